Context: an optimization exercise on an open-source flow, tuned for small area and a short achievable clock period. The choices shown serve that exercise and are no tape-out recipe. Function was checked by simulation only, so behaviour that the tests miss may differ from the original. Order is by start time. A run may have started before the one above it ended, and the first run may already hold edits. The series may have gaps, and a smaller design here may also do less where the tests do not look. Power figures rest on the tool's default switching activity, not on a simulated workload.

==> design/flow/design.v <==
`timescale 1ns/1ps
module pipeline_riscv (
  input          clk,
  input          nrst,
  input  [31:0]  inst,
  input  [31:0]  data_in,
  output [31:0]  inst_addr,
  output [31:0]  data_addr,
  output [31:0]  data_out,
  output         data_wr,
  output [31:0]  pc_IF,
  output [31:0]  pc_ID,
  output [31:0]  pc_EXE,
  output [31:0]  pc_MEM,
  output [31:0]  pc_WB
  );
  reg  [31:0] pc_r;                       
  reg  [31:0] pc_id, ir;                  
  reg  [31:0] pc_ex, opa_r, md_r;         
  reg  [15:0] imm_r;
  reg         ex_add, ex_sub, ex_slt, ex_beq, ex_bne, ex_uimm;
  reg         ex_ld, ex_sw, ex_jal, ex_rdw;
  reg  [4:0]  ex_wa;
  reg  [2:0]  fwd_a, fwd_b, fwd_s;        
  reg  [31:0] pc_mem, alu_m, md_m;        
  reg         me_ld, me_sw, me_jal, me_rdw;
  reg  [4:0]  me_wa;
  reg  [31:0] pc_wb, rd_w, fwd3;          
  reg         wb_ld, wb_rdw;
  reg  [4:0]  wb_wa;
  reg  [31:0] rf [1:31];
  wire [5:0] op  = ir[5:0];
  wire [4:0] rd  = ir[10:6];
  wire [4:0] rs1 = ir[19:15];
  wire [4:0] rs2 = ir[24:20];
  wire [6:0] fn  = ir[31:25];
  wire op0    = (op == 6'h00);
  wire f8     = (fn == 7'h08);
  wire d_jr   = op0 & f8;
  wire d_r    = op0 & ~f8;
  wire d_i    = (op == 6'h08) | (op == 6'h0A);
  wire d_ld   = (op == 6'h23);
  wire d_sw   = (op == 6'h2B);
  wire d_br   = (op == 6'h04) | (op == 6'h05);
  wire d_j    = (op == 6'h02);
  wire d_jal  = (op == 6'h03);
  wire d_jt   = d_jr | d_j | d_jal;
  wire d_wr   = op0 | d_i | d_ld | d_jal;
  wire d_rdw  = d_r | d_i | d_ld | d_jal;
  wire [4:0] rs2a = (d_jr | d_sw) ? rd : rs2;
  wire [31:0] rfa = (rs1  == 5'd0) ? 32'd0 : rf[rs1];
  wire [31:0] rfb = (rs2a == 5'd0) ? 32'd0 : rf[rs2a];
  wire [2:0] rs1hit = { rs1 == ex_wa & ex_rdw, rs1 == me_wa & me_rdw, rs1 == wb_wa & wb_rdw };
  wire [2:0] rs2hit = { rs2 == ex_wa & ex_rdw, rs2 == me_wa & me_rdw, rs2 == wb_wa & wb_rdw };
  wire [2:0] rdhit  = { rd  == ex_wa & ex_rdw, rd  == me_wa & me_rdw, rd  == wb_wa & wb_rdw };
  wire [2:0] rs1dep = (rs1 != 5'd0 && !d_jt)        ? rs1hit : 3'b000;
  wire [2:0] rs2dep = (rs2 != 5'd0 && (d_r | d_br)) ? rs2hit : 3'b000;
  wire [2:0] rddep  = (rd  != 5'd0 && ((d_jt & f8) | d_sw)) ? rdhit : 3'b000;
  wire stall = |((rs1dep | rs2dep | rddep) & {ex_ld, me_ld, wb_ld});
  wire [31:0] opa = fwd_a[2] ? alu_m : fwd_a[1] ? rd_w : fwd_a[0] ? fwd3 : opa_r;
  wire [31:0] opb = fwd_b[2] ? alu_m : fwd_b[1] ? rd_w : fwd_b[0] ? fwd3 :
                    ex_uimm ? {{16{imm_r[15]}}, imm_r} : md_r;
  wire [31:0] mdx = fwd_s[2] ? alu_m : fwd_s[1] ? rd_w : fwd_s[0] ? fwd3 : md_r;
  wire        sub  = ex_sub | ex_slt;
  wire [31:0] sum  = opa + (sub ? ~opb : opb) + {31'd0, sub};
  wire        lt   = (opa[31] ^ opb[31]) ? opa[31] : sum[31];
  wire [31:0] alu_e = (ex_add | ex_sub) ? sum : {31'd0, ex_slt & lt};
  wire        eq   = (opa == opb);
  wire        taken = (ex_beq & eq) | (ex_bne & ~eq);
  wire [31:0] bra_pc = pc_ex + 32'd4 + {{16{imm_r[15]}}, imm_r};
  wire flush1 = ~stall & (taken | d_jt);
  wire flush0 = ~stall & taken;
  wire [31:0] jr_pc = rddep[2] ? rd_w : rddep[1] ? alu_m : rddep[0] ? alu_e : rfb;
  wire [31:0] next_pc = taken ? bra_pc :
                        (d_j | d_jal) ? {{6{ir[31]}}, ir[31:6]} :
                        d_jr ? jr_pc : pc_r + 32'd4;
  wire [31:0] rdata_m = me_ld ? data_in : me_jal ? pc_mem + 32'd4 : alu_m;
  always @(posedge clk) begin
    if (!nrst)
      pc_r <= 32'd0;
    else if (!stall)
      pc_r <= next_pc;
    if (!nrst || flush1) begin
      pc_id <= 32'd0;
      ir    <= 32'd0;
    end else if (!stall) begin
      pc_id <= pc_r;
      ir    <= inst;
    end
    opa_r <= rfa;
    imm_r <= d_br ? {ir[31:25], ir[14:6]} : {ir[31:20], ir[14:11]};
    if (!nrst || flush0 || stall) begin
      pc_ex   <= 32'd0;
      md_r    <= 32'd0;
      ex_add  <= 1'b0;
      ex_sub  <= 1'b0;
      ex_slt  <= 1'b0;
      ex_beq  <= 1'b0;
      ex_bne  <= 1'b0;
      ex_uimm <= 1'b0;
      ex_ld   <= 1'b0;
      ex_sw   <= 1'b0;
      ex_jal  <= 1'b0;
      ex_rdw  <= 1'b0;
      ex_wa   <= 5'd0;
    end else begin
      pc_ex   <= pc_id;
      md_r    <= rfb;
      ex_add  <= (op == 6'h08) | d_ld | d_sw | (op0 & ((fn == 7'h20) | f8));
      ex_sub  <= d_br | (op0 & (fn == 7'h22));
      ex_slt  <= (op == 6'h0A) | (op0 & ((fn == 7'h0A) | (fn == 7'h2A)));
      ex_beq  <= (op == 6'h04);
      ex_bne  <= (op == 6'h05);
      ex_uimm <= d_i | d_ld | d_sw;
      ex_ld   <= d_ld;
      ex_sw   <= d_sw;
      ex_jal  <= d_jal;
      ex_rdw  <= d_rdw;
      ex_wa   <= d_wr ? (d_jal ? 5'd1 : rd) : 5'd0;
    end
    if (!nrst) begin
      fwd_a <= 3'b000;
      fwd_b <= 3'b000;
      fwd_s <= 3'b000;
    end else begin
      fwd_a <= rs1dep;
      fwd_b <= rs2dep;
      fwd_s <= rddep;
    end
    if (!nrst) begin
      pc_mem <= 32'd0;
      alu_m  <= 32'd0;
      md_m   <= 32'd0;
      me_ld  <= 1'b0;
      me_sw  <= 1'b0;
      me_jal <= 1'b0;
      me_rdw <= 1'b0;
      me_wa  <= 5'd0;
    end else begin
      pc_mem <= pc_ex;
      alu_m  <= alu_e;
      md_m   <= mdx;
      me_ld  <= ex_ld;
      me_sw  <= ex_sw;
      me_jal <= ex_jal;
      me_rdw <= ex_rdw;
      me_wa  <= ex_wa;
    end
    rd_w <= rdata_m;
    fwd3 <= rd_w;
    if (!nrst) begin
      pc_wb  <= 32'd0;
      wb_ld  <= 1'b0;
      wb_rdw <= 1'b0;
      wb_wa  <= 5'd0;
    end else begin
      pc_wb  <= pc_mem;
      wb_ld  <= me_ld;
      wb_rdw <= me_rdw;
      wb_wa  <= me_wa;
    end
  end
  genvar g;
  generate
    for (g = 1; g < 32; g = g + 1) begin : regs
      always @(posedge clk)
        if (!nrst || wb_wa == g)
          rf[g] <= nrst ? rd_w : 32'd0;
    end
  endgenerate
  assign inst_addr = pc_r;
  assign pc_IF     = pc_r;
  assign pc_ID     = pc_id;
  assign pc_EXE    = pc_ex;
  assign pc_MEM    = pc_mem;
  assign pc_WB     = pc_wb;
  assign data_addr = alu_m;
  assign data_out  = md_m;
  assign data_wr   = me_sw;
endmodule
==> design/flow/run.sh <==
#!/bin/bash
# synth_recipe.tcl (not shown) runs the flow's synth.tcl, then flattens the netlist and writes it again
# the make line also repeats each setting of config.mk as NAME=value (left out here)
make -C /OpenROAD-flow-scripts/flow DESIGN_CONFIG=/design/flow/config.mk WORK_HOME=/design/flow/orfs CLKGATE_MAP_FILE= SYNTH_SCRIPT=/design/flow/synth_recipe.tcl finish
==> design/flow/config.mk <==
export PLATFORM = sky130hd
export DESIGN_NAME = pipeline_riscv
export DESIGN_NICKNAME = pipeline_riscv
export VERILOG_FILES = /design/flow/design.v
export SDC_FILE = /design/flow/constraint.sdc
export NUM_CORES = 4
export LEC_CHECK = 0
export CAP_MARGIN = 20
export CORE_MARGIN = 2
export CORE_UTILIZATION = 40
export PLACE_DENSITY = 0.6
export SLEW_MARGIN = 20
==> design/flow/constraint.sdc <==
create_clock -name core_clock -period 7.5 [get_ports {clk}]
set_input_delay 1.5000 -clock core_clock [delete_from_list [all_inputs] [get_ports {clk}]]
set_output_delay 1.5000 -clock core_clock [all_outputs]
set_load 0.01 [all_outputs]
==> metrics.cfg, run 1 <==
[power_and_ir_drop]
p_leak_nw=29.0
peakVddDrop_mv=0.248
power_density_mw_per_mm2=252

[global_routing]
antenna_found_initial=33
grt_pass1_vias=59400
met3_usage_pct=19.7
met2_usage_pct=58.4
grt.busiest_layer=met2
use_met1_pct=48.9
grt-ovfl-total=0
grt_pass1_wl_um=500000
grt_max_degree=85
track_usage_pct=41.6

[die]
core_area_mm2=0.169
die_h_um=416
row_count=151
die_x_um=416
start_util_pct=40.2
dieArea_mm2=0.173
boundaryPins=323

[hold_path]
holdPathStages=0
hp-class=flop to flop
holdPathEnd=imm_r[11]$_DFF_P_
worstHoldStart=ir[27]$_SDFFE_PP0N_

[detailed_routing]
viasPerCell=7.36
ant_nets=0
vias=64800
drt_pass1_iterations=14
routedWlPerCell_um=42.6
totalWireLength_um=375000
drt_iter0_markers=15300
drc_errors=0

[clocking]
htree_levels=4
cts_hold_buf=0
clockRootBuffer=clkbuf_16
clk_latency_ps=860
cts_tree=done
path_clk_slew_ps=60
clockBufferDepth=3
cts_resized=0
cts_setup_buffers=0
numCtsBuffers=156
cts.sinks=1432

[timing]
tns_ps=0
maxSlewViolCount=0
hold_violations=0
min_period_over_period_pct=86.1
relSlewSlack_pct=14.2
setup_viol=0
skew_ps=62.4
setup_ws_ps=1050
rsz0062_at_grt=false
timing.fmax_ghz=0.155
timing.hold.ws_ps=406
period_needed_ps=6450
worst_pin_slew_ps=1280

[synth]
ys_seq_area_share_pct=56.7
synth_cell_types=98
synth-seq-cells=1432
synth-main-ff-cell=edfxtp_1
syn_avg_cell_area_um2=11.1
async_flop_share_pct=0
yosysTopAreaCellShare_pct=43.8
syn_area_mm2=0.0680
synth-edff-count=992
synth_top_cells_by_area=edfxtp_1, dfxtp_1, a22oi_1
yosys_warnings=34
synth_top_area_cell=edfxtp_1
syn-instance-count=6146

[outcome]
status=timing/DRC/antenna clean

[setup_path]
r2r_start=ir[28]$_SDFFE_PP0N_
crit_arrival_ps=7230
cpPeakStageDelay_ps=1090
cp_num_buf_inv=2
critPathKind=flop to flop
worstSetupEndpointType=flop
start_kind=flop
r2r_slack_ps=1050
cp_data_required_time_ps=8280
cp_max_fo=9
cp_top_family=simple AND/OR/NAND/NOR gates
path_cells=nor4b_1 > nand4_1 > nand3_1 > nand3_1 > nor3_2 > buf_4 > a22o_1 > a2111oi_0 > buf_4 > a21oi_1 > a221oi_1 > o21ai_0 > a21o_1
reg2regPathDepth=13
r2r-end=pc_r[24]$_SDFFE_PN0N_
slowest_stage=nor3_2

[placement]
place_area_mm2=0.0754
dpl_worst_slack_ps=1450
portBuffers=322
dp.cells=8497
hpwl_um=240000
gp_congestion=1.06

[finish]
fin_area_mm2=0.0809
fin_nets=6602
fin_cells=8807
final_cell_mix=edfxtp_1, nand2_1, dfxtp_1
final_common_cell=edfxtp_1
drive_gt1_share_pct=12.0
n_fill_cell=15100
syn_to_final_growth_pct=18.9

[flow_run]
drv_cap=0

logic make-up after synthesis:
group	share of synthesized area [%]
AO/OA/AOI/OAI	18.6
XOR/XNOR	2.55
adder cells (fa/ha/maj)	1.77
buffers and inverters	3.30
flip-flops	56.7
multiplexers	2.43
AND/OR/NAND/NOR	14.6
layout make-up:
type                            count  area [um^2]  area share (%)
Timing Repair Buffer              631         5730            7.09
Antenna cell                       19         47.5          0.0588
Clock buffer                      206         4280            5.29
Clock inverter                     81         1040            1.29
Tap cell                         2218         2780            3.43
Inverter                           49          184           0.227
Multi-Input combinational cell   4171        28200            34.9
Sequential cell                  1432        38600            47.7
where the power goes:
group / leakage, nW / switching, mW / internal [mW] / total (mW)
Sequential: 13.8 / 0.391 / 8.86 / 9.25
Clock: 2.57 / 3.46 / 4.64 / 8.11
Combinational: 12.6 / 2.22 / 0.850 / 3.07
Total: 29.0 / 6.07 / 14.3 / 20.4
worst reg2reg max path, stage by stage (launching register included):
cell,delay (ps)
dfxtp_1,460
nor4b_1,870
nand4_1,580
nand3_1,700
nand3_1,480
nor3_2,1090
buf_4,360
a22o_1,170
a2111oi_0,60
buf_4,190
a21oi_1,940
a221oi_1,180
o21ai_0,190
a21o_1,150
how the worst max path moves through the flow:
stage / start / endpoint / slack (ps) / depth (start not counted)
4_1_cts: ir[25]$_SDFFE_PP0N_ / pc_r[24]$_SDFFE_PN0N_ / 1430 / 12
6_report: ir[28]$_SDFFE_PP0N_ / pc_r[24]$_SDFFE_PN0N_ / 1050 / 13
5_1_grt: ir[1]$_SDFFE_PP0N_ / pc_r[24]$_SDFFE_PN0N_ / 1150 / 13
3_3_place_gp: ir[25]$_SDFFE_PP0N_ / pc_r[24]$_SDFFE_PN0N_ / 1540 / 12
3_5_place_dp: ir[28]$_SDFFE_PP0N_ / pc_r[9]$_SDFFE_PN0N_ / 1450 / 12
2_1_floorplan: fwd_b[2]$_SDFF_PN0_ / pc_r[29]$_SDFFE_PN0N_ / 2540 / 20
synthesized netlist by cell type, drive strengths merged, types with 15 or more instances:
library cell and n:
a31oi 39, nand4 174, a21o 42, mux2i 94
o21a 21, buf 117, clkbuf 377, a21oi 331
or3 32, o22ai 24, and4 16, nor2 286
nor4 45, a22o 180, xor2 96, and2 131
xnor2 102, mux2 61, nor3b 19, and3 129
nand2 462, ha 93, a22oi 314, nand3 429
nand2b 40, a211oi 52, o221ai 39, a221oi 159
edfxtp 992, a2111oi 41, a32oi 17, a222oi 50
dfxtp 440, nor3 100, a211o 15, inv 48
a221o 18, o21ai 248, o211ai 34, nor2b 45
flip-flops by register name (all words and copies together) (netlist names), 3 cells and up:
name,cells
rf,992
alu_m,32
fwd3,32
ir,32
md_m,32
md_r,32
opa_r,32
pc_ex,32
pc_id,32
pc_mem,32
pc_r,32
pc_wb,32
rd_w,32
imm_r,16
ex_wa,5
me_wa,5
wb_wa,5
fwd_a,3
fwd_b,3
fwd_s,3
routing by layer:
metal / routed length (um) / vias to the layer above
li1: - / 24600
met3: 62200 / 2306
met2: 149000 / 6962
met5: 184 / -
met4: 38600 / 21
met1: 125000 / 30900
through the flow:
stage | power [mW] | util (%)
CTS | 20.1 | 47.8
global placement | 12.2 | 44.6
global route | 20.7 | 47.8
floorplan | 10.6 | -
finish | 20.4 | 47.8
detailed placement | 12.2 | 44.6
==> run 2, diff against run 1 <==
--- a/design/flow/design.v
+++ b/design/flow/design.v
@@ -16,12 +16,15 @@
   );
   reg  [31:0] pc_r;                       
   reg  [31:0] pc_id, ir;                  
+  reg  [4:0]  rs2_r;                      
   reg  [31:0] pc_ex, opa_r, md_r;         
   reg  [15:0] imm_r;
   reg         ex_add, ex_sub, ex_slt, ex_beq, ex_bne, ex_uimm;
   reg         ex_ld, ex_sw, ex_jal, ex_rdw;
   reg  [4:0]  ex_wa;
-  reg  [2:0]  fwd_a, fwd_b, fwd_s;        
+  reg  [3:0]  sel_a;                      
+  reg  [3:0]  sel_b;                      
+  reg  [3:0]  sel_s;                      
   reg  [31:0] pc_mem, alu_m, md_m;        
   reg         me_ld, me_sw, me_jal, me_rdw;
   reg  [4:0]  me_wa;
@@ -47,9 +50,25 @@
   wire d_jt   = d_jr | d_j | d_jal;
   wire d_wr   = op0 | d_i | d_ld | d_jal;
   wire d_rdw  = d_r | d_i | d_ld | d_jal;
-  wire [4:0] rs2a = (d_jr | d_sw) ? rd : rs2;
-  wire [31:0] rfa = (rs1  == 5'd0) ? 32'd0 : rf[rs1];
-  wire [31:0] rfb = (rs2a == 5'd0) ? 32'd0 : rf[rs2a];
+  wire [4:0] rs2a = rs2_r;
+  wire [5:0] iop = inst[5:0];
+  wire [4:0] rs2_if = ((iop == 6'h00 && inst[31:25] == 7'h08) || iop == 6'h2B) ? inst[10:6] : inst[24:20];
+  wire [31:0] pc_if = pc_r;
+  wire [32*32-1:0] rf_flat;
+  wire [31:0] sel_ra, sel_rb, rfa, rfb;
+  assign rf_flat[31:0] = 32'd0;
+  genvar gr;
+  generate
+    for (gr = 1; gr < 32; gr = gr + 1) begin : rflat
+      assign rf_flat[gr*32 +: 32] = rf[gr];
+    end
+    for (gr = 0; gr < 32; gr = gr + 1) begin : rdec
+      assign sel_ra[gr] = (rs1 == gr);
+      assign sel_rb[gr] = (rs2a == gr);
+    end
+  endgenerate
+  rf_rdport port_a (.sel(sel_ra), .rf_flat(rf_flat), .q(rfa));
+  rf_rdport port_b (.sel(sel_rb), .rf_flat(rf_flat), .q(rfb));
   wire [2:0] rs1hit = { rs1 == ex_wa & ex_rdw, rs1 == me_wa & me_rdw, rs1 == wb_wa & wb_rdw };
   wire [2:0] rs2hit = { rs2 == ex_wa & ex_rdw, rs2 == me_wa & me_rdw, rs2 == wb_wa & wb_rdw };
   wire [2:0] rdhit  = { rd  == ex_wa & ex_rdw, rd  == me_wa & me_rdw, rd  == wb_wa & wb_rdw };
@@ -57,10 +76,13 @@
   wire [2:0] rs2dep = (rs2 != 5'd0 && (d_r | d_br)) ? rs2hit : 3'b000;
   wire [2:0] rddep  = (rd  != 5'd0 && ((d_jt & f8) | d_sw)) ? rdhit : 3'b000;
   wire stall = |((rs1dep | rs2dep | rddep) & {ex_ld, me_ld, wb_ld});
-  wire [31:0] opa = fwd_a[2] ? alu_m : fwd_a[1] ? rd_w : fwd_a[0] ? fwd3 : opa_r;
-  wire [31:0] opb = fwd_b[2] ? alu_m : fwd_b[1] ? rd_w : fwd_b[0] ? fwd3 :
-                    ex_uimm ? {{16{imm_r[15]}}, imm_r} : md_r;
-  wire [31:0] mdx = fwd_s[2] ? alu_m : fwd_s[1] ? rd_w : fwd_s[0] ? fwd3 : md_r;
+  wire [31:0] opb_r = ex_uimm ? {{16{imm_r[15]}}, imm_r} : md_r;
+  wire [31:0] opa = ({32{sel_a[3]}} & alu_m) | ({32{sel_a[2]}} & rd_w) |
+                    ({32{sel_a[1]}} & fwd3)  | ({32{sel_a[0]}} & opa_r);
+  wire [31:0] opb = ({32{sel_b[3]}} & alu_m) | ({32{sel_b[2]}} & rd_w) |
+                    ({32{sel_b[1]}} & fwd3)  | ({32{sel_b[0]}} & opb_r);
+  wire [31:0] mdx = ({32{sel_s[3]}} & alu_m) | ({32{sel_s[2]}} & rd_w) |
+                    ({32{sel_s[1]}} & fwd3)  | ({32{sel_s[0]}} & md_r);
   wire        sub  = ex_sub | ex_slt;
   wire [31:0] sum  = opa + (sub ? ~opb : opb) + {31'd0, sub};
   wire        lt   = (opa[31] ^ opb[31]) ? opa[31] : sum[31];
@@ -70,10 +92,10 @@
   wire [31:0] bra_pc = pc_ex + 32'd4 + {{16{imm_r[15]}}, imm_r};
   wire flush1 = ~stall & (taken | d_jt);
   wire flush0 = ~stall & taken;
-  wire [31:0] jr_pc = rddep[2] ? rd_w : rddep[1] ? alu_m : rddep[0] ? alu_e : rfb;
-  wire [31:0] next_pc = taken ? bra_pc :
-                        (d_j | d_jal) ? {{6{ir[31]}}, ir[31:6]} :
-                        d_jr ? jr_pc : pc_r + 32'd4;
+  wire jr_alu = d_jr & ~rddep[2] & ~rddep[1] & rddep[0];
+  wire [31:0] pc_early = (d_j | d_jal) ? {{6{ir[31]}}, ir[31:6]} :
+                         d_jr ? (rddep[2] ? rd_w : rddep[1] ? alu_m : rfb) : pc_if + 32'd4;
+  wire [31:0] next_pc = taken ? bra_pc : jr_alu ? alu_e : pc_early;
   wire [31:0] rdata_m = me_ld ? data_in : me_jal ? pc_mem + 32'd4 : alu_m;
   always @(posedge clk) begin
     if (!nrst)
@@ -83,9 +105,11 @@
     if (!nrst || flush1) begin
       pc_id <= 32'd0;
       ir    <= 32'd0;
+      rs2_r <= 5'd0;
     end else if (!stall) begin
-      pc_id <= pc_r;
+      pc_id <= pc_if;
       ir    <= inst;
+      rs2_r <= rs2_if;
     end
     opa_r <= rfa;
     imm_r <= d_br ? {ir[31:25], ir[14:6]} : {ir[31:20], ir[14:11]};
@@ -119,13 +143,13 @@
       ex_wa   <= d_wr ? (d_jal ? 5'd1 : rd) : 5'd0;
     end
     if (!nrst) begin
-      fwd_a <= 3'b000;
-      fwd_b <= 3'b000;
-      fwd_s <= 3'b000;
-    end else begin
-      fwd_a <= rs1dep;
-      fwd_b <= rs2dep;
-      fwd_s <= rddep;
+      sel_a <= 4'b0001;
+      sel_b <= 4'b0001;
+      sel_s <= 4'b0001;
+    end else begin
+      sel_a <= {rs1dep[2], ~rs1dep[2] & rs1dep[1], ~rs1dep[2] & ~rs1dep[1] & rs1dep[0], ~|rs1dep};
+      sel_b <= {rs2dep[2], ~rs2dep[2] & rs2dep[1], ~rs2dep[2] & ~rs2dep[1] & rs2dep[0], ~|rs2dep};
+      sel_s <= {rddep[2],  ~rddep[2]  & rddep[1],  ~rddep[2]  & ~rddep[1]  & rddep[0],  ~|rddep};
     end
     if (!nrst) begin
       pc_mem <= 32'd0;
@@ -168,8 +192,8 @@
           rf[g] <= nrst ? rd_w : 32'd0;
     end
   endgenerate
-  assign inst_addr = pc_r;
-  assign pc_IF     = pc_r;
+  assign inst_addr = pc_if;
+  assign pc_IF     = pc_if;
   assign pc_ID     = pc_id;
   assign pc_EXE    = pc_ex;
   assign pc_MEM    = pc_mem;
@@ -178,3 +202,31 @@
   assign data_out  = md_m;
   assign data_wr   = me_sw;
 endmodule
+module rf_rdport (
+  input  [31:0]      sel,
+  input  [32*32-1:0] rf_flat,
+  output [31:0]      q
+  );
+  wire [31:0] n [0:10];
+  genvar j, b;
+  generate
+    for (j = 0; j < 11; j = j + 1) begin : grp
+      for (b = 0; b < 32; b = b + 1) begin : bt
+        if (j < 10) begin : g3
+          rf_aoi222 u (.a1(sel[3*j+1]), .a2(rf_flat[(3*j+1)*32+b]),
+                       .b1(sel[3*j+2]), .b2(rf_flat[(3*j+2)*32+b]),
+                       .c1(sel[3*j+3]), .c2(rf_flat[(3*j+3)*32+b]), .y(n[j][b]));
+        end else begin : g1
+          assign n[j][b] = ~(sel[31] & rf_flat[31*32+b]);
+        end
+      end
+    end
+  endgenerate
+  assign q = ~(n[0] & n[1] & n[2] & n[3] & n[4] & n[5] & n[6] & n[7] & n[8] & n[9] & n[10]);
+endmodule
+module rf_aoi222 (
+  input  a1, a2, b1, b2, c1, c2,
+  output y
+  );
+  assign y = ~((a1 & a2) | (b1 & b2) | (c1 & c2));
+endmodule
--- a/design/flow/config.mk
+++ b/design/flow/config.mk
@@ -7,6 +7,11 @@
 export LEC_CHECK = 0
 export CAP_MARGIN = 20
 export CORE_MARGIN = 2
-export CORE_UTILIZATION = 40
-export PLACE_DENSITY = 0.6
+export CORE_UTILIZATION = 65
+export CTS_BUF_LIST = sky130_fd_sc_hd__clkbuf_16
+export CTS_CLUSTER_DIAMETER = 80
+export CTS_CLUSTER_SIZE = 20
+export PLACE_DENSITY = 0.75
+export SETUP_SLACK_MARGIN = 4
 export SLEW_MARGIN = 20
+export SYNTH_HIERARCHICAL = 1
==> run 2 against run 1 <==
Still clean. Register-to-register slack gained 2600 ps. Non-clock buffer count shrank 2. Core utilization grew 29 points. Sequential cell count grew 8. Sequential share of layout area grew 5.5 points. Global-route usage grew 6.4 points. Hold slack lost 4.4 ps. Critical endpoint is now rs2_r[0]$_SDFFE_PP0N_. Largest power group unchanged. Highest routed layer unchanged.
==> metrics.cfg, run 2 <==
[outcome]
status=timing/DRC/antenna clean  ; unchanged

[timing]
worst_pin_slew_ps=1220  ; was 1280 ps
tns_ps=0  ; unchanged
timing.fmax_ghz=0.256  ; was 0.155 GHz
setup_ws_ps=3600  ; was 1050 ps
hold_violations=0  ; unchanged
rsz0062_at_grt=true  ; was false
setup_viol=0  ; unchanged
maxSlewViolCount=0  ; unchanged
skew_ps=38.6  ; was 62.4 ps
period_needed_ps=3900  ; was 6450 ps
min_period_over_period_pct=52.0  ; was 86.1%
relSlewSlack_pct=18.8  ; was 14.2%
timing.hold.ws_ps=402  ; was 406 ps

[detailed_routing]
vias=52900  ; was 64800
drt_iter0_markers=14300  ; was 15300
totalWireLength_um=249000  ; was 375000 um
drt_pass1_iterations=13  ; was 14
drc_errors=0  ; unchanged
ant_nets=0  ; unchanged
routedWlPerCell_um=38.4  ; was 42.6 um
viasPerCell=8.15  ; was 7.36

[finish]
seqCellArea_mm2=0.0388  ; was 0.0386 mm^2
multi_input_area_mm2=0.0238  ; was 0.0282 mm^2
final_cell_mix=edfxtp_1, a222oi_1, dfxtp_1  ; was edfxtp_1, nand2_1, dfxtp_1
post-route-util_pct=77.1  ; was 47.8%
fin_nets=5352  ; was 6602
drive_gt1_share_pct=16.0  ; was 12.0%
n_fill_cell=5829  ; was 15100
syn_to_final_growth_pct=18.0  ; was 18.9%
largest_register_ffs=992  ; unchanged
regMostFlops=rf  ; unchanged
final_common_cell=edfxtp_1  ; unchanged

[setup_path]
critical_path_depth=15  ; was 13
worstSetupEndpointType=flop  ; unchanged
cp_max_fo=6  ; was 9
crit_arrival_ps=4520  ; was 7230 ps
r2r-end=rs2_r[0]$_SDFFE_PP0N_  ; was pc_r[24]$_SDFFE_PN0N_
r2r_start=sel_b[3]$_SDFF_PN0_  ; was ir[28]$_SDFFE_PP0N_
path_cells=bufbuf_16 > a222oi_1 > o21ai_1 > buf_4 > buf_4 > xor2_2 > nor4_4 > nand4_1 > nor2_4 > mux2i_4 > buf_12 > a21oi_4 > nand2b_4 > buf_12 > a211oi_2  ; was nor4b_1 > nand4_1 > nand3_1 > nand3_1 > nor3_2 > buf_4 > a22o_1 > a2111oi_0 > buf_4 > a21oi_1 > a221oi_1 > o21ai_0 > a21o_1
slowest_stage=dfxtp_4  ; was nor3_2
cp_top_family=simple AND/OR/NAND/NOR gates  ; unchanged
critPathCapture=rs2_r[0]$_SDFFE_PP0N_  ; was pc_r[24]$_SDFFE_PN0N_
cp_data_required_time_ps=8120  ; was 8280 ps
r2r_slack_ps=3600  ; was 1050 ps
start_kind=flop  ; unchanged
crit_start=sel_b[3]$_SDFF_PN0_  ; was ir[28]$_SDFFE_PP0N_
cp_num_buf_inv=5  ; was 2
critPathKind=flop to flop  ; unchanged
cpPeakStageDelay_ps=400  ; was 1090 ps
reg2regPathDepth=15  ; was 13

[die]
start_util_pct=65.4  ; was 40.2%
die_x_um=312  ; was 416 um
row_count=113  ; was 151
dieArea_mm2=0.0976  ; was 0.173 mm^2
boundaryPins=323  ; unchanged
core_area_mm2=0.0946  ; was 0.169 mm^2
die_h_um=312  ; was 416 um

[power_and_ir_drop]
intPower_mw=11.7  ; was 14.3 mW
seqPwrFrac_pct=57.0  ; was 45.3%
power_density_mw_per_mm2=221  ; was 252 mW/mm^2
swShare_pct=27.4  ; was 29.7%
clock_power_share_pct=29.1  ; was 39.7%
p_leak_nw=26.1  ; was 29.0 nW
switching_power_mw=4.42  ; was 6.07 mW
total_power_mw=16.2  ; was 20.4 mW
peakVddDrop_mv=0.252  ; was 0.248 mV
comb_power_share_pct=13.9  ; was 15.0%

[global_routing]
antenna_found_initial=10  ; was 33
track_usage_pct=48.0  ; was 41.6%
grt_pass1_vias=48900  ; was 59400
grt-ovfl-total=0  ; unchanged
grt_max_degree=84  ; was 85
grt_pass1_wl_um=339000  ; was 500000 um

[clocking]
path_clk_slew_ps=90  ; was 60 ps
clockRootBuffer=clkbuf_16  ; unchanged
htree_levels=3  ; was 4
clockBufferDepth=3  ; unchanged
cts_hold_buf=0  ; unchanged
cts_tree=done  ; unchanged
clk_latency_ps=730  ; was 860 ps
cts.sinks=1440  ; was 1432
numCtsBuffers=83  ; was 156

[hold_path]
worstHoldStart=ir[31]$_SDFFE_PP0N_  ; was ir[27]$_SDFFE_PP0N_
holdPathStages=0  ; unchanged
hp-class=flop to flop  ; unchanged

[placement]
hpwl_um=153000  ; was 240000 um
dpl_worst_slack_ps=2730  ; was 1450 ps
gp_congestion=1.04  ; was 1.06
portBuffers=322  ; unchanged

[synth]
syn_area_mm2=0.0618  ; was 0.0680 mm^2
syn_avg_cell_area_um2=13.2  ; was 11.1 um^2
yosys_warnings=9  ; was 34
syn-instance-count=4693  ; was 6146

[flow_run]
drv_cap=0  ; unchanged

-- run 2: how the worst min path moves through the flow --
stage | to | slack [ps]
final | imm_r[15]$_DFF_P_ | 400
after global placement | imm_r[15]$_DFF_P_ | 380
after detailed placement | imm_r[15]$_DFF_P_ | 380
after CTS | imm_r[15]$_DFF_P_ | 390
after global routing | imm_r[15]$_DFF_P_ | 420
after floorplan | imm_r[15]$_DFF_P_ | 370
-- run 2: timing repair --
item	4_1_cts	5_1_grt
gates cloned	9	19
resized for setup	197	216
setup endpoints to repair	213	328
setup buffers	101	64
pin swaps	99	91
-- run 2: per-layer routing --
| metal | wire, um | track usage [%] | vias up |
|---|---|---|---|
| met4 | 24300 | 33.2 | 8 |
| met3 | 41800 | 16.6 | 1456 |
| li1 | - | - | 20700 |
| met5 | 47 | 0 | - |
| met2 | 107000 | 72.2 | 5664 |
| met1 | 76600 | 58.4 | 25100 |
-- run 2: power by group through the flow --
stage	Combinational (mW)	Sequential [mW]	Clock [mW]
2_1_floorplan	0.951	9.21	0
3_3_place_gp	1.69	9.32	0
3_5_place_dp	1.69	9.35	0
4_1_cts	1.91	9.16	4.68
5_1_grt	2.27	9.21	4.94
6_report	2.24	9.20	4.71
-- run 2: cell type report --
type / instances / area share, %
Antenna cell: 9 / 0.0309
Clock buffer: 83 / 2.85
Clock inverter: 31 / 0.405
Inverter: 28 / 0.144
Multi-Input combinational cell: 3009 / 32.6
Sequential cell: 1440 / 53.2
Tap cell: 1265 / 2.17
Timing Repair Buffer: 629 / 8.55
-- run 2: stage by stage --
| stage | instances | area (um^2) |
|---|---|---|
| 3_3_place_gp | 6175 | 67000 |
| 2_1_floorplan | 4693 | 61900 |
| 3_5_place_dp | 6175 | 67000 |
| 4_1_cts | 6399 | 71000 |
| 6_report | 6494 | 73000 |
| 5_1_grt | 6485 | 72900 |
==> run 3, diff against run 2 <==
--- a/design/flow/design.v
+++ b/design/flow/design.v
@@ -17,18 +17,16 @@
   reg  [31:0] pc_r;                       
   reg  [31:0] pc_id, ir;                  
   reg  [4:0]  rs2_r;                      
-  reg  [31:0] pc_ex, opa_r, md_r;         
-  reg  [15:0] imm_r;
-  reg         ex_add, ex_sub, ex_slt, ex_beq, ex_bne, ex_uimm;
+  reg  [31:0] pc_ex, opa_r, opb_r, md_r;  
+  reg  [15:0] imm_r;                      
+  reg         ex_add, ex_sub, ex_slt, ex_beq, ex_bne;
   reg         ex_ld, ex_sw, ex_jal, ex_rdw;
   reg  [4:0]  ex_wa;
-  reg  [3:0]  sel_a;                      
-  reg  [3:0]  sel_b;                      
-  reg  [3:0]  sel_s;                      
+  reg         fa_r, fb_r, fs_r;           
   reg  [31:0] pc_mem, alu_m, md_m;        
   reg         me_ld, me_sw, me_jal, me_rdw;
   reg  [4:0]  me_wa;
-  reg  [31:0] pc_wb, rd_w, fwd3;          
+  reg  [31:0] pc_wb, rd_w;                
   reg         wb_ld, wb_rdw;
   reg  [4:0]  wb_wa;
   reg  [31:0] rf [1:31];
@@ -50,10 +48,9 @@
   wire d_jt   = d_jr | d_j | d_jal;
   wire d_wr   = op0 | d_i | d_ld | d_jal;
   wire d_rdw  = d_r | d_i | d_ld | d_jal;
-  wire [4:0] rs2a = rs2_r;
+  wire d_uimm = d_i | d_ld | d_sw;
   wire [5:0] iop = inst[5:0];
   wire [4:0] rs2_if = ((iop == 6'h00 && inst[31:25] == 7'h08) || iop == 6'h2B) ? inst[10:6] : inst[24:20];
-  wire [31:0] pc_if = pc_r;
   wire [32*32-1:0] rf_flat;
   wire [31:0] sel_ra, sel_rb, rfa, rfb;
   assign rf_flat[31:0] = 32'd0;
@@ -64,7 +61,7 @@
     end
     for (gr = 0; gr < 32; gr = gr + 1) begin : rdec
       assign sel_ra[gr] = (rs1 == gr);
-      assign sel_rb[gr] = (rs2a == gr);
+      assign sel_rb[gr] = (rs2_r == gr);
     end
   endgenerate
   rf_rdport port_a (.sel(sel_ra), .rf_flat(rf_flat), .q(rfa));
@@ -76,52 +73,64 @@
   wire [2:0] rs2dep = (rs2 != 5'd0 && (d_r | d_br)) ? rs2hit : 3'b000;
   wire [2:0] rddep  = (rd  != 5'd0 && ((d_jt & f8) | d_sw)) ? rdhit : 3'b000;
   wire stall = |((rs1dep | rs2dep | rddep) & {ex_ld, me_ld, wb_ld});
-  wire [31:0] opb_r = ex_uimm ? {{16{imm_r[15]}}, imm_r} : md_r;
-  wire [31:0] opa = ({32{sel_a[3]}} & alu_m) | ({32{sel_a[2]}} & rd_w) |
-                    ({32{sel_a[1]}} & fwd3)  | ({32{sel_a[0]}} & opa_r);
-  wire [31:0] opb = ({32{sel_b[3]}} & alu_m) | ({32{sel_b[2]}} & rd_w) |
-                    ({32{sel_b[1]}} & fwd3)  | ({32{sel_b[0]}} & opb_r);
-  wire [31:0] mdx = ({32{sel_s[3]}} & alu_m) | ({32{sel_s[2]}} & rd_w) |
-                    ({32{sel_s[1]}} & fwd3)  | ({32{sel_s[0]}} & md_r);
-  wire        sub  = ex_sub | ex_slt;
-  wire [31:0] sum  = opa + (sub ? ~opb : opb) + {31'd0, sub};
-  wire        lt   = (opa[31] ^ opb[31]) ? opa[31] : sum[31];
+  wire [31:0] rdata_m = me_ld ? data_in : me_jal ? pc_mem + 32'd4 : alu_m;
+  wire [31:0] opa_id = rs1dep[1] ? rdata_m : rs1dep[0] ? rd_w : rfa;
+  wire        d_sub  = d_br | (op0 & (fn == 7'h22));
+  wire        d_slt  = (op == 6'h0A) | (op0 & ((fn == 7'h0A) | (fn == 7'h2A)));
+  wire [31:0] opb_id = (d_uimm ? {{16{ir[31]}}, ir[31:20], ir[14:11]} :
+                        rs2dep[1] ? rdata_m : rs2dep[0] ? rd_w : rfb) ^ {32{d_sub | d_slt}};
+  wire [31:0] md_id  = rddep[1] ? rdata_m : rddep[0] ? rd_w : rfb;
+  wire        sub = ex_sub | ex_slt;
+  wire [31:0] opa = fa_r ? alu_m : opa_r;
+  wire [31:0] bx  = fb_r ? alu_m ^ {32{sub}} : opb_r;    
+  wire [31:0] mdx = fs_r ? alu_m : md_r;
+  wire [31:0] ag, at, ax, carry, sum;
+  alu_gt   u_gt   (.a(opa), .b(bx), .g(ag), .t(at));
+  alu_xor  u_xa   (.a(opa), .b(bx), .y(ax));
+  alu_pfx  u_pfx  (.g(ag), .t(at), .cin(sub), .c(carry));
+  alu_xor  u_xs   (.a(ax), .b({carry[30:0], sub}), .y(sum));
+  wire        lt   = (opa[31] ^ ~bx[31]) ? opa[31] : sum[31];    
   wire [31:0] alu_e = (ex_add | ex_sub) ? sum : {31'd0, ex_slt & lt};
-  wire        eq   = (opa == opb);
+  wire        eq   = &ax;                                     
   wire        taken = (ex_beq & eq) | (ex_bne & ~eq);
   wire [31:0] bra_pc = pc_ex + 32'd4 + {{16{imm_r[15]}}, imm_r};
   wire flush1 = ~stall & (taken | d_jt);
   wire flush0 = ~stall & taken;
   wire jr_alu = d_jr & ~rddep[2] & ~rddep[1] & rddep[0];
   wire [31:0] pc_early = (d_j | d_jal) ? {{6{ir[31]}}, ir[31:6]} :
-                         d_jr ? (rddep[2] ? rd_w : rddep[1] ? alu_m : rfb) : pc_if + 32'd4;
-  wire [31:0] next_pc = taken ? bra_pc : jr_alu ? alu_e : pc_early;
-  wire [31:0] rdata_m = me_ld ? data_in : me_jal ? pc_mem + 32'd4 : alu_m;
+                         d_jr ? (rddep[2] ? rd_w : rddep[1] ? alu_m : rfb) : pc_r + 32'd4;
+  wire        pc_go   = nrst & ~stall & ~taken;
+  wire [31:0] pc_rest = !nrst ? 32'd0 : stall ? pc_r : taken ? bra_pc : jr_alu ? 32'd0 : pc_early;
+  wire [31:0] pc_d    = pc_rest | ({32{pc_go & jr_alu & (ex_add | ex_sub)}} & sum) |
+                        {31'd0, pc_go & jr_alu & ex_slt & lt};
+  wire [31:0] alu_d   = ({32{nrst & (ex_add | ex_sub)}} & sum) | {31'd0, nrst & ex_slt & lt};
   always @(posedge clk) begin
-    if (!nrst)
-      pc_r <= 32'd0;
-    else if (!stall)
-      pc_r <= next_pc;
+    pc_r <= pc_d;
     if (!nrst || flush1) begin
       pc_id <= 32'd0;
       ir    <= 32'd0;
       rs2_r <= 5'd0;
     end else if (!stall) begin
-      pc_id <= pc_if;
+      pc_id <= pc_r;
       ir    <= inst;
       rs2_r <= rs2_if;
     end
-    opa_r <= rfa;
-    imm_r <= d_br ? {ir[31:25], ir[14:6]} : {ir[31:20], ir[14:11]};
+    opa_r <= opa_id;
+    opb_r <= opb_id;
+    imm_r <= {ir[31:25], ir[14:6]};
+    if (!nrst)
+      md_r <= 32'd0;
+    else if (rddep[1] || rddep[0] || !(flush0 || stall))
+      md_r <= md_id;
+    else
+      md_r <= 32'd0;
     if (!nrst || flush0 || stall) begin
       pc_ex   <= 32'd0;
-      md_r    <= 32'd0;
       ex_add  <= 1'b0;
       ex_sub  <= 1'b0;
       ex_slt  <= 1'b0;
       ex_beq  <= 1'b0;
       ex_bne  <= 1'b0;
-      ex_uimm <= 1'b0;
       ex_ld   <= 1'b0;
       ex_sw   <= 1'b0;
       ex_jal  <= 1'b0;
@@ -129,13 +138,11 @@
       ex_wa   <= 5'd0;
     end else begin
       pc_ex   <= pc_id;
-      md_r    <= rfb;
       ex_add  <= (op == 6'h08) | d_ld | d_sw | (op0 & ((fn == 7'h20) | f8));
       ex_sub  <= d_br | (op0 & (fn == 7'h22));
       ex_slt  <= (op == 6'h0A) | (op0 & ((fn == 7'h0A) | (fn == 7'h2A)));
       ex_beq  <= (op == 6'h04);
       ex_bne  <= (op == 6'h05);
-      ex_uimm <= d_i | d_ld | d_sw;
       ex_ld   <= d_ld;
       ex_sw   <= d_sw;
       ex_jal  <= d_jal;
@@ -143,17 +150,16 @@
       ex_wa   <= d_wr ? (d_jal ? 5'd1 : rd) : 5'd0;
     end
     if (!nrst) begin
-      sel_a <= 4'b0001;
-      sel_b <= 4'b0001;
-      sel_s <= 4'b0001;
-    end else begin
-      sel_a <= {rs1dep[2], ~rs1dep[2] & rs1dep[1], ~rs1dep[2] & ~rs1dep[1] & rs1dep[0], ~|rs1dep};
-      sel_b <= {rs2dep[2], ~rs2dep[2] & rs2dep[1], ~rs2dep[2] & ~rs2dep[1] & rs2dep[0], ~|rs2dep};
-      sel_s <= {rddep[2],  ~rddep[2]  & rddep[1],  ~rddep[2]  & ~rddep[1]  & rddep[0],  ~|rddep};
+      fa_r <= 1'b0;
+      fb_r <= 1'b0;
+      fs_r <= 1'b0;
+    end else begin
+      fa_r <= rs1dep[2];
+      fb_r <= rs2dep[2];
+      fs_r <= rddep[2];
     end
     if (!nrst) begin
       pc_mem <= 32'd0;
-      alu_m  <= 32'd0;
       md_m   <= 32'd0;
       me_ld  <= 1'b0;
       me_sw  <= 1'b0;
@@ -162,7 +168,6 @@
       me_wa  <= 5'd0;
     end else begin
       pc_mem <= pc_ex;
-      alu_m  <= alu_e;
       md_m   <= mdx;
       me_ld  <= ex_ld;
       me_sw  <= ex_sw;
@@ -170,8 +175,8 @@
       me_rdw <= ex_rdw;
       me_wa  <= ex_wa;
     end
+    alu_m <= alu_d;
     rd_w <= rdata_m;
-    fwd3 <= rd_w;
     if (!nrst) begin
       pc_wb  <= 32'd0;
       wb_ld  <= 1'b0;
@@ -192,8 +197,8 @@
           rf[g] <= nrst ? rd_w : 32'd0;
     end
   endgenerate
-  assign inst_addr = pc_if;
-  assign pc_IF     = pc_if;
+  assign inst_addr = pc_r;
+  assign pc_IF     = pc_r;
   assign pc_ID     = pc_id;
   assign pc_EXE    = pc_ex;
   assign pc_MEM    = pc_mem;
@@ -230,3 +235,42 @@
   );
   assign y = ~((a1 & a2) | (b1 & b2) | (c1 & c2));
 endmodule
+module alu_gt (
+  input  [31:0] a, b,
+  output [31:0] g, t
+  );
+  assign g = a & b;
+  assign t = a | b;
+endmodule
+module alu_xor (
+  input  [31:0] a, b,
+  output [31:0] y
+  );
+  assign y = a ^ b;
+endmodule
+module alu_pfx (
+  input  [31:0] g, t,
+  input         cin,
+  output [31:0] c
+  );
+  reg [31:0] gg, tt, gn, tn;
+  integer i, l;
+  always @(*) begin
+    gg = g;
+    gg[0] = g[0] | (t[0] & cin);
+    tt = t;
+    for (l = 1; l < 32; l = l * 2) begin
+      for (i = 0; i < 32; i = i + 1)
+        if (i >= l) begin
+          gn[i] = gg[i] | (tt[i] & gg[i-l]);
+          tn[i] = tt[i] & tt[i-l];
+        end else begin
+          gn[i] = gg[i];
+          tn[i] = tt[i];
+        end
+      gg = gn;
+      tt = tn;
+    end
+  end
+  assign c = gg;
+endmodule
==> design/flow/flow/run.sh (new file) <==
#!/bin/bash
# The standard layout (standard.sh, unchanged synthesis and steps) with two
# changes: the port buffers are buf_1 cells instead of the default delay
# buffers, and clock tree synthesis inserts no dummy loads.
set -euo pipefail
export BUFFER_PORTS_ARGS="-buffer_cell sky130_fd_sc_hd__buf_1"
export CTS_ARGS="-sink_clustering_enable -repair_clock_nets -sink_clustering_size 20 -sink_clustering_max_diameter 80 -buf_list sky130_fd_sc_hd__clkbuf_16 -dont_use_dummy_load"
bash standard.sh > standard.log 2>&1
==> design/flow/standard.sh (new file) <==
#!/bin/bash
# synth_recipe.tcl (not shown) runs the flow's synth.tcl, then flattens the netlist and writes it again
# the make line also repeats each setting of config.mk as NAME=value (left out here)
make -C /OpenROAD-flow-scripts/flow DESIGN_CONFIG=/design/flow/config.mk WORK_HOME=/design/flow/orfs CLKGATE_MAP_FILE= SYNTH_SCRIPT=/design/flow/synth_recipe.tcl "${@:-finish}"
--- a/design/flow/config.mk
+++ b/design/flow/config.mk
@@ -7,11 +7,11 @@
 export LEC_CHECK = 0
 export CAP_MARGIN = 20
 export CORE_MARGIN = 2
-export CORE_UTILIZATION = 65
+export CORE_UTILIZATION = 72
 export CTS_BUF_LIST = sky130_fd_sc_hd__clkbuf_16
 export CTS_CLUSTER_DIAMETER = 80
 export CTS_CLUSTER_SIZE = 20
-export PLACE_DENSITY = 0.75
+export PLACE_DENSITY = 0.82
 export SETUP_SLACK_MARGIN = 4
 export SLEW_MARGIN = 20
 export SYNTH_HIERARCHICAL = 1
removed: design/flow/run.sh
==> run 3 against run 2 <==
Synthesized cell count grew 2.5%. Maximum frequency decreased by 2.1%. Via count shrank 0.15%. Die area shrank 8.0%. Non-clock buffer count fell by 35. Highest routed layer unchanged. Clock power fell by 6.6%. Core utilization grew 5.6 points. Sequential cell count shrank 10. Combinational power increased by 4%. Wire length is 7.0% lower. Global-route usage rose by 1.3 points. Power fell by 1.4%.
==> metrics.cfg, run 3 <==
[outcome]
status=timing/DRC/antenna clean  ; unchanged

[clocking]
clk_latency_ps=690  ; was 730 ps
cts_tree=done  ; unchanged
htree_levels=3  ; unchanged
clockRootBuffer=clkbuf_16  ; unchanged
path_clk_slew_ps=90  ; about the same
cts.sinks=1430  ; was 1440
numCtsBuffers=82  ; was 83
clockBufferDepth=3  ; unchanged

[finish]
final_common_cell=edfxtp_1  ; unchanged
fin_nets=5394  ; was 5352
fin_cells=6424  ; was 6494
largest_register_ffs=992  ; unchanged
final_cell_mix=edfxtp_1, a222oi_1, dfxtp_1  ; unchanged
drive_gt1_share_pct=16.6  ; was 16.0%
syn_to_final_growth_pct=13.9  ; was 18.0%
post-route-util_pct=82.7  ; was 77.1%
regMostFlops=rf  ; unchanged
n_fill_cell=4702  ; was 5829

[die]
dieArea_mm2=0.0897  ; was 0.0976 mm^2
boundaryPins=323  ; unchanged
die_x_um=300  ; was 312 um
core_area_mm2=0.0866  ; was 0.0946 mm^2
row_count=108  ; was 113
start_util_pct=72.6  ; was 65.4%
die_h_um=300  ; was 312 um

[setup_path]
crit_arrival_ps=4600  ; was 4520 ps
cp_num_buf_inv=6  ; was 5
cp_max_fo=6  ; unchanged
cp_top_family=simple AND/OR/NAND/NOR gates  ; unchanged
critPathKind=flop to flop  ; unchanged
path_cells=nor2_4 > buf_12 > buf_16 > buf_12 > xnor2_1 > mux2_4 > xor2_2 > nand4_1 > nor4_4 > nand2_2 > mux2_4 > buf_12 > buf_12 > buf_6 > nor2_4 > a32oi_2 > a21oi_1 > a21o_1  ; was bufbuf_16 > a222oi_1 > o21ai_1 > buf_4 > buf_4 > xor2_2 > nor4_4 > nand4_1 > nor2_4 > mux2i_4 > buf_12 > a21oi_4 > nand2b_4 > buf_12 > a211oi_2
cpPeakStageDelay_ps=470  ; was 400 ps
worstSetupEndpointType=flop  ; unchanged
start_kind=flop  ; unchanged
slowest_stage=nor4_4  ; was dfxtp_4
cp_data_required_time_ps=8110  ; was 8120 ps
r2r_start=ex_sub$_SDFF_PP0_  ; was sel_b[3]$_SDFF_PN0_
r2r_slack_ps=3520  ; was 3600 ps
cpMostUsedCell=buf_12
crit_start=ex_sub$_SDFF_PP0_  ; was sel_b[3]$_SDFF_PN0_

[timing]
min_period_over_period_pct=53.1  ; was 52.0%
timing.fmax_ghz=0.251  ; was 0.256 GHz
tns_ps=0  ; unchanged
setup_viol=0  ; unchanged
skew_ps=61.9  ; was 38.6 ps
period_needed_ps=3980  ; was 3900 ps
maxSlewViolCount=0  ; unchanged
worst_pin_slew_ps=1140  ; was 1220 ps
hold_violations=0  ; unchanged
relSlewSlack_pct=23.1  ; was 18.8%
rsz0062_at_grt=true  ; unchanged

[synth]
syn_avg_cell_area_um2=13.1  ; was 13.2 um^2
yosys_warnings=10  ; was 9
syn_area_mm2=0.0629  ; was 0.0618 mm^2
syn-instance-count=4812  ; was 4693

[power_and_ir_drop]
switching_power_mw=4.27  ; was 4.42 mW
seqPwrFrac_pct=57.8  ; was 57.0%
total_power_mw=15.9  ; was 16.2 mW
clock_power_share_pct=27.6  ; was 29.1%
p_leak_nw=26.8  ; was 26.1 nW
peakVddDrop_mv=0.271  ; was 0.252 mV
swShare_pct=26.8  ; was 27.4%
intPower_mw=11.7  ; about the same
power_density_mw_per_mm2=222  ; was 221 mW/mm^2
comb_power_share_pct=14.6  ; was 13.9%

[global_routing]
grt_max_degree=93  ; was 84
grt-ovfl-total=0  ; unchanged
grt_pass1_wl_um=323000  ; was 339000 um
grt_pass1_vias=49500  ; was 48900
antenna_found_initial=5  ; was 10
track_usage_pct=49.3  ; was 48.0%

[placement]
hpwl_um=138000  ; was 153000 um
gp_congestion=1.00  ; was 1.04
dp.cells=6194  ; was 6175
portBuffers=322  ; unchanged

[detailed_routing]
drt_iter0_markers=14600  ; was 14300
viasPerCell=8.23  ; was 8.15
drc_errors=0  ; unchanged
ant_nets=0  ; unchanged
totalWireLength_um=232000  ; was 249000 um
routedWlPerCell_um=36.1  ; was 38.4 um
drt_pass1_iterations=15  ; was 13
vias=52900  ; about the same

[flow_run]
drv_cap=0  ; unchanged

[hold_path]
worstHoldStart=ir[25]$_SDFFE_PP0N_  ; was ir[31]$_SDFFE_PP0N_
hp-class=flop to flop  ; unchanged

[run 3: routing by layer]
layer  vias up  global-route usage [%]  routed length, um
li1      20700                       -                  -
met1     24800                    65.5              73600
met2      5967                    69.9              96100
met3      1349                    16.9              42300
met4         2                    30.7              19600
met5         -                   0.159                 12
[run 3: area by class of cell]
type | instances | area [um^2] | share of cell area, %
diodes | 7 | 17.5 | 0.0245
multi-input cells | 3118 | 25100 | 35.0
clock buffers | 82 | 2050 | 2.86
repair buffers | 594 | 4310 | 6.01
inverters | 38 | 143 | 0.199
well taps | 1155 | 1450 | 2.02
flip-flops and latches | 1430 | 38600 | 53.9
[run 3: repair_timing]
item / CTS / global route
buffers inserted: 85 / 25
pin swaps: 61 / 76
hold buffers: 0 / 0
gates cloned: 27 / 3
endpoints found under the setup margin: 218 / 193
resized for setup: 310 / 145
[run 3: metrics by stage]
stage          hold WS, ps  instance area [um^2]  setup WS, ps
5_1_grt                438                 71600          3490
3_3_place_gp           390                 66000          2650
2_1_floorplan          326                 62900          3630
4_1_cts                411                 70700          3740
3_5_place_dp           396                 66000          2550
6_report               424                 71600          3520
[run 3: worst paths after layout]
kind / depth (start not counted) / end
min reg2reg: 0 / imm_r[9]$_DFF_P_
min: 0 / imm_r[9]$_DFF_P_
max reg2reg: 18 / pc_r[12]$_DFF_P_
max: 18 / pc_r[12]$_DFF_P_
[run 3: power groups by stage]
stage          registers (mW)  logic (mW)  clock network, mW
2_1_floorplan            9.24        1.21                  0
3_3_place_gp             9.30        1.83                  0
3_5_place_dp             9.34        1.84                  0
4_1_cts                  9.16        2.09               4.34
5_1_grt                  9.22        2.38               4.59
6_report                 9.20        2.33               4.40
[run 3: worst register-to-register path, cell delays in order, from the launching register on]
cell and delay (ps):
dfxtp_2 350, nor2_4 190, buf_12 160, buf_16 140
buf_12 120, xnor2_1 60, mux2_4 300, xor2_2 180
nand4_1 280, nor4_4 470, nand2_2 150, mux2_4 380
buf_12 150, buf_12 140, buf_6 120, nor2_4 220
a32oi_2 160, a21oi_1 210, a21o_1 110
==> run 4, diff against run 3 <==
--- a/design/flow/design.v
+++ b/design/flow/design.v
@@ -22,7 +22,7 @@
   reg         ex_add, ex_sub, ex_slt, ex_beq, ex_bne;
   reg         ex_ld, ex_sw, ex_jal, ex_rdw;
   reg  [4:0]  ex_wa;
-  reg         fa_r, fb_r, fs_r;           
+  reg         ex_inv;                     
   reg  [31:0] pc_mem, alu_m, md_m;        
   reg         me_ld, me_sw, me_jal, me_rdw;
   reg  [4:0]  me_wa;
@@ -74,28 +74,30 @@
   wire [2:0] rddep  = (rd  != 5'd0 && ((d_jt & f8) | d_sw)) ? rdhit : 3'b000;
   wire stall = |((rs1dep | rs2dep | rddep) & {ex_ld, me_ld, wb_ld});
   wire [31:0] rdata_m = me_ld ? data_in : me_jal ? pc_mem + 32'd4 : alu_m;
-  wire [31:0] opa_id = rs1dep[1] ? rdata_m : rs1dep[0] ? rd_w : rfa;
   wire        d_sub  = d_br | (op0 & (fn == 7'h22));
   wire        d_slt  = (op == 6'h0A) | (op0 & ((fn == 7'h0A) | (fn == 7'h2A)));
-  wire [31:0] opb_id = (d_uimm ? {{16{ir[31]}}, ir[31:20], ir[14:11]} :
-                        rs2dep[1] ? rdata_m : rs2dep[0] ? rd_w : rfb) ^ {32{d_sub | d_slt}};
-  wire [31:0] md_id  = rddep[1] ? rdata_m : rddep[0] ? rd_w : rfb;
-  wire        sub = ex_sub | ex_slt;
-  wire [31:0] opa = fa_r ? alu_m : opa_r;
-  wire [31:0] bx  = fb_r ? alu_m ^ {32{sub}} : opb_r;    
-  wire [31:0] mdx = fs_r ? alu_m : md_r;
+  wire [31:0] opa_id = rs1dep[2] ? alu_e : rs1dep[1] ? rdata_m : rs1dep[0] ? rd_w : rfa;
+  wire [31:0] opb_id = d_uimm ? {{16{ir[31]}}, ir[31:20], ir[14:11]} :
+                       rs2dep[2] ? alu_e : rs2dep[1] ? rdata_m : rs2dep[0] ? rd_w : rfb;
+  wire        sub = ex_inv;
+  wire [31:0] opa = opa_r;
+  wire [31:0] bx  = opb_r ^ {32{sub}};                  
+  wire [31:0] mdx = md_r;
   wire [31:0] ag, at, ax, carry, sum;
   alu_gt   u_gt   (.a(opa), .b(bx), .g(ag), .t(at));
   alu_xor  u_xa   (.a(opa), .b(bx), .y(ax));
   alu_pfx  u_pfx  (.g(ag), .t(at), .cin(sub), .c(carry));
   alu_xor  u_xs   (.a(ax), .b({carry[30:0], sub}), .y(sum));
-  wire        lt   = (opa[31] ^ ~bx[31]) ? opa[31] : sum[31];    
-  wire [31:0] alu_e = (ex_add | ex_sub) ? sum : {31'd0, ex_slt & lt};
-  wire        eq   = &ax;                                     
+  wire        lt   = (opa[31] ^ opb_r[31]) ? opa[31] : sum[31];
+  wire [31:0] alu_e = ({32{ex_add | ex_sub}} & sum) | {31'd0, ex_slt & lt};
+  wire        eq   = (opa_r == opb_r);
   wire        taken = (ex_beq & eq) | (ex_bne & ~eq);
   wire [31:0] bra_pc = pc_ex + 32'd4 + {{16{imm_r[15]}}, imm_r};
   wire flush1 = ~stall & (taken | d_jt);
   wire flush0 = ~stall & taken;
+  wire        md_kill = flush0 | stall;
+  wire [31:0] md_id  = rddep[2] ? alu_e : rddep[1] ? rdata_m : rddep[0] ? rd_w :
+                       md_kill ? 32'd0 : rfb;
   wire jr_alu = d_jr & ~rddep[2] & ~rddep[1] & rddep[0];
   wire [31:0] pc_early = (d_j | d_jal) ? {{6{ir[31]}}, ir[31:6]} :
                          d_jr ? (rddep[2] ? rd_w : rddep[1] ? alu_m : rfb) : pc_r + 32'd4;
@@ -120,15 +122,14 @@
     imm_r <= {ir[31:25], ir[14:6]};
     if (!nrst)
       md_r <= 32'd0;
-    else if (rddep[1] || rddep[0] || !(flush0 || stall))
+    else
       md_r <= md_id;
-    else
-      md_r <= 32'd0;
     if (!nrst || flush0 || stall) begin
       pc_ex   <= 32'd0;
       ex_add  <= 1'b0;
       ex_sub  <= 1'b0;
       ex_slt  <= 1'b0;
+      ex_inv  <= 1'b0;
       ex_beq  <= 1'b0;
       ex_bne  <= 1'b0;
       ex_ld   <= 1'b0;
@@ -140,7 +141,8 @@
       pc_ex   <= pc_id;
       ex_add  <= (op == 6'h08) | d_ld | d_sw | (op0 & ((fn == 7'h20) | f8));
       ex_sub  <= d_br | (op0 & (fn == 7'h22));
-      ex_slt  <= (op == 6'h0A) | (op0 & ((fn == 7'h0A) | (fn == 7'h2A)));
+      ex_slt  <= d_slt;
+      ex_inv  <= d_sub | d_slt;
       ex_beq  <= (op == 6'h04);
       ex_bne  <= (op == 6'h05);
       ex_ld   <= d_ld;
@@ -148,15 +150,6 @@
       ex_jal  <= d_jal;
       ex_rdw  <= d_rdw;
       ex_wa   <= d_wr ? (d_jal ? 5'd1 : rd) : 5'd0;
-    end
-    if (!nrst) begin
-      fa_r <= 1'b0;
-      fb_r <= 1'b0;
-      fs_r <= 1'b0;
-    end else begin
-      fa_r <= rs1dep[2];
-      fb_r <= rs2dep[2];
-      fs_r <= rddep[2];
     end
     if (!nrst) begin
       pc_mem <= 32'd0;
==> run 4 against run 3 <==
Synthesized cell count increased by 1.2%. The run now fails in global routing. Synthesized area down 1.0%.
==> metrics.cfg, run 4 <==
[clocking]
cts.sinks=1428  ; was 1430
cts_hold_buf=0  ; unchanged
clockBufferDepth=3  ; unchanged
numCtsBuffers=83  ; was 82
htree_levels=3  ; unchanged
clockRootBuffer=clkbuf_16  ; unchanged

[placement]
portBuffers=322  ; unchanged
dpl_worst_slack_ps=2710  ; was 2550 ps
place_area_mm2=0.0654  ; was 0.0660 mm^2
hpwl_um=163000  ; was 138000 um
dp.cells=6236  ; was 6194
gp_congestion=1.07  ; was 1.00

[global_routing]
grt_max_degree=94
track_usage_pct=79.8
antenna_found_initial=31
grt-ovfl-total=18

[synth]
syn_avg_cell_area_um2=12.8  ; was 13.1 um^2
yosys_warnings=10  ; unchanged
syn-instance-count=4871  ; was 4812
syn_area_mm2=0.0623  ; was 0.0629 mm^2

[die]
row_count=107  ; was 108
die_h_um=298  ; was 300 um
start_util_pct=72.9  ; was 72.6%
boundaryPins=323  ; unchanged
die_x_um=298  ; was 300 um

[outcome]
status=did not finish  ; was timing/DRC/antenna clean
haltStage=global routing
error=[ERROR GRT-0232] Routing congestion too high. Check the congestion heatmap in the GUI.

[timing]
postGrtWorstEndpoint=pc_r[15]$_DFF_P_/D
worst_path_end_type=register input

run 4: worst max path at each step:
stage,start,to,slack (ps),depth (start not counted)
3_5_place_dp,ir[31]$_SDFFE_PP0N_,rs2_r[1]$_SDFFE_PP0N_,2710,11
3_3_place_gp,ir[31]$_SDFFE_PP0N_,rs2_r[2]$_SDFFE_PP0N_,2820,11
4_1_cts,ex_inv$_SDFF_PP0_,pc_r[0]$_DFF_P_,3900,19
2_1_floorplan,wb_wa[2]$_SDFF_PN0_,rf[21][0]$_DFFE_PP_,3620,3
run 4: repair_timing:
item                                    4_1_cts
setup buffers                                52
gates resized for setup                     200
endpoints found under the hold margin         0
cloned                                       11
pin swaps                                    63
endpoints found under the setup margin      249
run 4: per-layer routing:
metal,overflow,track usage (%)
met4,6,77.8
met5,0,41.6
met3,3,66.5
met1,1,81.7
met2,8,92.8
run 4: power groups by stage:
| stage | registers, mW | logic [mW] | clock network, mW |
|---|---|---|---|
| global placement | 9.39 | 1.99 | 0 |
| floorplan | 9.27 | 1.20 | 0 |
| CTS | 9.28 | 2.20 | 4.41 |
| detailed placement | 9.44 | 2.02 | 0 |
==> run 5, diff against run 4 <==
==> design/flow/run.sh (new file) <==
#!/bin/bash
# synth_recipe.tcl (not shown) runs the flow's synth.tcl, then flattens the netlist and writes it again
# the make line also repeats each setting of config.mk as NAME=value (left out here)
make -C /OpenROAD-flow-scripts/flow DESIGN_CONFIG=/design/flow/config.mk WORK_HOME=/design/flow/orfs CLKGATE_MAP_FILE= SYNTH_SCRIPT=/design/flow/synth_recipe.tcl finish
removed: design/flow/flow/run.sh
removed: design/flow/standard.sh
==> run 5 against run 4 <==
The flow again stops in global routing. Synthesized cell count stayed put. Synthesized area stayed put.
==> metrics.cfg, run 5 <==
[outcome]
status=did not finish  ; unchanged
haltStage=global routing  ; unchanged
error=[ERROR GRT-0232] Routing congestion too high. Check the congestion heatmap in the GUI.  ; unchanged

[clocking]
clockRootBuffer=clkbuf_16  ; unchanged
numCtsBuffers=82  ; was 83
cts.sinks=1428  ; unchanged
htree_levels=3  ; unchanged
cts_hold_buf=0  ; unchanged
clockBufferDepth=3  ; unchanged

[placement]
dp.cells=6233  ; was 6236
hpwl_um=167000  ; was 163000 um
portBuffers=322  ; unchanged
place_area_mm2=0.0674  ; was 0.0654 mm^2
gp_congestion=1.06  ; was 1.07

[global_routing]
grt-ovfl-total=7
track_usage_pct=77.2
grt_max_degree=69

[synth]
yosys_warnings=10  ; unchanged
syn_area_mm2=0.0623  ; unchanged
syn-instance-count=4871  ; unchanged
syn_avg_cell_area_um2=12.8  ; unchanged

[die]
die_x_um=298  ; unchanged
die_h_um=298  ; unchanged
boundaryPins=323  ; unchanged
start_util_pct=72.9  ; unchanged
row_count=107  ; unchanged

==> run 5: layer usage <==
layer / track usage [%] / GRT overflow
met5: 38.7 / 0
met4: 73.8 / 6
met3: 63.8 / 0
met2: 90.8 / 1
met1: 79.3 / 0
==> run 5: what timing repair did <==
action	in CTS
resized for setup	241
endpoints found under the hold margin	0
setup buffers	69
gates cloned	7
endpoints found under the setup margin	468
pin swaps	97
==> run 5: power by group through the flow <==
stage               Combinational [mW]  Clock (mW)  Sequential [mW]
floorplan                         1.20           0             9.27
global placement                  2.08           0             9.40
detailed placement                2.11           0             9.45
CTS                               2.32        4.60             9.30
==> run 5: worst max-delay path by stage <==
| stage | start | to | slack (ps) | depth (start not counted) |
|---|---|---|---|---|
| after CTS | ex_inv$_SDFF_PP0_ | pc_r[0]$_DFF_P_ | 3880 | 19 |
| after detailed placement | ir[28]$_SDFFE_PP0N_ | pc_id[20]$_SDFFE_PP0N_ | 2570 | 11 |
| after global placement | ir[27]$_SDFFE_PP0N_ | pc_id[20]$_SDFFE_PP0N_ | 2720 | 11 |
| after floorplan | wb_wa[2]$_SDFF_PN0_ | rf[21][0]$_DFFE_PP_ | 3620 | 3 |
==> run 5: metrics by stage <==
step           setup slack (ps)  util, %
4_1_cts                    3880     83.6
3_5_place_dp               2570     78.9
3_3_place_gp               2720     78.8
2_1_floorplan              3620        -
==> run 6, diff against run 5 <==
--- a/design/flow/design.v
+++ b/design/flow/design.v
@@ -17,6 +17,7 @@
   reg  [31:0] pc_r;                       
   reg  [31:0] pc_id, ir;                  
   reg  [4:0]  rs2_r;                      
+  reg  [18:0] pd;                         
   reg  [31:0] pc_ex, opa_r, opb_r, md_r;  
   reg  [15:0] imm_r;                      
   reg         ex_add, ex_sub, ex_slt, ex_beq, ex_bne;
@@ -35,22 +36,58 @@
   wire [4:0] rs1 = ir[19:15];
   wire [4:0] rs2 = ir[24:20];
   wire [6:0] fn  = ir[31:25];
-  wire op0    = (op == 6'h00);
-  wire f8     = (fn == 7'h08);
-  wire d_jr   = op0 & f8;
-  wire d_r    = op0 & ~f8;
-  wire d_i    = (op == 6'h08) | (op == 6'h0A);
-  wire d_ld   = (op == 6'h23);
-  wire d_sw   = (op == 6'h2B);
-  wire d_br   = (op == 6'h04) | (op == 6'h05);
-  wire d_j    = (op == 6'h02);
-  wire d_jal  = (op == 6'h03);
-  wire d_jt   = d_jr | d_j | d_jal;
-  wire d_wr   = op0 | d_i | d_ld | d_jal;
-  wire d_rdw  = d_r | d_i | d_ld | d_jal;
-  wire d_uimm = d_i | d_ld | d_sw;
-  wire [5:0] iop = inst[5:0];
-  wire [4:0] rs2_if = ((iop == 6'h00 && inst[31:25] == 7'h08) || iop == 6'h2B) ? inst[10:6] : inst[24:20];
+  wire [5:0] iop   = inst[5:0];
+  wire [6:0] ifn   = inst[31:25];
+  wire       i_op0 = (iop == 6'h00);
+  wire       i_f8  = (ifn == 7'h08);
+  wire       i_jr  = i_op0 & i_f8;
+  wire       i_r   = i_op0 & ~i_f8;
+  wire       i_i   = (iop == 6'h08) | (iop == 6'h0A);
+  wire       i_ld  = (iop == 6'h23);
+  wire       i_sw  = (iop == 6'h2B);
+  wire       i_br  = (iop == 6'h04) | (iop == 6'h05);
+  wire       i_j   = (iop == 6'h02);
+  wire       i_jal = (iop == 6'h03);
+  wire       i_jt  = i_jr | i_j | i_jal;
+  wire [18:0] pd_if = {
+    (inst[19:15] != 5'd0) & ~i_jt,                           
+    (inst[24:20] != 5'd0) & (i_r | i_br),                    
+    (inst[10:6]  != 5'd0) & ((i_jt & i_f8) | i_sw),          
+    i_jt,                                                    
+    i_jr,                                                    
+    i_j | i_jal,                                             
+    i_i | i_ld | i_sw,                                       
+    i_ld,                                                    
+    i_sw,                                                    
+    i_jal,                                                   
+    i_br,                                                    
+    (iop == 6'h08) | i_ld | i_sw | (i_op0 & ((ifn == 7'h20) | i_f8)),  
+    i_br | (i_op0 & (ifn == 7'h22)),                         
+    (iop == 6'h0A) | (i_op0 & ((ifn == 7'h0A) | (ifn == 7'h2A))),      
+    (iop == 6'h04),                                          
+    (iop == 6'h05),                                          
+    i_r | i_i | i_ld | i_jal,                                
+    i_op0 | i_i | i_ld | i_jal                               
+    , 1'b0 };
+  wire p_rs1chk = pd[18];
+  wire p_rs2chk = pd[17];
+  wire p_rdchk  = pd[16];
+  wire d_jt     = pd[15];
+  wire d_jr     = pd[14];
+  wire d_jj     = pd[13];
+  wire d_uimm   = pd[12];
+  wire d_ld     = pd[11];
+  wire d_sw     = pd[10];
+  wire d_jal    = pd[9];
+  wire d_br     = pd[8];
+  wire d_add    = pd[7];
+  wire d_sub    = pd[6];
+  wire d_slt    = pd[5];
+  wire d_beq    = pd[4];
+  wire d_bne    = pd[3];
+  wire d_rdw    = pd[2];
+  wire d_wr     = pd[1];
+  wire [4:0] rs2_if = (i_jr | i_sw) ? inst[10:6] : inst[24:20];
   wire [32*32-1:0] rf_flat;
   wire [31:0] sel_ra, sel_rb, rfa, rfb;
   assign rf_flat[31:0] = 32'd0;
@@ -69,16 +106,11 @@
   wire [2:0] rs1hit = { rs1 == ex_wa & ex_rdw, rs1 == me_wa & me_rdw, rs1 == wb_wa & wb_rdw };
   wire [2:0] rs2hit = { rs2 == ex_wa & ex_rdw, rs2 == me_wa & me_rdw, rs2 == wb_wa & wb_rdw };
   wire [2:0] rdhit  = { rd  == ex_wa & ex_rdw, rd  == me_wa & me_rdw, rd  == wb_wa & wb_rdw };
-  wire [2:0] rs1dep = (rs1 != 5'd0 && !d_jt)        ? rs1hit : 3'b000;
-  wire [2:0] rs2dep = (rs2 != 5'd0 && (d_r | d_br)) ? rs2hit : 3'b000;
-  wire [2:0] rddep  = (rd  != 5'd0 && ((d_jt & f8) | d_sw)) ? rdhit : 3'b000;
+  wire [2:0] rs1dep = {3{p_rs1chk}} & rs1hit;
+  wire [2:0] rs2dep = {3{p_rs2chk}} & rs2hit;
+  wire [2:0] rddep  = {3{p_rdchk}}  & rdhit;
   wire stall = |((rs1dep | rs2dep | rddep) & {ex_ld, me_ld, wb_ld});
   wire [31:0] rdata_m = me_ld ? data_in : me_jal ? pc_mem + 32'd4 : alu_m;
-  wire        d_sub  = d_br | (op0 & (fn == 7'h22));
-  wire        d_slt  = (op == 6'h0A) | (op0 & ((fn == 7'h0A) | (fn == 7'h2A)));
-  wire [31:0] opa_id = rs1dep[2] ? alu_e : rs1dep[1] ? rdata_m : rs1dep[0] ? rd_w : rfa;
-  wire [31:0] opb_id = d_uimm ? {{16{ir[31]}}, ir[31:20], ir[14:11]} :
-                       rs2dep[2] ? alu_e : rs2dep[1] ? rdata_m : rs2dep[0] ? rd_w : rfb;
   wire        sub = ex_inv;
   wire [31:0] opa = opa_r;
   wire [31:0] bx  = opb_r ^ {32{sub}};                  
@@ -89,41 +121,51 @@
   alu_pfx  u_pfx  (.g(ag), .t(at), .cin(sub), .c(carry));
   alu_xor  u_xs   (.a(ax), .b({carry[30:0], sub}), .y(sum));
   wire        lt   = (opa[31] ^ opb_r[31]) ? opa[31] : sum[31];
-  wire [31:0] alu_e = ({32{ex_add | ex_sub}} & sum) | {31'd0, ex_slt & lt};
+  wire        alu_as = ex_add | ex_sub;
+  wire [31:0] slt_e = {31'd0, ex_slt & lt};                
+  wire [31:0] alu_e = ({32{alu_as}} & sum) | slt_e;
   wire        eq   = (opa_r == opb_r);
   wire        taken = (ex_beq & eq) | (ex_bne & ~eq);
   wire [31:0] bra_pc = pc_ex + 32'd4 + {{16{imm_r[15]}}, imm_r};
   wire flush1 = ~stall & (taken | d_jt);
   wire flush0 = ~stall & taken;
+  wire [31:0] opa_e  = rs1dep[2] ? slt_e : rs1dep[1] ? rdata_m : rs1dep[0] ? rd_w : rfa;
+  wire [31:0] opb_e  = d_uimm ? {{16{ir[31]}}, ir[31:20], ir[14:11]} :
+                       rs2dep[2] ? slt_e : rs2dep[1] ? rdata_m : rs2dep[0] ? rd_w : rfb;
+  wire [31:0] opa_d, opb_d;
+  late_ao u_la (.a(sum), .s(rs1dep[2] & alu_as), .e(opa_e), .y(opa_d));
+  late_ao u_lb (.a(sum), .s(~d_uimm & rs2dep[2] & alu_as), .e(opb_e), .y(opb_d));
   wire        md_kill = flush0 | stall;
-  wire [31:0] md_id  = rddep[2] ? alu_e : rddep[1] ? rdata_m : rddep[0] ? rd_w :
+  wire [31:0] md_e   = !nrst ? 32'd0 : rddep[2] ? slt_e : rddep[1] ? rdata_m : rddep[0] ? rd_w :
                        md_kill ? 32'd0 : rfb;
+  wire [31:0] md_d;
+  late_ao u_lm (.a(sum), .s(nrst & rddep[2] & alu_as), .e(md_e), .y(md_d));
   wire jr_alu = d_jr & ~rddep[2] & ~rddep[1] & rddep[0];
-  wire [31:0] pc_early = (d_j | d_jal) ? {{6{ir[31]}}, ir[31:6]} :
+  wire [31:0] pc_early = d_jj ? {{6{ir[31]}}, ir[31:6]} :
                          d_jr ? (rddep[2] ? rd_w : rddep[1] ? alu_m : rfb) : pc_r + 32'd4;
   wire        pc_go   = nrst & ~stall & ~taken;
   wire [31:0] pc_rest = !nrst ? 32'd0 : stall ? pc_r : taken ? bra_pc : jr_alu ? 32'd0 : pc_early;
-  wire [31:0] pc_d    = pc_rest | ({32{pc_go & jr_alu & (ex_add | ex_sub)}} & sum) |
-                        {31'd0, pc_go & jr_alu & ex_slt & lt};
-  wire [31:0] alu_d   = ({32{nrst & (ex_add | ex_sub)}} & sum) | {31'd0, nrst & ex_slt & lt};
+  wire [31:0] pc_d, alu_d;
+  late_ao u_lp (.a(sum), .s(pc_go & jr_alu & alu_as),
+                .e(pc_rest | {31'd0, pc_go & jr_alu & ex_slt & lt}), .y(pc_d));
+  late_ao u_lu (.a(sum), .s(nrst & alu_as), .e({31'd0, nrst & ex_slt & lt}), .y(alu_d));
   always @(posedge clk) begin
     pc_r <= pc_d;
     if (!nrst || flush1) begin
       pc_id <= 32'd0;
       ir    <= 32'd0;
       rs2_r <= 5'd0;
+      pd    <= 19'd0;
     end else if (!stall) begin
       pc_id <= pc_r;
       ir    <= inst;
       rs2_r <= rs2_if;
-    end
-    opa_r <= opa_id;
-    opb_r <= opb_id;
+      pd    <= pd_if;
+    end
+    opa_r <= opa_d;
+    opb_r <= opb_d;
     imm_r <= {ir[31:25], ir[14:6]};
-    if (!nrst)
-      md_r <= 32'd0;
-    else
-      md_r <= md_id;
+    md_r  <= md_d;
     if (!nrst || flush0 || stall) begin
       pc_ex   <= 32'd0;
       ex_add  <= 1'b0;
@@ -139,12 +181,12 @@
       ex_wa   <= 5'd0;
     end else begin
       pc_ex   <= pc_id;
-      ex_add  <= (op == 6'h08) | d_ld | d_sw | (op0 & ((fn == 7'h20) | f8));
-      ex_sub  <= d_br | (op0 & (fn == 7'h22));
+      ex_add  <= d_add;
+      ex_sub  <= d_sub;
       ex_slt  <= d_slt;
       ex_inv  <= d_sub | d_slt;
-      ex_beq  <= (op == 6'h04);
-      ex_bne  <= (op == 6'h05);
+      ex_beq  <= d_beq;
+      ex_bne  <= d_bne;
       ex_ld   <= d_ld;
       ex_sw   <= d_sw;
       ex_jal  <= d_jal;
@@ -267,3 +309,11 @@
   end
   assign c = gg;
 endmodule
+module late_ao (
+  input  [31:0] a,
+  input         s,
+  input  [31:0] e,
+  output [31:0] y
+  );
+  assign y = ({32{s}} & a) | e;
+endmodule
==> design/flow/flow/run.sh (new file) <==
#!/bin/bash
# The standard layout (standard.sh, unchanged synthesis and steps) with two
# changes: the port buffers are buf_1 cells instead of the default delay
# buffers, and clock tree synthesis inserts no dummy loads.
set -euo pipefail
export BUFFER_PORTS_ARGS="-buffer_cell sky130_fd_sc_hd__buf_1"
export CTS_ARGS="-sink_clustering_enable -repair_clock_nets -sink_clustering_size 20 -sink_clustering_max_diameter 80 -buf_list sky130_fd_sc_hd__clkbuf_16 -dont_use_dummy_load"
bash standard.sh > standard.log 2>&1
==> design/flow/standard.sh (new file) <==
#!/bin/bash
# synth_recipe.tcl (not shown) runs the flow's synth.tcl, then flattens the netlist and writes it again
# the make line also repeats each setting of config.mk as NAME=value (left out here)
make -C /OpenROAD-flow-scripts/flow DESIGN_CONFIG=/design/flow/config.mk WORK_HOME=/design/flow/orfs CLKGATE_MAP_FILE= SYNTH_SCRIPT=/design/flow/synth_recipe.tcl "${@:-finish}"
--- a/design/flow/config.mk
+++ b/design/flow/config.mk
@@ -7,11 +7,11 @@
 export LEC_CHECK = 0
 export CAP_MARGIN = 20
 export CORE_MARGIN = 2
-export CORE_UTILIZATION = 72
+export CORE_UTILIZATION = 62
 export CTS_BUF_LIST = sky130_fd_sc_hd__clkbuf_16
 export CTS_CLUSTER_DIAMETER = 80
 export CTS_CLUSTER_SIZE = 20
-export PLACE_DENSITY = 0.82
+export PLACE_DENSITY = 0.72
 export SETUP_SLACK_MARGIN = 4
 export SLEW_MARGIN = 20
 export SYNTH_HIERARCHICAL = 1
removed: design/flow/run.sh
==> run 6 against run 5 <==
The run now finishes clean. Synthesized area up 1.2%. Synthesized cell count up 0.94%.
==> metrics.cfg, run 6 <==
[die]
dieArea_mm2=0.104
start_util_pct=62.7  ; was 72.9%
boundaryPins=323  ; unchanged
die_h_um=323  ; was 298 um
row_count=116  ; was 107
core_area_mm2=0.100
die_x_um=323  ; was 298 um

[clocking]
numCtsBuffers=83  ; was 82
path_clk_slew_ps=90
clk_latency_ps=710
cts_hold_buf=0  ; unchanged
cts_tree=done
cts.sinks=1439  ; was 1428
htree_levels=3  ; unchanged
clockRootBuffer=clkbuf_16  ; unchanged
clockBufferDepth=3  ; unchanged

[detailed_routing]
routedWlPerCell_um=35.8
drt_pass1_iterations=15
viasPerCell=7.66
ant_nets=0
drc_errors=0
totalWireLength_um=241000
vias=51600
drt_iter0_markers=11800

[timing]
timing.hold.ws_ps=422
min_period_over_period_pct=51.6
hold_violations=0
period_needed_ps=3870
setup_ws_ps=3630
worst_pin_slew_ps=1280
rsz0062_at_grt=true
relSlewSlack_pct=14.1
skew_ps=65.9
setup_viol=0
maxSlewViolCount=0
tns_ps=0
timing.fmax_ghz=0.258

[global_routing]
grt_pass1_vias=47400
antenna_found_initial=8
grt_pass1_wl_um=336000
grt-ovfl-total=0
track_usage_pct=44.9
grt_max_degree=97

[finish]
post-route-util_pct=70.7
final_cell_mix=edfxtp_1, a222oi_1, dfxtp_1
fin_cells=6731
antennaDiodeCount=0
fin_nets=5506
syn_to_final_growth_pct=12.7
fin_area_mm2=0.0710
largest_register_ffs=992
drive_gt1_share_pct=12.3
regMostFlops=rf
final_common_cell=edfxtp_1

[synth]
syn-instance-count=4917  ; was 4871
syn_avg_cell_area_um2=12.8  ; about the same
syn_area_mm2=0.0630  ; was 0.0623 mm^2
yosys_warnings=10  ; unchanged

[setup_path]
cpPeakStageDelay_ps=570
critPathKind=flop to flop
start_kind=flop
cp_max_fo=5
crit_start=rs2_r[4]$_SDFFE_PP0N_
crit_arrival_ps=4450
worstSetupEndpointType=flop
slowest_stage=a222oi_1
path_cells=buf_6 > nand3b_1 > buf_6 > nor2_4 > buf_12 > buf_4 > a222oi_1 > nand4_1 > a2111o_1 > mux2i_1 > o211ai_1 > o211ai_1 > a21oi_1 > a211oi_1 > nor2_1 > a21o_1
cp_data_required_time_ps=8080
r2r_start=rs2_r[4]$_SDFFE_PP0N_

[outcome]
status=timing/DRC/antenna clean  ; was did not finish

[power_and_ir_drop]
power_density_mw_per_mm2=227
total_power_mw=16.1
peakVddDrop_mv=0.247
p_leak_nw=27.2

[placement]
dp.cells=6531  ; was 6233
gp_congestion=1.11  ; was 1.06
hpwl_um=159000  ; was 167000 um
dpl_worst_slack_ps=3040  ; was 2570 ps
place_area_mm2=0.0665  ; was 0.0674 mm^2
portBuffers=322  ; unchanged

[flow_run]
drv_cap=0

[hold_path]
hp-class=flop to flop
worstHoldStart=ir[12]$_SDFFE_PP0N_

[run 6: critical path: cells and delay by family (launching register included)]
kind | cells | cell delay [ps]
and+or+nand+nor | 4 | 480
DFF | 1 | 370
muxes | 1 | 190
buffers and inverters | 4 | 570
AOI/OAI and AO/OA | 7 | 2120
[run 6: area by class of cell]
cell class	count	area, um^2
Multi-Input combinational cell	3235	24200
Inverter	29	109
Sequential cell	1439	38800
Timing Repair Buffer	588	4050
Fill cell	7235	29500
Clock buffer	83	2080
Tap cell	1357	1700
[run 6: worst paths after layout]
kind,to,slack (ps),cells past startpoint
worst max-delay path,pc_r[23]$_DFF_P_,3630,16
worst min-delay path,imm_r[6]$_DFF_P_,420,0
worst max register to register,pc_r[23]$_DFF_P_,3630,16
worst min register to register,imm_r[6]$_DFF_P_,420,0
[run 6: layer usage]
layer | wire [um] | global-route usage (%)
met5 | 58 | 0.0926
met4 | 19500 | 26.7
met3 | 33800 | 12.1
met2 | 109000 | 71.2
met1 | 79100 | 55.4
[run 6: power by group]
group	internal [mW]	switching, mW	leakage (nW)
Clock	1.97	2.51	1.02
Sequential	9.00	0.385	13.8
Combinational	0.684	1.59	12.4
Total	11.6	4.48	27.2
[run 6: repair_timing]
action | 4_1_cts | 5_1_grt
cloned | 15 | 5
buffers inserted | 52 | 42
gates resized for setup | 171 | 116
pin swaps | 97 | 158
endpoints found under the setup margin | 222 | 144
==> run 7, diff against run 6 <==
--- a/design/flow/config.mk
+++ b/design/flow/config.mk
@@ -7,11 +7,11 @@
 export LEC_CHECK = 0
 export CAP_MARGIN = 20
 export CORE_MARGIN = 2
-export CORE_UTILIZATION = 62
+export CORE_UTILIZATION = 57
 export CTS_BUF_LIST = sky130_fd_sc_hd__clkbuf_16
 export CTS_CLUSTER_DIAMETER = 80
 export CTS_CLUSTER_SIZE = 20
-export PLACE_DENSITY = 0.72
+export PLACE_DENSITY = 0.68
 export SETUP_SLACK_MARGIN = 4
 export SLEW_MARGIN = 20
 export SYNTH_HIERARCHICAL = 1
==> run 7 against run 6 <==
Critical endpoint is now pc_r[18]$_DFF_P_. Still clean on timing, DRC and antenna. Global-route usage fell by 2.3 points. First-iteration DRC count rose by 6.5%. Count of clock-buffer cells in the layout up 2. Clock skew up 39 ps.
==> metrics.cfg, run 7 <==
[detailed_routing]
viasPerCell=7.49  ; was 7.66
routedWlPerCell_um=36.4  ; was 35.8 um
vias=51400  ; was 51600
totalWireLength_um=250000  ; was 241000 um
drt_pass1_iterations=12  ; was 15
ant_nets=0  ; unchanged
drc_errors=0  ; unchanged
drt_iter0_markers=12600  ; was 11800

[flow_run]
drv_cap=0  ; unchanged

[finish]
fin_nets=5524  ; was 5506
drive_gt1_share_pct=13.4  ; was 12.3%
syn_to_final_growth_pct=13.7  ; was 12.7%
largest_register_ffs=992  ; unchanged
seqCellArea_mm2=0.0388  ; about the same
multi_input_area_mm2=0.0245  ; was 0.0242 mm^2
final_common_cell=edfxtp_1  ; unchanged
post-route-util_pct=65.5  ; was 70.7%
n_fill_cell=8291  ; was 7235
regMostFlops=rf  ; unchanged
final_cell_mix=edfxtp_1, a222oi_1, dfxtp_1  ; unchanged

[timing]
skew_ps=105  ; was 65.9 ps
timing.fmax_ghz=0.250  ; was 0.258 GHz
tns_ps=0  ; unchanged
setup_ws_ps=3500  ; was 3630 ps
period_needed_ps=4000  ; was 3870 ps
worst_pin_slew_ps=1240  ; was 1280 ps
hold_violations=0  ; unchanged
min_period_over_period_pct=53.3  ; was 51.6%
setup_viol=0  ; unchanged
relSlewSlack_pct=17.2  ; was 14.1%
rsz0062_at_grt=true  ; unchanged
maxSlewViolCount=0  ; unchanged

[setup_path]
cpPeakStageDelay_ps=620  ; was 570 ps
cp_num_buf_inv=2  ; was 4
crit_arrival_ps=4570  ; was 4450 ps
cpMostUsedCell=o21ai_1
cp_top_family=compound AO/OA/AOI/OAI gates  ; unchanged
worstSetupEndpointType=flop  ; unchanged
start_kind=flop  ; unchanged
r2r_slack_ps=3500  ; was 3630 ps
critPathKind=flop to flop  ; unchanged
path_cells=nand2b_4 > nor2_4 > buf_12 > buf_6 > a222oi_1 > nand4_1 > a2111o_1 > mux2i_1 > o211ai_1 > o21ai_1 > o21ai_1 > a22oi_1 > a21oi_1 > a21o_1  ; was buf_6 > nand3b_1 > buf_6 > nor2_4 > buf_12 > buf_4 > a222oi_1 > nand4_1 > a2111o_1 > mux2i_1 > o211ai_1 > o211ai_1 > a21oi_1 > a211oi_1 > nor2_1 > a21o_1
slowest_stage=a2111o_1  ; was a222oi_1
cp_data_required_time_ps=8070  ; was 8080 ps
cp_max_fo=6  ; was 5

[die]
dieArea_mm2=0.113  ; was 0.104 mm^2
row_count=121  ; was 116
die_x_um=336  ; was 323 um
core_area_mm2=0.109  ; was 0.100 mm^2
start_util_pct=57.6  ; was 62.7%
die_h_um=336  ; was 323 um
boundaryPins=323  ; unchanged

[global_routing]
grt-ovfl-total=0  ; unchanged
antenna_found_initial=10  ; was 8
grt_pass1_wl_um=345000  ; was 336000 um
grt_max_degree=112  ; was 97
grt_pass1_vias=47700  ; was 47400
track_usage_pct=42.6  ; was 44.9%

[clocking]
clockBufferDepth=3  ; unchanged
numCtsBuffers=85  ; was 83
cts_tree=done  ; unchanged
htree_levels=3  ; unchanged
path_clk_slew_ps=90  ; about the same
cts_hold_buf=0  ; unchanged
cts.sinks=1439  ; unchanged
clk_latency_ps=740  ; was 710 ps
clockRootBuffer=clkbuf_16  ; unchanged

[synth]
syn_area_mm2=0.0630  ; unchanged
yosys_warnings=10  ; unchanged
syn-instance-count=4917  ; unchanged
syn_avg_cell_area_um2=12.8  ; unchanged

[power_and_ir_drop]
power_density_mw_per_mm2=228  ; was 227 mW/mm^2
peakVddDrop_mv=0.245  ; was 0.247 mV
total_power_mw=16.3  ; was 16.1 mW
p_leak_nw=27.3  ; was 27.2 nW

[placement]
dpl_worst_slack_ps=2890  ; was 3040 ps
hpwl_um=160000  ; was 159000 um
gp_congestion=1.05  ; was 1.11
portBuffers=322  ; unchanged

[outcome]
status=timing/DRC/antenna clean  ; unchanged

[hold_path]
hp-class=flop to flop  ; unchanged

==> run 7: stage by stage <==
step | area (um^2) | hold WS [ps] | std cells
floorplan | 63100 | 326 | 4947
global placement | 66500 | 414 | 6634
detailed placement | 66500 | 421 | 6634
CTS | 70400 | 442 | 6797
global route | 71600 | 452 | 6868
finish | 71600 | 438 | 6872
==> run 7: layout make-up <==
type / count / share of cell area [%]
repair buffers: 606 / 5.93
well taps: 1476 / 2.58
multi-input cells: 3233 / 34.2
flip-flops and latches: 1439 / 54.2
clock buffers: 85 / 2.97
inverters: 29 / 0.152
diodes: 4 / 0.0140
==> run 7: path summary, 6_finish.rpt <==
path	from	to	cells after the start
worst max-delay path	rs2_r[0]$_SDFFE_PP0N_	pc_r[18]$_DFF_P_	14
worst min register to register	md_r[27]$_DFF_P_	md_m[27]$_SDFF_PN0_	1
worst min-delay path	md_r[27]$_DFF_P_	md_m[27]$_SDFF_PN0_	1
worst max register to register	rs2_r[0]$_SDFFE_PP0N_	pc_r[18]$_DFF_P_	14
==> run 7: per-layer routing <==
| layer | GRT usage [%] | up-vias | wire [um] |
|---|---|---|---|
| li1 | - | 21100 | - |
| met1 | 53.8 | 24900 | 85400 |
| met2 | 66.0 | 4477 | 111000 |
| met3 | 11.4 | 904 | 34100 |
| met4 | 26.1 | 20 | 19500 |
| met5 | 0.426 | - | 184 |
==> run 7: report_power, final <==
part	internal, mW	switching [mW]
Combinational	0.766	1.65
Sequential	9.00	0.369
Clock	2.01	2.56
Total	11.8	4.57
==> run 7: what timing repair did <==
| item | in CTS | in global routing |
|---|---|---|
| pin swaps | 93 | 140 |
| endpoints found under the setup margin | 254 | 140 |
| gates resized for setup | 229 | 127 |
| cloned | 11 | 5 |
| buffers inserted | 67 | 65 |
==> run 8, diff against run 7 <==
--- a/design/flow/config.mk
+++ b/design/flow/config.mk
@@ -7,11 +7,11 @@
 export LEC_CHECK = 0
 export CAP_MARGIN = 20
 export CORE_MARGIN = 2
-export CORE_UTILIZATION = 57
+export CORE_UTILIZATION = 66
 export CTS_BUF_LIST = sky130_fd_sc_hd__clkbuf_16
 export CTS_CLUSTER_DIAMETER = 80
 export CTS_CLUSTER_SIZE = 20
-export PLACE_DENSITY = 0.68
+export PLACE_DENSITY = 0.76
 export SETUP_SLACK_MARGIN = 4
 export SLEW_MARGIN = 20
 export SYNTH_HIERARCHICAL = 1
==> run 8 against run 7 <==
Count of clock-buffer cells in the layout decreased by 2. Wire length decreased by 5.1%. Still clean on timing, DRC and antenna. Critical path type unchanged. Cell count decreased by 4.4%. Critical path depth decreased by 1. Register-to-register slack improved by 30 ps. Non-clock buffer count decreased by 88. Final area decreased by 2.7%. Power decreased by 1.9%. Largest power group unchanged. Sequential share of layout area increased by 1.5 points. Clock skew decreased by 16 ps. Maximum frequency increased by 0.83%. Hold slack got worse by 31 ps.
==> metrics.cfg, run 8 <==
[setup_path]
slowest_stage=o211ai_1  ; was a2111o_1
cpPeakStageDelay_ps=830  ; was 620 ps
start_kind=flop  ; unchanged
cpMostUsedCell=o211ai_1  ; was o21ai_1
cp_num_buf_inv=1  ; was 2
cp_data_required_time_ps=8110  ; was 8070 ps
cp_top_family=compound AO/OA/AOI/OAI gates  ; unchanged
cp_max_fo=27  ; was 6
path_cells=or3b_4 > nor2_4 > buf_8 > a222oi_1 > nand4_1 > a2111o_1 > mux2i_1 > o211ai_1 > o211ai_1 > a21oi_1 > a211oi_1 > nor2_1 > a21o_1  ; was nand2b_4 > nor2_4 > buf_12 > buf_6 > a222oi_1 > nand4_1 > a2111o_1 > mux2i_1 > o211ai_1 > o21ai_1 > o21ai_1 > a22oi_1 > a21oi_1 > a21o_1
crit_arrival_ps=4580  ; was 4570 ps
critPathKind=flop to flop  ; unchanged
worstSetupEndpointType=flop  ; unchanged

[timing]
period_needed_ps=3970  ; was 4000 ps
relSlewSlack_pct=15.2  ; was 17.2%
timing.hold.ws_ps=407  ; was 438 ps
min_period_over_period_pct=52.9  ; was 53.3%
setup_ws_ps=3530  ; was 3500 ps
tns_ps=0  ; unchanged
worst_pin_slew_ps=1270  ; was 1240 ps
rsz0062_at_grt=true  ; unchanged
skew_ps=88.8  ; was 105 ps
maxSlewViolCount=0  ; unchanged
timing.fmax_ghz=0.252  ; was 0.250 GHz
hold_violations=0  ; unchanged
setup_viol=0  ; unchanged

[flow_run]
drv_cap=0  ; unchanged

[clocking]
cts.sinks=1439  ; unchanged
path_clk_slew_ps=90  ; about the same
cts_tree=done  ; unchanged
htree_levels=3  ; unchanged
clockBufferDepth=3  ; unchanged
numCtsBuffers=83  ; was 85
clockRootBuffer=clkbuf_16  ; unchanged
clk_latency_ps=740  ; about the same

[die]
die_x_um=313  ; was 336 um
core_area_mm2=0.0947  ; was 0.109 mm^2
boundaryPins=323  ; unchanged
dieArea_mm2=0.0979  ; was 0.113 mm^2
start_util_pct=66.5  ; was 57.6%
die_h_um=313  ; was 336 um
row_count=113  ; was 121

[hold_path]
hp-class=flop to flop  ; unchanged

[detailed_routing]
ant_nets=0  ; unchanged
drt_pass1_iterations=12  ; unchanged
routedWlPerCell_um=36.1  ; was 36.4 um
drc_errors=0  ; unchanged
totalWireLength_um=237000  ; was 250000 um
routed.top_layer=met5  ; unchanged
viasPerCell=7.91  ; was 7.49
dr_wl_met2_um=104000  ; was 111000 um
met3_length_um=38600  ; was 34100 um
wl_met1_um=76700  ; was 85400 um
drt_iter0_markers=13700  ; was 12600
vias=52000  ; was 51400

[finish]
drive_gt1_share_pct=11.0  ; was 13.4%
largest_register_ffs=992  ; unchanged
n_fill_cell=6468  ; was 8291
fin_cells=6572  ; was 6872
post-route-util_pct=73.6  ; was 65.5%
final_common_cell=edfxtp_1  ; unchanged
fin_nets=5436  ; was 5524
final_cell_mix=edfxtp_1, a222oi_1, dfxtp_1  ; unchanged
seqCellArea_mm2=0.0388  ; about the same
regMostFlops=rf  ; unchanged
syn_to_final_growth_pct=10.6  ; was 13.7%
multi_input_area_mm2=0.0241  ; was 0.0245 mm^2
fin_area_mm2=0.0697  ; was 0.0716 mm^2

[placement]
hpwl_um=154000  ; was 160000 um
place_area_mm2=0.0663  ; was 0.0665 mm^2
gp_congestion=1.04  ; was 1.05
dp.cells=6423  ; was 6634
portBuffers=322  ; unchanged
dpl_worst_slack_ps=2800  ; was 2890 ps

[global_routing]
grt_pass1_vias=47900  ; was 47700
antenna_found_initial=10  ; unchanged
track_usage_pct=47.0  ; was 42.6%
grt_max_degree=147  ; was 112
grt-ovfl-total=0  ; unchanged
grt_pass1_wl_um=335000  ; was 345000 um

[synth]
syn-instance-count=4917  ; unchanged
syn_avg_cell_area_um2=12.8  ; unchanged
syn_area_mm2=0.0630  ; unchanged
yosys_warnings=10  ; unchanged

[power_and_ir_drop]
peakVddDrop_mv=0.266  ; was 0.245 mV
power_density_mw_per_mm2=230  ; was 228 mW/mm^2
p_leak_nw=26.6  ; was 27.3 nW
total_power_mw=16.0  ; was 16.3 mW

[outcome]
status=timing/DRC/antenna clean  ; unchanged

==> run 8: worst reg2reg max path, cell delays in order, from the launching register on <==
cell and delay (ps):
dfxtp_4 430, or3b_4 480, nor2_4 290, buf_8 320, a222oi_1 250, nand4_1 190, a2111o_1 250, mux2i_1 100
o211ai_1 830, o211ai_1 230, a21oi_1 230, a211oi_1 70, nor2_1 130, a21o_1 90
==> run 8: final timing paths <==
| check | from | to | slack [ps] | cells past startpoint |
|---|---|---|---|---|
| worst min-delay path | md_r[29]$_DFF_P_ | md_m[29]$_SDFF_PN0_ | 410 | 1 |
| worst max-delay path | rs2_r[4]$_SDFFE_PP0N_ | pc_r[23]$_DFF_P_ | 3530 | 13 |
| worst max register to register | rs2_r[4]$_SDFFE_PP0N_ | pc_r[23]$_DFF_P_ | 3530 | 13 |
| worst min register to register | md_r[29]$_DFF_P_ | md_m[29]$_SDFF_PN0_ | 410 | 1 |
==> run 8: routing by layer <==
layer  GRT usage [%]  vias to the layer above
met2            72.3                     5255
met5               0                        -
met1            60.0                    24700
li1                -                    21000
met4            25.4                        8
met3            14.5                     1084
==> run 8: area by class of cell <==
cell class,instances,area share (%)
multi-input combinational,3235,34.6
inverter,29,0.156
sequential,1439,55.7
antenna,3,0.0108
timing repair buffer,518,4.35
clock buffer,83,2.98
tap,1265,2.27
==> run 8: power breakdown <==
group / internal (mW) / switching [mW] / total (mW)
Sequential: 9.00 / 0.381 / 9.38
Combinational: 0.633 / 1.55 / 2.19
Clock: 1.97 / 2.51 / 4.48
Total: 11.6 / 4.45 / 16.0
==> run 8: repair_timing <==
| action | in CTS | in global routing |
|---|---|---|
| setup buffers | 38 | 19 |
| endpoints found under the setup margin | 263 | 123 |
| gates cloned | 4 | 0 |
| hold buffers | 0 | 0 |
| resized for setup | 120 | 87 |
| pin swaps | 53 | 76 |
| endpoints found under the hold margin | 0 | 0 |
==> run 9, diff against run 8 <==
--- a/design/flow/config.mk
+++ b/design/flow/config.mk
@@ -7,11 +7,11 @@
 export LEC_CHECK = 0
 export CAP_MARGIN = 20
 export CORE_MARGIN = 2
-export CORE_UTILIZATION = 66
+export CORE_UTILIZATION = 69
 export CTS_BUF_LIST = sky130_fd_sc_hd__clkbuf_16
 export CTS_CLUSTER_DIAMETER = 80
 export CTS_CLUSTER_SIZE = 20
-export PLACE_DENSITY = 0.76
+export PLACE_DENSITY = 0.79
 export SETUP_SLACK_MARGIN = 4
 export SLEW_MARGIN = 20
 export SYNTH_HIERARCHICAL = 1
==> run 9 against run 8 <==
Via count increased by 4.2%. Global-route usage is 4.9 points higher. Die area decreased by 4.3%. Final area is 2.0% higher. Clock power is essentially flat. Register-to-register slack worse by 210 ps. Synthesized cell count unchanged. Sequential cell count did not move. Combinational power rose by 7%. Sequential share of layout area shrank 1.1 points. Hold slack improved by 33 ps. Critical path type unchanged. Largest cell class unchanged.
==> metrics.cfg, run 9 <==
[finish]
fin_nets=5521  ; was 5436
regMostFlops=rf  ; unchanged
final_common_cell=edfxtp_1  ; unchanged
syn_to_final_growth_pct=12.9  ; was 10.6%
n_fill_cell=5392  ; was 6468
drive_gt1_share_pct=13.2  ; was 11.0%
final_cell_mix=edfxtp_1, a222oi_1, dfxtp_1  ; unchanged
largest_register_ffs=992  ; unchanged

[global_routing]
track_usage_pct=51.9  ; was 47.0%
grt_pass1_vias=49900  ; was 47900
antenna_found_initial=15  ; was 10
grt_max_degree=106  ; was 147
grt-ovfl-total=0  ; unchanged
grt_pass1_wl_um=350000  ; was 335000 um

[power_and_ir_drop]
power_density_mw_per_mm2=229  ; was 230 mW/mm^2
switching_power_mw=4.61  ; was 4.45 mW
seqPwrFrac_pct=57.9  ; was 58.4%
peakVddDrop_mv=0.226  ; was 0.266 mV
intPower_mw=11.7  ; was 11.6 mW
clock_power_share_pct=27.7  ; was 27.9%
total_power_mw=16.3  ; was 16.0 mW
p_leak_nw=27.3  ; was 26.6 nW
comb_power_share_pct=14.5  ; was 13.6%
swShare_pct=28.4  ; was 27.7%

[detailed_routing]
routedWlPerCell_um=38.9  ; was 36.1 um
drt_iter0_markers=14800  ; was 13700
drt_pass1_iterations=22  ; was 12
vias=54200  ; was 52000
drc_errors=0  ; unchanged
totalWireLength_um=256000  ; was 237000 um
viasPerCell=8.24  ; was 7.91
ant_nets=0  ; unchanged

[setup_path]
cpMostUsedCell=a21oi_1  ; was o211ai_1
critPathKind=flop to flop  ; unchanged
worstSetupEndpointType=flop  ; unchanged
r2r-end=pc_r[17]$_DFF_P_  ; was pc_r[23]$_DFF_P_
cp_data_required_time_ps=8110  ; about the same
slowest_stage=o211ai_1  ; unchanged
r2r_slack_ps=3320  ; was 3530 ps
start_kind=flop  ; unchanged
cp_max_fo=16  ; was 27
reg2regPathDepth=15  ; was 13
r2r_start=rs2_r[3]$_SDFFE_PP0N_  ; was rs2_r[4]$_SDFFE_PP0N_
crit_arrival_ps=4790  ; was 4580 ps
cpPeakStageDelay_ps=800  ; was 830 ps
path_cells=buf_4 > nand2_4 > buf_4 > nor2_4 > bufbuf_16 > a222oi_1 > nand4_1 > a2111o_1 > mux2i_1 > o211ai_1 > o211ai_1 > a21oi_1 > a21oi_1 > a21oi_1 > a21o_1  ; was or3b_4 > nor2_4 > buf_8 > a222oi_1 > nand4_1 > a2111o_1 > mux2i_1 > o211ai_1 > o211ai_1 > a21oi_1 > a211oi_1 > nor2_1 > a21o_1

[die]
boundaryPins=323  ; unchanged
start_util_pct=69.8  ; was 66.5%
core_area_mm2=0.0903  ; was 0.0947 mm^2
row_count=110  ; was 113
die_x_um=306  ; was 313 um
dieArea_mm2=0.0937  ; was 0.0979 mm^2
die_h_um=306  ; was 313 um

[timing]
skew_ps=81.1  ; was 88.8 ps
tns_ps=0  ; unchanged
worst_pin_slew_ps=1300  ; was 1270 ps
setup_viol=0  ; unchanged
maxSlewViolCount=0  ; unchanged
min_period_over_period_pct=55.7  ; was 52.9%
relSlewSlack_pct=13.0  ; was 15.2%
rsz0062_at_grt=true  ; unchanged
period_needed_ps=4180  ; was 3970 ps
timing.fmax_ghz=0.239  ; was 0.252 GHz
hold_violations=0  ; unchanged

[placement]
hpwl_um=154000  ; about the same
portBuffers=322  ; unchanged
gp_congestion=1.07  ; was 1.04

[flow_run]
drv_cap=0  ; unchanged

[outcome]
status=timing/DRC/antenna clean  ; unchanged

[clocking]
numCtsBuffers=82  ; was 83
htree_levels=3  ; unchanged
clk_latency_ps=740  ; about the same
clockBufferDepth=3  ; unchanged
path_clk_slew_ps=80  ; was 90 ps
cts.sinks=1439  ; unchanged
cts_tree=done  ; unchanged
cts_hold_buf=0  ; unchanged
clockRootBuffer=clkbuf_16  ; unchanged

[hold_path]
holdPathStages=1  ; unchanged
hp-class=flop to flop  ; unchanged
worstHoldStart=ex_jal$_SDFF_PP0_  ; was md_r[29]$_DFF_P_
holdPathEnd=me_jal$_SDFF_PN0_  ; was md_m[29]$_SDFF_PN0_

[synth]
syn-instance-count=4917  ; unchanged
yosys_warnings=10  ; unchanged
syn_avg_cell_area_um2=12.8  ; unchanged
syn_area_mm2=0.0630  ; unchanged

-- run 9: final cells by class --
class	instances	area [um^2]	share of cell area, %
multi-input cells	3234	24400	34.3
flip-flops and latches	1439	38800	54.5
diodes	7	17.5	0.0246
clock buffers	82	2050	2.89
inverters	29	109	0.153
repair buffers	605	4280	6.02
well taps	1176	1470	2.07
-- run 9: critical path, delay by kind of cell, from the launching register on --
kind	cells	cell delay, ps
AOI/OAI and AO/OA	8	1980
buffers and inverters	3	800
and+or+nand+nor	3	730
DFF	1	440
muxes	1	120
-- run 9: how the worst max path moves through the flow --
| stage | startpoint | end | cells after the start |
|---|---|---|---|
| after floorplan | nrst | rf[21][0]$_DFFE_PP_ | 4 |
| after global placement | ex_inv$_SDFF_PP0_ | md_r[0]$_DFF_P_ | 16 |
| after detailed placement | ex_inv$_SDFF_PP0_ | md_r[0]$_DFF_P_ | 16 |
| after CTS | rs2_r[2]$_SDFFE_PP0N_ | pc_r[12]$_DFF_P_ | 16 |
| after global routing | rs2_r[3]$_SDFFE_PP0N_ | pc_r[18]$_DFF_P_ | 15 |
| final | rs2_r[3]$_SDFFE_PP0N_ | pc_r[17]$_DFF_P_ | 15 |
-- run 9: per-stage QoR --
step / instance area (um^2) / setup WS, ps / utilization, % / std cells / hold slack [ps]
2_1_floorplan: 63100 / 3670 / - / 4947 / 326
3_3_place_gp: 66100 / 2810 / 73.2 / 6335 / 416
3_5_place_dp: 66100 / 2740 / 73.2 / 6335 / 418
4_1_cts: 69700 / 3870 / 77.2 / 6490 / 438
5_1_grt: 71100 / 3440 / 78.8 / 6567 / 454
6_report: 71100 / 3320 / 78.8 / 6572 / 440
-- run 9: metal layers --
metal	GRT usage [%]	share of wire [%]	vias to the layer above
met2	77.2	42	6156
li1	-	-	21200
met1	60.8	30	25000
met3	21.0	17	1821
met5	0.310	0.11	-
met4	38.3	11	20
-- run 9: power groups by stage --
stage | logic (mW) | clock network, mW | registers, mW
4_1_cts | 2.03 | 4.38 | 9.35
5_1_grt | 2.35 | 4.65 | 9.43
3_3_place_gp | 1.91 | 0 | 9.49
6_report | 2.35 | 4.50 | 9.41
3_5_place_dp | 1.93 | 0 | 9.53
2_1_floorplan | 1.07 | 0 | 9.39
-- run 9: repair_timing --
action	in CTS	in global routing
buffers inserted	60	70
gates resized for setup	169	199
cloned	13	4
setup endpoints to repair	403	207
pin swaps	96	180
==> run 10, diff against run 9 <==
--- a/design/flow/design.v
+++ b/design/flow/design.v
@@ -15,6 +15,7 @@
   output [31:0]  pc_WB
   );
   reg  [31:0] pc_r;                       
+  reg         pc_md;                      
   reg  [31:0] pc_id, ir;                  
   reg  [4:0]  rs2_r;                      
   reg  [18:0] pd;                         
@@ -31,6 +32,7 @@
   reg         wb_ld, wb_rdw;
   reg  [4:0]  wb_wa;
   reg  [31:0] rf [1:31];
+  wire [31:0] pc_if = pc_md ? md_r : pc_r;
   wire [5:0] op  = ir[5:0];
   wire [4:0] rd  = ir[10:6];
   wire [4:0] rs1 = ir[19:15];
@@ -141,23 +143,25 @@
   wire [31:0] md_d;
   late_ao u_lm (.a(sum), .s(nrst & rddep[2] & alu_as), .e(md_e), .y(md_d));
   wire jr_alu = d_jr & ~rddep[2] & ~rddep[1] & rddep[0];
+  wire jr_rf  = d_jr & ~rddep[2] & ~rddep[1] & ~rddep[0];
   wire [31:0] pc_early = d_jj ? {{6{ir[31]}}, ir[31:6]} :
-                         d_jr ? (rddep[2] ? rd_w : rddep[1] ? alu_m : rfb) : pc_r + 32'd4;
+                         d_jr ? (rddep[2] ? rd_w : alu_m) : pc_if + 32'd4;
   wire        pc_go   = nrst & ~stall & ~taken;
-  wire [31:0] pc_rest = !nrst ? 32'd0 : stall ? pc_r : taken ? bra_pc : jr_alu ? 32'd0 : pc_early;
+  wire [31:0] pc_rest = !nrst ? 32'd0 : stall ? pc_if : taken ? bra_pc : jr_alu ? 32'd0 : pc_early;
   wire [31:0] pc_d, alu_d;
   late_ao u_lp (.a(sum), .s(pc_go & jr_alu & alu_as),
                 .e(pc_rest | {31'd0, pc_go & jr_alu & ex_slt & lt}), .y(pc_d));
   late_ao u_lu (.a(sum), .s(nrst & alu_as), .e({31'd0, nrst & ex_slt & lt}), .y(alu_d));
   always @(posedge clk) begin
-    pc_r <= pc_d;
+    pc_r  <= pc_d;
+    pc_md <= pc_go & jr_rf;
     if (!nrst || flush1) begin
       pc_id <= 32'd0;
       ir    <= 32'd0;
       rs2_r <= 5'd0;
       pd    <= 19'd0;
     end else if (!stall) begin
-      pc_id <= pc_r;
+      pc_id <= pc_if;
       ir    <= inst;
       rs2_r <= rs2_if;
       pd    <= pd_if;
@@ -232,8 +236,8 @@
           rf[g] <= nrst ? rd_w : 32'd0;
     end
   endgenerate
-  assign inst_addr = pc_r;
-  assign pc_IF     = pc_r;
+  assign inst_addr = pc_if;
+  assign pc_IF     = pc_if;
   assign pc_ID     = pc_id;
   assign pc_EXE    = pc_ex;
   assign pc_MEM    = pc_mem;
--- a/design/flow/config.mk
+++ b/design/flow/config.mk
@@ -7,11 +7,11 @@
 export LEC_CHECK = 0
 export CAP_MARGIN = 20
 export CORE_MARGIN = 2
-export CORE_UTILIZATION = 69
+export CORE_UTILIZATION = 64
 export CTS_BUF_LIST = sky130_fd_sc_hd__clkbuf_16
 export CTS_CLUSTER_DIAMETER = 80
 export CTS_CLUSTER_SIZE = 20
-export PLACE_DENSITY = 0.79
+export PLACE_DENSITY = 0.74
 export SETUP_SLACK_MARGIN = 4
 export SLEW_MARGIN = 20
 export SYNTH_HIERARCHICAL = 1
==> run 10 against run 9 <==
Core utilization shrank 6.2 points. First-iteration DRC count fell by 2.3%. Clock skew rose by 17 ps. Maximum frequency increased by 15%. Critical path depth down 6. Final area grew 0.55%. Setup slack gained 550 ps. Wire length up 2.8%. Synthesized area is 1.3% higher. Non-clock buffer count down 53. Highest routed layer unchanged.
==> metrics.cfg, run 10 <==
[finish]
fin_nets=5497  ; was 5521
post-route-util_pct=72.6  ; was 78.8%
final_common_cell=edfxtp_1  ; unchanged
largest_register_ffs=992  ; unchanged
drive_gt1_share_pct=14.5  ; was 13.2%
final_cell_mix=edfxtp_1, a222oi_1, dfxtp_1  ; unchanged
regMostFlops=rf  ; unchanged
fin_area_mm2=0.0715  ; was 0.0711 mm^2
syn_to_final_growth_pct=12.1  ; was 12.9%

[clocking]
path_clk_slew_ps=90  ; was 80 ps
htree_levels=3  ; unchanged
cts_tree=done  ; unchanged
numCtsBuffers=84  ; was 82
cts.sinks=1440  ; was 1439
cts_hold_buf=0  ; unchanged
clk_latency_ps=740  ; about the same
clockRootBuffer=clkbuf_16  ; unchanged
clockBufferDepth=3  ; unchanged

[detailed_routing]
vias=53900  ; was 54200
viasPerCell=8.09  ; was 8.24
ant_nets=0  ; unchanged
routedWlPerCell_um=39.5  ; was 38.9 um
totalWireLength_um=263000  ; was 256000 um
drt_iter0_markers=14400  ; was 14800
drc_errors=0  ; unchanged
drt_pass1_iterations=15  ; was 22

[timing]
hold_violations=0  ; unchanged
setup_viol=0  ; unchanged
rsz0062_at_grt=true  ; unchanged
skew_ps=98.1  ; was 81.1 ps
worst_pin_slew_ps=1450  ; was 1300 ps
period_needed_ps=3620  ; was 4180 ps
min_period_over_period_pct=48.3  ; was 55.7%
timing.fmax_ghz=0.276  ; was 0.239 GHz
tns_ps=0  ; unchanged
relSlewSlack_pct=3.19  ; was 13.0%
maxSlewViolCount=0  ; unchanged

[power_and_ir_drop]
p_leak_nw=27.5  ; was 27.3 nW
seqPwrFrac_pct=58.1  ; was 57.9%
clock_power_share_pct=27.8  ; was 27.7%
switching_power_mw=4.55  ; was 4.61 mW
intPower_mw=11.7  ; about the same
power_density_mw_per_mm2=227  ; was 229 mW/mm^2
comb_power_share_pct=14.2  ; was 14.5%
peakVddDrop_mv=0.251  ; was 0.226 mV
swShare_pct=28.1  ; was 28.4%
total_power_mw=16.2  ; was 16.3 mW

[setup_path]
r2r_start=ir[18]$_SDFFE_PP0N_  ; was rs2_r[3]$_SDFFE_PP0N_
path_cells=or3b_4 > nor2_2 > buf_4 > a222oi_1 > nand4_1 > a2111o_1 > mux2i_1 > a211oi_1 > a21o_1  ; was buf_4 > nand2_4 > buf_4 > nor2_4 > bufbuf_16 > a222oi_1 > nand4_1 > a2111o_1 > mux2i_1 > o211ai_1 > o211ai_1 > a21oi_1 > a21oi_1 > a21oi_1 > a21o_1
crit_start=ir[18]$_SDFFE_PP0N_  ; was rs2_r[3]$_SDFFE_PP0N_
start_kind=flop  ; unchanged
reg2regPathDepth=9  ; was 15
cpPeakStageDelay_ps=750  ; was 800 ps
slowest_stage=a211oi_1  ; was o211ai_1
worstSetupEndpointType=flop  ; unchanged
cp_data_required_time_ps=8150  ; was 8110 ps
r2r_slack_ps=3880  ; was 3320 ps
critPathKind=flop to flop  ; unchanged
r2r-end=opa_r[19]$_DFF_P_  ; was pc_r[17]$_DFF_P_
cp_max_fo=26  ; was 16
crit_arrival_ps=4270  ; was 4790 ps

[global_routing]
grt-ovfl-total=0  ; unchanged
grt_max_degree=111  ; was 106
track_usage_pct=49.9  ; was 51.9%
grt_pass1_wl_um=363000  ; was 350000 um
antenna_found_initial=21  ; was 15
grt_pass1_vias=49300  ; was 49900

[die]
die_h_um=320  ; was 306 um
boundaryPins=323  ; unchanged
start_util_pct=64.7  ; was 69.8%
dieArea_mm2=0.102  ; was 0.0937 mm^2
core_area_mm2=0.0986  ; was 0.0903 mm^2
row_count=115  ; was 110
die_x_um=320  ; was 306 um

[hold_path]
hp-class=flop to flop  ; unchanged
holdPathEnd=imm_r[15]$_DFF_P_  ; was me_jal$_SDFF_PN0_
worstHoldStart=ir[31]$_SDFFE_PP0N_  ; was ex_jal$_SDFF_PP0_
holdPathStages=0  ; was 1

[synth]
syn_area_mm2=0.0638  ; was 0.0630 mm^2
yosys_warnings=10  ; unchanged
syn-instance-count=4937  ; was 4917
syn_avg_cell_area_um2=12.9  ; was 12.8 um^2

[placement]
hpwl_um=166000  ; was 154000 um
gp_congestion=1.07  ; about the same
place_area_mm2=0.0670  ; was 0.0661 mm^2
portBuffers=322  ; unchanged

[outcome]
status=timing/DRC/antenna clean  ; unchanged

[flow_run]
drv_cap=0  ; unchanged

[run 10: critical path, delay by kind of cell (launching register included)]
family,cells,cell delay [ps]
mux,1,130
compound gates,4,1290
simple gates,3,1170
buf+inv,1,500
flops,1,480
[run 10: metrics by stage]
stage / hold slack [ps] / setup WS (ps) / instances
floorplan: 326 / 3640 / 4967
global placement: 420 / 3030 / 6466
detailed placement: 427 / 2930 / 6468
CTS: 439 / 3940 / 6592
global route: 452 / 3860 / 6654
finish: 444 / 3880 / 6664
[run 10: cell type report]
| class | count | area, um^2 |
|---|---|---|
| Sequential cell | 1440 | 38800 |
| Fill cell | 6771 | 27000 |
| Multi-Input combinational cell | 3212 | 25200 |
| Timing Repair Buffer | 552 | 3500 |
| Clock buffer | 84 | 2100 |
| Tap cell | 1287 | 1610 |
| Inverter | 76 | 303 |
| Antenna cell | 12 | 30.0 |
| Timing Repair inverter | 1 | 5.00 |
[run 10: what timing repair did]
item                       4_1_cts  5_1_grt
setup buffers                   34       53
gates resized for setup        138      206
gates cloned                     6        5
pin swaps                       17       46
hold endpoints to repair         0        0
setup endpoints to repair      326      258
[run 10: worst max-delay path by stage]
stage,cells past startpoint,endpoint
final,9,opa_r[19]$_DFF_P_
after global routing,19,opb_r[0]$_DFF_P_
after CTS,5,inst_addr[15]
after detailed placement,10,pc_r[31]$_DFF_P_
after global placement,10,pc_r[30]$_DFF_P_
after floorplan,4,rf[2][0]$_DFFE_PP_
[run 10: power by group through the flow]
stage          sequential [mW]  combinational (mW)  clock [mW]
2_1_floorplan             9.41                1.09           0
3_3_place_gp              9.51                1.97           0
3_5_place_dp              9.55                1.98           0
4_1_cts                   9.37                2.03        4.45
5_1_grt                   9.44                2.30        4.71
6_report                  9.42                2.30        4.50
[run 10: layer usage]
| layer | part of all wire (%) | GRT usage [%] | vias to the layer above | wire length, um |
|---|---|---|---|---|
| met1 | 31 | 60.1 | 25500 | 81700 |
| met2 | 42 | 73.4 | 5726 | 110000 |
| met3 | 17 | 20.4 | 1529 | 45100 |
| met4 | 9.7 | 34.4 | 22 | 25500 |
| li1 | - | - | 21200 | - |
| met5 | 0.14 | 1.09 | - | 357 |

==> separate check: timing with driven ports <==
The flow's constraints put no driver on any port. The routed layouts listed below were extracted and timed again, unchanged, in two steps. Step 1, drivers: a clkbuf_16 drives clk and a buf_2 each remaining input, both assumed. Step 2 moves the port delays by t, midway between the first and last clock arrival at a register: inputs arrive t later, outputs are due t later. That takes back most of the time a late clock gives input paths. Slacks: no drivers / after step 1 / after step 2; pairs: no drivers / after step 1.
run	shift t [ns]	setup slack, ns	worst setup path at the end	worst register clock-pin slew, ns
run 1	0.906	1.046 / 1.046 / 1.046	register to register	0.07 / 0.07
run 2	0.784	3.600 / 3.600 / 3.357	input to register	0.09 / 0.09
run 3	0.739	3.518 / 3.518 / 3.269	input to register	0.09 / 0.09
run 6	0.750	3.628 / 3.628 / 3.469	input to register	0.09 / 0.09
run 7	0.769	3.500 / 3.500 / 3.396	input to register	0.09 / 0.09
run 8	0.776	3.533 / 3.533 / 3.409	input to register	0.10 / 0.10
run 9	0.774	3.321 / 3.321 / 3.321	register to register	0.10 / 0.10
run 10	0.767	3.876 / 3.839 / 3.341	input to register	0.09 / 0.09
After both steps setup and hold are still met in every run listed. The setup slack of run 10, which loses most, moves by -0.037 ns with the drivers and by -0.535 ns with both steps.
